Context: an optimization exercise on an open-source flow, tuned for small area, a short achievable clock period and few clock cycles. The choices shown serve that exercise and are no tape-out recipe.
In this exercise RTL edits were held to simulation tests only and were not proved equivalent to the original.
Runs are listed by start time; runs that overlapped did not see each other's results, and the first one shown may already differ from the original design.
Not every run is shown, and edits may drop behaviour that the tests do not exercise.
Power and IR drop assume default switching activity.

===== flow/run.sh =====
#!/bin/bash
# synth_recipe.tcl (not shown) runs the flow's synth.tcl, then flattens the netlist and writes it again
# the make line also repeats each setting of config.mk as NAME=value (left out here)
make -C /OpenROAD-flow-scripts/flow DESIGN_CONFIG=/design/flow/config.mk WORK_HOME=/design/flow/orfs CLKGATE_MAP_FILE= SYNTH_SCRIPT=/design/flow/synth_recipe.tcl finish

===== flow/config.mk =====
export PLATFORM = sky130hd
export DESIGN_NAME = Dense
export DESIGN_NICKNAME = Dense
export VERILOG_FILES = /design/flow/design.v
export SDC_FILE = /design/flow/constraint.sdc
export NUM_CORES = 8
export LEC_CHECK = 0
export CAP_MARGIN = 20
export CORE_MARGIN = 2
export CORE_UTILIZATION = 40
export SLEW_MARGIN = 20

===== flow/constraint.sdc =====
create_clock -name core_clock -period 22.0 [get_ports {clk}]
set_input_delay 4.4000 -clock core_clock [delete_from_list [all_inputs] [get_ports {clk}]]
set_output_delay 4.4000 -clock core_clock [all_outputs]
set_load 0.01 [all_outputs]

===== flow/design.v =====
module LoopCounter #(parameter STOP = 10, WIDTH = 4) (
    clk, 
    rst,
    en, 
    clr, 
    co, 
    cnt
);
    input clk, rst, en, clr;
    output co;
    output reg [WIDTH-1:0] cnt;
    always @(posedge clk or posedge rst) begin
        if (rst)
            cnt <= {WIDTH{1'b0}};
        else if (clr)
            cnt <= {WIDTH{1'b0}};
        else if (en) begin
            if (cnt == STOP - 1) begin
                cnt <= {WIDTH{1'b0}};
            end
            else
                cnt <= cnt + 1;
        end
    end
    assign co = (en & (cnt == STOP - 1));
endmodule
module Register #(parameter SIZE = 32) (
    clk, 
    rst, 
    ld,
    clr,
    dataIn,
    dataOut
);
    input clk, rst, ld, clr;
    input [SIZE-1:0] dataIn;
    output reg [SIZE-1:0] dataOut;
    always @(posedge clk or posedge rst) begin
        if (rst)
            dataOut <= {SIZE{1'b0}};
        else if (clr)
            dataOut <= {SIZE{1'b0}};
        else if (ld)
            dataOut <= dataIn;
    end
endmodule
module Mux2 #(parameter SIZE = 32) (
    data0,
    data1,
    sel,
    out
);
    input [SIZE-1:0] data0, data1;
    input sel;
    output wire [SIZE-1:0] out;
    assign out = sel ? data1 : data0;
endmodule
module Adder #(parameter IN = 32, OUT = 32) (
    data0, 
    data1,
    sum
);
    input [IN-1:0] data0, data1;
    output [OUT-1:0] sum;
    assign sum = data0 + data1;
endmodule
module FixedPointMultiplier #(parameter WIDTH = 32, FRAC_SIZE = 30) (
    data0,
    data1,
    prod
);
    input   signed   [WIDTH-1:0] data0, data1;
    output  signed  [WIDTH-1:0] prod;
    localparam PARTIAL_PROD_SIZE = 2 * WIDTH;
    localparam INT_SIZE = WIDTH - FRAC_SIZE;
    wire    [PARTIAL_PROD_SIZE-1:0]     partialProd;
    assign partialProd = data0 * data1;
    assign prod = partialProd[PARTIAL_PROD_SIZE - INT_SIZE - 1 : FRAC_SIZE];
endmodule
module DenseDatapath #(parameter 
    IN_COUNT = 1600, 
    OUT_COUNT = 10, 
    DATA_SIZE = 32,
    WEIGHT_ADR_WIDTH = 14,
    BIAS_ADR_WIDTH = 4,
    IN_ADR_WIDTH = 11,
    OUT_ADR_WIDTH = 4
) (
    clk,
    rst,
    clear,
    inCntEn,
    clearReg,
    WorB,
    load,
    outCntEn,
    mulDone,
    calcDone,
    putData,
    weightAdr,
    weightData,
    biasAdr,
    biasData,
    axisif_bufferIn_data,
    axisif_bufferIn_adr,
    axisif_bufferOut_data,
    axisif_bufferOut_adr
);
    input clk, rst;
    input clear;
    input inCntEn;
    input clearReg;
    input WorB;
    input load;
    input outCntEn;
    output mulDone;
    output calcDone;
    output putData;
    output  [WEIGHT_ADR_WIDTH-1:0]              weightAdr;
    input   [DATA_SIZE-1:0]                     weightData;
    output  [BIAS_ADR_WIDTH-1:0]                biasAdr;
    input   [DATA_SIZE-1:0]                     biasData;
    input    [DATA_SIZE-1:0]             axisif_bufferIn_data;
    output   [IN_ADR_WIDTH-1:0]          axisif_bufferIn_adr;
    output   [DATA_SIZE-1:0]             axisif_bufferOut_data;
    output   [OUT_ADR_WIDTH-1:0]         axisif_bufferOut_adr;
    wire inputIndexGenerator_co;
    wire [IN_ADR_WIDTH-1:0] inputIndexGenerator_cnt;
    LoopCounter #(IN_COUNT, IN_ADR_WIDTH) inputIndexGenerator (
        .clk(clk), 
        .rst(rst),
        .en(inCntEn), 
        .clr(clear), 
        .co(inputIndexGenerator_co), 
        .cnt(inputIndexGenerator_cnt)
    );
    assign mulDone = inputIndexGenerator_co;
    wire outputIndexGenerator_co;
    wire [OUT_ADR_WIDTH-1:0] outputIndexGenerator_cnt;
    LoopCounter #(OUT_COUNT, OUT_ADR_WIDTH) outputIndexGenerator (
        .clk(clk), 
        .rst(rst),
        .en(outCntEn), 
        .clr(clear), 
        .co(outputIndexGenerator_co), 
        .cnt(outputIndexGenerator_cnt)
    );
    assign calcDone = outputIndexGenerator_co;
    assign putData = outputIndexGenerator_co;
    assign axisif_bufferIn_adr = inputIndexGenerator_cnt;
    assign axisif_bufferOut_adr = outputIndexGenerator_cnt;
    assign biasAdr = outputIndexGenerator_cnt;
    assign weightAdr = (inputIndexGenerator_cnt * OUT_COUNT) + outputIndexGenerator_cnt;
    localparam CALC_DATA_SIZE = DATA_SIZE;  
    wire [CALC_DATA_SIZE-1:0] signExtened_axisif_bufferIn_data;
    wire [CALC_DATA_SIZE-1:0] signExtened_weightData;
    assign signExtened_axisif_bufferIn_data = axisif_bufferIn_data;  
    assign signExtened_weightData = weightData;
    wire [CALC_DATA_SIZE-1:0] mul_prod;
    FixedPointMultiplier #(.WIDTH(CALC_DATA_SIZE), .FRAC_SIZE(30)) mul (
        .data0(signExtened_axisif_bufferIn_data),
        .data1(signExtened_weightData),
        .prod(mul_prod)
    );
    wire [CALC_DATA_SIZE-1:0] muxWeightOrBias_out;
    Mux2 #(CALC_DATA_SIZE) muxWeightOrBias(
        .data0(mul_prod),
        .data1(biasData),  
        .sel(WorB),
        .out(muxWeightOrBias_out)
    );
    wire [CALC_DATA_SIZE-1:0] add_data0, add_sum;
    Adder #(CALC_DATA_SIZE, CALC_DATA_SIZE) add (
        .data0(add_data0), 
        .data1(muxWeightOrBias_out),
        .sum(add_sum)
    );
    assign axisif_bufferOut_data = add_sum;
    Register #(CALC_DATA_SIZE) partialProductRegister (
        .clk(clk), 
        .rst(rst), 
        .ld(load),
        .clr(clearReg),
        .dataIn(add_sum),
        .dataOut(add_data0)
    );
endmodule
module DenseController (
    clk, 
    rst,
    mulDone,
    calcDone,
    putData,
    clear,
    WorB,
    load,
    inCntEn,
    outCntEn,
    clearReg,
    axisif_start,
    axisif_bufferOut_wr,
    axisif_done
);
    input clk, rst;
    input axisif_start;
    input mulDone;
    input calcDone;
    input putData;
    output reg clear;
    output reg WorB;
    output reg load;
    output reg inCntEn;
    output reg outCntEn;
    output reg clearReg;
    output reg axisif_bufferOut_wr;
    output reg axisif_done;
    localparam STATE_Idle = 0, 
               STATE_Init = 1, 
               STATE_GetData = 2, 
               STATE_ReInitInputCounter = 3, 
               STATE_CalcWeights = 4, 
               STATE_CalcBias = 5, 
               STATE_ReInitOutputCounter = 6, 
               STATE_PutData = 7;
    reg [2:0] ps, ns;
    always @(posedge clk or posedge rst) begin
        if (rst) begin
            ps <= STATE_Idle;
        end else begin
            ps <= ns;
        end
    end
    always @(*) begin
        ns = STATE_Idle;
        case (ps)
            STATE_Idle: ns = axisif_start ? STATE_CalcWeights : STATE_Idle;
            STATE_CalcWeights: ns = mulDone ? STATE_CalcBias : STATE_CalcWeights;
            STATE_CalcBias: ns = calcDone ? STATE_ReInitOutputCounter : STATE_CalcWeights;
            STATE_ReInitOutputCounter: ns = STATE_PutData;
            STATE_PutData: ns = putData ? STATE_Idle : STATE_PutData;
        endcase
    end
    always @(*) begin
        {clear, axisif_done, WorB, load, inCntEn, axisif_bufferOut_wr, outCntEn, clearReg} = 8'b0;
        case (ps)
            STATE_Idle: begin 
                clear = 1;
                axisif_done = 1;
            end
            STATE_CalcWeights: begin
                WorB = 0;
                load = 1;
                inCntEn = 1;
            end
            STATE_CalcBias: begin
                WorB = 1;
                axisif_bufferOut_wr = 1;
                outCntEn = 1;
                clearReg = 1;
            end
            STATE_ReInitOutputCounter: begin
                clear = 1;
            end
            STATE_PutData: begin
                outCntEn = 1;
            end
        endcase
    end
endmodule
module Dense #(parameter 
    IN_COUNT = 1600, 
    OUT_COUNT = 10, 
    DATA_SIZE = 32,
    WEIGHT_ADR_WIDTH = 14,
    BIAS_ADR_WIDTH = 4,
    IN_ADR_WIDTH = 11,
    OUT_ADR_WIDTH = 4
) (
    clk, 
    rst,
    weightAdr,
    weightData,
    biasAdr,
    biasData,
    axisif_start,
    axisif_done,
    axisif_bufferIn_adr,
    axisif_bufferIn_data,
    axisif_bufferOut_adr,
    axisif_bufferOut_data,
    axisif_bufferOut_wr
);
    input clk, rst;
    output  [WEIGHT_ADR_WIDTH-1:0]              weightAdr;
    input   [DATA_SIZE-1:0]                     weightData;
    output  [BIAS_ADR_WIDTH-1:0]                biasAdr;
    input   [DATA_SIZE-1:0]                     biasData;
    input                                   axisif_start;
    output                                  axisif_done;
    output      [IN_ADR_WIDTH-1:0]          axisif_bufferIn_adr;
    input       [DATA_SIZE-1:0]             axisif_bufferIn_data;
    output      [OUT_ADR_WIDTH-1:0]         axisif_bufferOut_adr;
    output      [DATA_SIZE-1:0]             axisif_bufferOut_data;
    output                                  axisif_bufferOut_wr;
    wire clear, inCntEn, clearReg, WorB, load, outCntEn;
    wire mulDone, calcDone, putData;
    DenseDatapath #(
        .IN_COUNT(IN_COUNT),
        .OUT_COUNT(OUT_COUNT),
        .DATA_SIZE(DATA_SIZE),
        .WEIGHT_ADR_WIDTH(WEIGHT_ADR_WIDTH),
        .BIAS_ADR_WIDTH(BIAS_ADR_WIDTH),
        .IN_ADR_WIDTH(IN_ADR_WIDTH),
        .OUT_ADR_WIDTH(OUT_ADR_WIDTH)
    ) denseDP (
        .clk(clk),
        .rst(rst),
        .clear(clear),
        .inCntEn(inCntEn),
        .clearReg(clearReg),
        .WorB(WorB),
        .load(load),
        .outCntEn(outCntEn),
        .mulDone(mulDone),
        .calcDone(calcDone),
        .putData(putData),
        .weightAdr(weightAdr),
        .weightData(weightData),
        .biasAdr(biasAdr),
        .biasData(biasData),
        .axisif_bufferIn_data(axisif_bufferIn_data),
        .axisif_bufferIn_adr(axisif_bufferIn_adr),
        .axisif_bufferOut_data(axisif_bufferOut_data),
        .axisif_bufferOut_adr(axisif_bufferOut_adr)
    );
    DenseController denseCU (
        .clk(clk), 
        .rst(rst),
        .mulDone(mulDone),
        .calcDone(calcDone),
        .putData(putData),
        .clear(clear),
        .WorB(WorB),
        .load(load),
        .inCntEn(inCntEn),
        .outCntEn(outCntEn),
        .clearReg(clearReg),
        .axisif_start(axisif_start),
        .axisif_bufferOut_wr(axisif_bufferOut_wr),
        .axisif_done(axisif_done)
    );
endmodule

==> results of run 1 <==
## flip-flops by register name, indices dropped and copies added, names as in the netlist
| signal | cells |
|---|---|
| denseDP.inputIndexGenerator.cnt | 11 |
| denseDP.partialProductRegister.dataOut | 32 |
| denseDP.outputIndexGenerator.cnt | 4 |
| denseCU.ps | 3 |
## layer usage
metal	GRT usage, %	vias to the layer above	wire [µm]
li1	-	12442	-
met1	30.1	14757	45200
met2	37.9	692	53000
met3	1.66	135	4550
met4	7.27	0	3870
met5	0	-	0
## worst max-delay path: cells and delay by family
kind | cells | cell delay, ps
adder cells (fa/ha/maj) | 10 | 4850
AO/OA/AOI/OAI | 15 | 3670
AND/OR/NAND/NOR | 3 | 740
buffers and inverters | 5 | 1970
XOR/XNOR | 2 | 460
## worst paths after layout
path                       cells after the start                                  startpoint  slack [ps]                                    endpoint
setup / recovery                              35                     axisif_bufferIn_data[9]        1470                   axisif_bufferOut_data[31]
hold / removal                                 2  denseDP.partialProductRegister.dataOut[28]         500  denseDP.partialProductRegister.dataOut[28]
setup reg to reg                              17                               denseCU.ps[1]       15630  denseDP.partialProductRegister.dataOut[31]
hold reg to reg                                2  denseDP.partialProductRegister.dataOut[28]         500  denseDP.partialProductRegister.dataOut[28]
max in group asynchronous                      3                                         rst       16910  denseDP.partialProductRegister.dataOut[29]
min in group asynchronous                      3                                         rst        4580          denseDP.inputIndexGenerator.cnt[5]
## cells in the final DEF (no fill, tap or decap), drive strengths merged, types with 30 or more instances in the layout
cell type,netlist,layout
xnor2,68,68
xor2,36,36
dfrtp,50,50
buf,15,90
a21oi,93,93
nand2,618,618
inv,954,956
fa,1064,1064
a21o,42,42
clkdlybuf4s50,0,158
nor2b,30,30
nor2,57,57
o21ai,72,72
and2,444,444
nand3,31,31
ha,234,234
## synthesized netlist by cell type, drive strengths merged (4+ instances only)
library cell / instances / area share [%]
nand2b: 20 / 0.32
o211ai: 9 / 0.18
nand4: 13 / 0.21
o21bai: 19 / 0.36
nor2b: 30 / 0.48
xor2: 36 / 0.80
ha: 234 / 7.5
clkbuf: 212 / 2.0
and2: 444 / 7.1
nand2: 618 / 5.9
buf: 15 / 0.20
nand3: 31 / 0.39
a31oi: 13 / 0.21
a21oi: 93 / 1.2
xnor2: 68 / 1.5
o21a: 5 / 0.096
or3: 6 / 0.096
a22oi: 4 / 0.076
a211oi: 13 / 0.29
a22o: 28 / 0.62
dfrtp: 50 / 3.2
nor4: 7 / 0.15
a21o: 42 / 0.80
o21ai: 72 / 0.93
nor3: 9 / 0.11
o31ai: 10 / 0.19
and3: 18 / 0.29
fa: 1064 / 54
inv: 954 / 9.1
nor2: 57 / 0.54
## kinds of logic (layout without fill, tap and decap cells)
logic type	Yosys count	after routing	synth area share, %
compound gates	336	336	5.64
xor+xnor	104	104	2.32
fa+ha+maj	1298	1298	61.7
buf+inv	1181	1210	11.3
flops	50	50	3.18
mux	1	1	0.0255
other cells	0	5	0
simple gates	1266	1266	15.8
## per-stage QoR
step	area (µm²)	hold WS [ps]
after floorplan	39300	455
after global placement	42300	471
after detailed placement	42300	482
after CTS	42400	506
after global routing	42400	531
final	42400	504
## final cells by class
cell class / instances / area share, %
Multi-Input combinational cell: 3005 / 79.2
Inverter: 954 / 8.44
Tap cell: 1276 / 3.76
Timing Repair Buffer: 248 / 5.28
Clock inverter: 3 / 0.0678
Antenna cell: 5 / 0.0295
Sequential cell: 50 / 2.95
Clock buffer: 5 / 0.295
==> key figures, run 1 <==
Outcome
  – Outcome: no timing/DRC/antenna violations

Place
  – Dpl hpwl: roughly 92 mm
  – Buffers added on ports: ~170
  – Gpl congestion: 0.908
  – Cell total after placement: 5533
  – Pre-CTS setup slack: around 1500 ps

STA
  – RSZ-0062 raised after global routing: no
  – Final TNS setup: 0 ps
  – Actual slew at the worst max-slew pin: 1180 ps
  – Count of final hold-check violations: 0
  – Clock Skew: slightly above 9 ps
  – Slew HR: 21.1%
  – Max Clk Rate: 0.0487 GHz
  – Crit share post-route: 93.3%
  – Setup Viol. Count Final: 0
  – Tmin final: 20530 ps
  – Fin. max-slew vios: 0
  – Final worst slack: 1470 ps

Clock network
  – H-tree levels: 2
  – # Post-CTS Setup Buffers: 0
  – PostCTS Resize Cnt: 0
  – Worst skew pair latency: slightly above 300 ps
  – CTS buffer count: 5
  – Post-CTS Hold Buffers: 0
  – Root buf cell: clkbuf_16
  – CTS tree: done
  – CTS clk-pin slew, worst paths: approximately 70 ps
  – Clock Sinks: 50
  – Clk buf depth: 2

Synthesis
  – Top FF cell, synth: dfrtp_1
  – Asr flop ratio synth: 100%
  – Synthesized instance count: 4236
  – Yosys reg bits: 50
  – Netlist Area Pre-Place: ~0.04 mm²
  – Avg Cell Area, Syn: 9.28 µm²
  – Sequential cell area fraction in the yosys report: 3.18%
  – Post-synth cell types: 69
  – Yosys warnings: 4
  – Post-synth EDFFs: 0

Global routing
  – Largest net degree at the start of global routing: 51
  – Vias in the first global route: approximately 31000
  – Initial antenna violation count: 4
  – Global-route wire length before repair: 177 mm
  – Gr usage total: 22.2%
  – GR Overflow Total: 0

Finish
  – Footprint of the multi-input gates: 0.0336 mm²
  – Area Growth Syn to Fin: 7.96%
  – Util after Layout: between 40% and 50%
  – Nets: about 5700
  – Share of layout cells above drive strength 1: 2.70%
  – Non-Filler Instances: 5546
  – # fillers: around 9500
  – Register Area: 0.00125 mm²

Setup path
  – Setup crit start kind: input port
  – Slowest stage delay, CP: 1250 ps
  – Critical Path End Type: output port
  – Slowest-stage cell, CP: clkdlybuf4s50_1
  – Worst-path fanout max: 23
  – Cell mode on critical path: fa_1
  – WP data required: about 18000 ps
  – Worst Path Arrival: about 16000 ps
  – Critical path class: input port to output port

Detailed routing
  – Vias per cell: 5.05
  – First DRT Iteration DRCs: 1561
  – WL per Instance: 19.2 µm
  – Final WL: 107 mm
  – Drt drc: 0
  – First drt pass iteration count: 5
  – ANT nets after route: 0
  – Vias: 28026

Floorplanning
  – Die Ht: 317 µm
  – Initial core utilization: about 40%
  – Cell Rows: 114
  – Die width: 317 µm
  – # IOs: 166
  – Die Area: 0.101 mm²
  – Core area: 0.0970 mm²

Worst hold path
  – Hold Crit Class: flip-flop to flip-flop

Job
  – Max-Cap Viols: 0
Testbench counts, summed over its fixed seeds: cycles 640,880.
Power of run 1 is not shown: default switching activity piles up to over one toggle a cycle in this logic, so the estimate is an artifact.
--- run 2: outline of the changes from run 1 ---
flow/design.v: 352 -> 2901 lines; modules unchanged: 0
  FullAdd: new, 10 lines
  HalfAdd: new, 9 lines
  MacTree: new, 2711 lines, shown in part
  Dense: edited, 83 -> 171 lines
  removed: LoopCounter, Register, Mux2, Adder, FixedPointMultiplier, DenseDatapath, DenseController
==> module FullAdd as of run 2 <==
module FullAdd (
    input  a,
    input  b,
    input  c,
    output s,
    output co
);
    assign s = a ^ b ^ c;
    assign co = (a & b) | (a & c) | (b & c);
endmodule
==> module HalfAdd as of run 2 <==
module HalfAdd (
    input  a,
    input  b,
    output s,
    output co
);
    assign s = a ^ b;
    assign co = a & b;
endmodule
==> module MacTree as of run 2, first 170 of 2711 lines <==
module MacTree (
    input  [31:0] x,
    input  [31:0] w,
    input  [31:0] acc,
    output [31:0] hs,
    output [31:0] hc,
    output        cin
);
wire bo0;
wire bt0;
wire bn0;
wire bo1;
wire bt1;
wire bn1;
wire bo2;
wire bt2;
wire bn2;
wire bo3;
wire bt3;
wire bn3;
wire bo4;
wire bt4;
wire bn4;
wire bo5;
wire bt5;
wire bn5;
wire bo6;
wire bt6;
wire bn6;
wire bo7;
wire bt7;
wire bn7;
wire bo8;
wire bt8;
wire bn8;
wire bo9;
wire bt9;
wire bn9;
wire bo10;
wire bt10;
wire bn10;
wire bo11;
wire bt11;
wire bn11;
wire bo12;
wire bt12;
wire bn12;
wire bo13;
wire bt13;
wire bn13;
wire bo14;
wire bt14;
wire bn14;
wire bo15;
wire bt15;
wire bn15;
wire p1;
wire p2;
wire p3;
wire p4;
wire p5;
wire p6;
wire p7;
wire p8;
wire p9;
wire p10;
wire p11;
wire p12;
wire p13;
wire p14;
wire p15;
wire p16;
wire p17;
wire p18;
wire p19;
wire p20;
wire p21;
wire p22;
wire p23;
wire p24;
wire p25;
wire p26;
wire p27;
wire p28;
wire p29;
wire p30;
wire p31;
wire p32;
wire p33;
wire p34;
wire p35;
wire p36;
wire p37;
wire p38;
wire p39;
wire p40;
wire p41;
wire p42;
wire p43;
wire p44;
wire p45;
wire p46;
wire p47;
wire p48;
wire p49;
wire p50;
wire p51;
wire p52;
wire p53;
wire p54;
wire p55;
wire p56;
wire p57;
wire p58;
wire p59;
wire p60;
wire p61;
wire p62;
wire p63;
wire p64;
wire p65;
wire p66;
wire p67;
wire p68;
wire p69;
wire p70;
wire p71;
wire p72;
wire p73;
wire p74;
wire p75;
wire p76;
wire p77;
wire p78;
wire p79;
wire p80;
wire p81;
wire p82;
wire p83;
wire p84;
wire p85;
wire p86;
wire p87;
wire p88;
wire p89;
wire p90;
wire p91;
wire p92;
wire p93;
wire p94;
wire p95;
wire p96;
wire p97;
wire p98;
wire p99;
wire p100;
wire p101;
wire p102;
wire p103;
wire p104;
wire p105;
wire p106;
wire p107;
wire p108;
wire p109;
wire p110;
wire p111;
wire p112;
wire p113;
wire p114;
==> module Dense as of run 2 <==
module Dense #(parameter
    IN_COUNT = 1600,
    OUT_COUNT = 10,
    DATA_SIZE = 32,
    WEIGHT_ADR_WIDTH = 14,
    BIAS_ADR_WIDTH = 4,
    IN_ADR_WIDTH = 11,
    OUT_ADR_WIDTH = 4
) (
    clk,
    rst,
    weightAdr,
    weightData,
    biasAdr,
    biasData,
    axisif_start,
    axisif_done,
    axisif_bufferIn_adr,
    axisif_bufferIn_data,
    axisif_bufferOut_adr,
    axisif_bufferOut_data,
    axisif_bufferOut_wr
);
    input clk, rst;
    output  [WEIGHT_ADR_WIDTH-1:0]              weightAdr;
    input   [DATA_SIZE-1:0]                     weightData;
    output  [BIAS_ADR_WIDTH-1:0]                biasAdr;
    input   [DATA_SIZE-1:0]                     biasData;
    input                                   axisif_start;
    output                                  axisif_done;
    output      [IN_ADR_WIDTH-1:0]          axisif_bufferIn_adr;
    input       [DATA_SIZE-1:0]             axisif_bufferIn_data;
    output      [OUT_ADR_WIDTH-1:0]         axisif_bufferOut_adr;
    output      [DATA_SIZE-1:0]             axisif_bufferOut_data;
    output                                  axisif_bufferOut_wr;
    localparam PH_IDLE = 2'd0, PH_BIAS = 2'd1, PH_RUN = 2'd2;
    reg [1:0]  ph;
    reg [2:0]  bcnt;      
    reg        pass;      
    reg [10:0] s;         
    reg [13:0] sbase;     
    reg        sdone;     
    reg        hold2;     
    reg [2:0]  cnt;       
    reg [2:0]  sl;        
    reg [13:0] wa;        
    reg        aB, aC, aW;
    reg        bB, bC;
    reg [3:0]  adrB, adrC, adrW;
    reg        done_r;
    reg [31:0] x1, wr1;
    reg [31:0] r0, r1, r2, r3;
    reg [31:0] hs_r, hc_r;
    reg        cin_r;
    wire nz = |axisif_bufferIn_data;
    wire busy = (ph != PH_IDLE);
    wire free = (cnt[2:1] == 2'b00);              
    wire gate = (ph == PH_RUN) | ((ph == PH_BIAS) & (bcnt == 3'd1));
    wire dec = busy & ~sdone & ~hold2 & nz & free & gate;
    wire adv = busy & ~sdone & (hold2 | ~nz);
    wire last_in = (s == IN_COUNT - 1);
    wire pass_end = (ph == PH_RUN) & sdone & free;
    wire [2:0] sl_n = (sl == 3'd4) ? 3'd0 : sl + 3'd1;
    wire aA = busy;
    wire aA_n = (ph == PH_IDLE) ? axisif_start : ~(pass_end & pass);
    wire bA = (ph == PH_BIAS);
    wire [3:0] adrA = pass ? {1'b0, sl} + 4'd5 : {1'b0, sl};
    always @(posedge clk or posedge rst) begin
        if (rst) begin
            ph <= PH_IDLE;
            bcnt <= 3'd0;
            pass <= 1'b0;
            s <= 11'd0;
            sbase <= 14'd0;
            sdone <= 1'b0;
            hold2 <= 1'b0;
            cnt <= 3'd0;
            sl <= 3'd0;
            wa <= 14'd0;
            aB <= 1'b0;
            aC <= 1'b0;
            aW <= 1'b0;
            bB <= 1'b0;
            bC <= 1'b0;
            adrB <= 4'd0;
            adrC <= 4'd0;
            adrW <= 4'd0;
            done_r <= 1'b1;
        end else begin
            sl <= sl_n;
            aB <= aA;
            aC <= aB;
            aW <= aC;
            bB <= bA;
            bC <= bB;
            adrB <= adrA;
            adrC <= adrB;
            adrW <= adrC;
            done_r <= ~(aA_n | aA | aB | aC);
            hold2 <= dec;
            if (dec)
                wa <= sbase + {11'd0, sl_n};
            else if (sl_n == 3'd0)
                wa <= wa - 14'd4;
            else
                wa <= wa + 14'd1;
            if (dec)
                cnt <= 3'd5;
            else if (cnt != 3'd0)
                cnt <= cnt - 3'd1;
            if (adv) begin
                if (last_in)
                    sdone <= 1'b1;
                else begin
                    s <= s + 11'd1;
                    sbase <= sbase + 14'd10;
                end
            end
            case (ph)
                PH_IDLE: if (axisif_start) begin
                    ph <= PH_BIAS;
                    bcnt <= 3'd5;
                    pass <= 1'b0;
                    s <= 11'd0;
                    sbase <= 14'd0;
                    sdone <= 1'b0;
                end
                PH_BIAS: begin
                    bcnt <= bcnt - 3'd1;
                    if (bcnt == 3'd1)
                        ph <= PH_RUN;
                end
                default: if (pass_end) begin
                    if (pass) begin
                        ph <= PH_IDLE;
                    end else begin
                        ph <= PH_BIAS;
                        bcnt <= 3'd5;
                        pass <= 1'b1;
                        s <= 11'd0;
                        sbase <= 14'd5;
                        sdone <= 1'b0;
                    end
                end
            endcase
        end
    end
    wire [31:0] hs, hc;
    wire cin;
    MacTree tree (.x(x1), .w(wr1), .acc(r3), .hs(hs), .hc(hc), .cin(cin));
    wire [32:0] sum = {hs_r, 1'b1} + {hc_r, cin_r};
    always @(posedge clk) begin
        wr1 <= weightData & {32{cnt != 3'd0}};
        if (hold2)
            x1 <= axisif_bufferIn_data;
        hs_r <= hs;
        hc_r <= hc;
        cin_r <= cin;
        r0 <= bC ? biasData : sum[32:1];
        r1 <= r0;
        r2 <= r1;
        r3 <= r2;
    end
    assign weightAdr = wa;
    assign biasAdr = adrC;
    assign axisif_bufferIn_adr = s;
    assign axisif_bufferOut_adr = adrW;
    assign axisif_bufferOut_data = r0;
    assign axisif_bufferOut_wr = aW;
    assign axisif_done = done_r;
endmodule
--- a/flow/config.mk
+++ b/flow/config.mk
@@ -9,3 +9,4 @@
 export CORE_MARGIN = 2
 export CORE_UTILIZATION = 40
 export SLEW_MARGIN = 20
+export SYNTH_HIERARCHICAL = 1
==> key figures, run 2 <==
STA
  – Final TNS setup: 0 ps (unchanged)
  – Count of final hold-check violations: 0 (unchanged)
  – Clock Skew: 24.3 ps (was 9.12 ps)
  – Slew HR: 39.5% (was 21.1%)
  – Crit share post-route: 30.3% (was 93.3%)
  – RSZ-0062 raised after global routing: no (unchanged)
  – Actual slew at the worst max-slew pin: 908 ps (was 1180 ps)
  – Fin. max-slew vios: 0 (unchanged)
  – Tmin final: 6660 ps (was 20530 ps)
  – Setup Viol. Count Final: 0 (unchanged)
  – Max Clk Rate: 0.150 GHz (was 0.0487 GHz)

Synthesis
  – Most instantiated cells after synthesis: xnor2_1 (543), a22oi_1 (467), fa_1 (452), dfxtp_1 (225), clkbuf_1 (191) (was fa_1 (1064), inv_1 (954), nand2_1 (618), and2_1 (444), ha_1 (234))
  – Yosys reg bits: 328 (was 50)
  – Area leader, netlist: fa_1 (unchanged)
  – Asr flop ratio synth: 21.6% (was 100%)
  – Most common cell in the netlist: xnor2_1 (was fa_1)
  – Post-synth EDFFs: 32 (was 0)
  – Synth top area share: 27.5% (was 54.2%)
  – Synthesized instance count: 3169 (was 4236)
  – Netlist Area Pre-Place: 0.0329 mm² (was 0.0393 mm²)
  – Sequential cell area fraction in the yosys report: 22.0% (was 3.18%)
  – Synth top area cells: fa_1 (27%), xnor2_1 (14%), dfxtp_1 (14%) (was fa_1 (54%), inv_1 (9.1%), ha_1 (7.5%))
  – Post-synth cell types: 69 (unchanged)
  – Avg Cell Area, Syn: 10.4 µm² (was 9.28 µm²)
  – Top FF cell, synth: dfxtp_1 (was dfrtp_1)
  – Yosys warnings: 7 (was 4)

Place
  – Gpl congestion: 0.899 (was 0.908)
  – Buffers added on ports: 165 (unchanged)
  – Dpl hpwl: 67.5 mm (was 92.0 mm)

Clock network
  – Clk buf depth: 3 (was 2)
  – Root buf cell: clkbuf_16 (unchanged)
  – CTS buffer count: 38 (was 5)
  – H-tree levels: 2 (unchanged)
  – CTS tree: done (unchanged)
  – # Post-CTS Setup Buffers: 0 (unchanged)
  – Worst skew pair latency: 590 ps (was 310 ps)
  – PostCTS Resize Cnt: 0 (unchanged)
  – Clock Sinks: 328 (was 50)
  – CTS clk-pin slew, worst paths: 60 ps (was 70 ps)
  – Post-CTS Hold Buffers: 0 (unchanged)

Outcome
  – Outcome: no timing/DRC/antenna violations (unchanged)

Job
  – Max-Cap Viols: 0 (unchanged)

Global routing
  – Global-route wire length before repair: 156 mm (was 177 mm)
  – Initial antenna violation count: 0 (was 4)
  – Gr usage total: 24.0% (was 22.2%)
  – Vias in the first global route: 25438 (was 31160)
  – GR Overflow Total: 0 (unchanged)
  – Largest net degree at the start of global routing: 72 (was 51)

Floorplanning
  – Initial core utilization: 40.3% (was 40.5%)
  – Die width: 291 µm (was 317 µm)
  – Core area: 0.0817 mm² (was 0.0970 mm²)
  – Die Area: 0.0846 mm² (was 0.101 mm²)
  – Die Ht: 291 µm (was 317 µm)
  – Cell Rows: 105 (was 114)
  – # IOs: 166 (unchanged)

Finish
  – Commonest non-fill, non-tap cell in the layout: xnor2_1 (was fa_1)
  – Area Growth Syn to Fin: 9.87% (was 7.96%)
  – # fillers: 7774 (was 9526)
  – Most frequent cells in the layout: xnor2_1 (543), a22oi_1 (467), fa_1 (452) (was fa_1 (1064), inv_1 (953), nand2_1 (618))
  – Diodes inserted: 0 (was 5)
  – Share of layout cells above drive strength 1: 6.13% (was 2.70%)
  – Nets: 3800 (was 5661)

Detailed routing
  – WL per Instance: 24.3 µm (was 19.2 µm)
  – Drt drc: 0 (unchanged)
  – Vias: 24753 (was 28026)
  – Vias per cell: 5.89 (was 5.05)
  – First DRT Iteration DRCs: 2625 (was 1561)
  – Final WL: 102 mm (was 107 mm)
  – ANT nets after route: 0 (unchanged)
  – First drt pass iteration count: 6 (was 5)

Setup path
  – WP data required: 22530 ps (was 17600 ps)
  – Worst-path fanout max: 32 (was 23)
  – Setup crit start kind: flip-flop (was input port)
  – Critical path class: flip-flop to flip-flop (was input port to output port)
  – Critical Path End Type: flip-flop (was output port)
  – Worst Path Arrival: 7190 ps (was 16130 ps)

Worst hold path
  – Hold Crit Class: flip-flop to flip-flop (unchanged)
-- run 2: cell types whose count changed after synthesis, sizes merged, moves of 32 or more --
cell,before,now
inv,954,98
fa,1064,452
nand2,618,128
xnor2,68,543
a22oi,4,467
and2,444,5
dfxtp,0,225
buf,15,167
ha,234,147
edfxtp,0,32
-- run 2: stage by stage --
| step | cells | setup slack, ps | hold slack, ps | instance area, µm² | utilization (%) |
|---|---|---|---|---|---|
| 2_1_floorplan | 3169 | 15810 | 310 | 32900 | - |
| 3_3_place_gp | 4132 | 14830 | 310 | 34900 | 42.7 |
| 3_5_place_dp | 4132 | 14820 | 312 | 34900 | 42.7 |
| 4_1_cts | 4200 | 15430 | 325 | 36200 | 44.2 |
| 5_1_grt | 4200 | 15200 | 328 | 36200 | 44.2 |
| 6_report | 4200 | 15340 | 323 | 36200 | 44.2 |
-- run 2: logic make-up after synthesis --
logic type | after synthesis | synth area share (%)
compound gates | 763 | 16.0
xor+xnor | 593 | 15.8
fa+ha+maj | 599 | 33.1
buf+inv | 468 | 6.46
flops | 328 | 22.0
mux | 13 | 0.418
simple gates | 405 | 6.25
-- run 2: worst paths after layout --
path | end | cells after the start | slack [ps] | startpoint
min reg2reg | r3[1] | 0 | 320 | r2[1]
max reg2reg | cin_r | 18 | 15340 | wr1[1]
min in group asynchronous | adrW[0] | 3 | 4400 | rst
max in group asynchronous | bC | 3 | 16960 | rst
min | r3[1] | 0 | 320 | r2[1]
max | cin_r | 18 | 15340 | wr1[1]
-- run 2: worst max-delay path: stages, from the launching register on --
cell       delay (ps)
dfxtp_2           310
buf_4             390
ha_1              620
buf_4             440
a22oi_1           170
xnor2_1           230
fa_1              460
fa_1              430
fa_1              450
fa_1              400
fa_1              510
fa_1              410
ha_1              320
ha_1              310
nand4_1           200
nor3_2            280
nand2_1           140
a2111oi_2         340
a21o_1            150
-- run 2: layer usage --
layer / vias to the layer above / GRT usage, % / routed length, µm
met2: 1542 / 35.7 / 43900
met3: 223 / 6.20 / 11800
met5: - / 0 / 0
met4: 0 / 8.20 / 3300
li1: 10642 / - / -
met1: 12346 / 33.7 / 43200
-- run 2: layout make-up --
type                    count  area, µm²  area share (%)
inverters                 110        415            1.15
multi-input cells        2373      23600            65.3
well taps                1070       1340            3.70
repair buffers            251       2300            6.35
clock inverters            16        181           0.502
flip-flops and latches    328       7250            20.0
clock buffers              52       1070            2.97
-- run 2: Yosys stat by module, one instance, submodules excluded --
module   flops+latches  cells
HalfAdd              0      1
FullAdd              0      1
Dense              328   1018
MacTree              0   1657
Testbench counts for the RTL of run 2, summed over its fixed seeds: cycles 328,620.
Power of run 2 is not shown: the default activity estimate is doubtful for this run.
==> run 3, diff against run 2 <==
--- a/flow/design.v
+++ b/flow/design.v
@@ -21,8 +21,8 @@
     input  [31:0] x,
     input  [31:0] w,
     input  [31:0] acc,
-    output [31:0] hs,
-    output [31:0] hc,
+    output [41:0] hs,
+    output [41:0] hc,
     output        cin
 );
 wire bo0;
@@ -2721,12 +2721,12 @@
 assign s1544 = ~(acc[31] ^ p527);
 assign k1545 = acc[31] | p527;
 HalfAdd us1546 (.a(s1544), .b(k1541), .s(s1546), .co(k1547));
-wire [29:0] lowa = {k919, s916, k865, k839, k815, k791, k769, k747, k727, k707, s704, k671, k655, k639, k625, k611, s608, k587, k577, s574, s564, k551, s548, s542, s536, s532, k529, p34, p2, bn0};
-wire [29:0] lowb = {s946, s918, s890, s864, s838, s814, s790, s768, s746, s726, s706, s688, s670, s654, s638, s624, s610, s598, s586, s576, s566, s558, s550, s544, s538, s534, s530, s528, 1'b0, p1};
-wire [30:0] lows = {1'b0, lowa} + {1'b0, lowb};
-assign cin = lows[30];
-assign hs = {s1546, k1539, s1538, k1527, s1526, k1511, s1510, k1491, s1490, k1467, s1466, k1439, s1438, k1407, s1406, k1371, s1370, k1331, s1330, k1287, s1286, k1239, s1238, k1187, s1186, k1131, s1130, k1071, k1039, k1007, s1006, k947};
-assign hc = {k1543, s1542, k1533, s1532, k1519, s1518, k1501, s1500, k1479, s1478, k1453, s1452, k1423, s1422, k1389, s1388, k1351, s1350, k1309, s1308, k1263, s1262, k1213, s1212, k1159, s1158, k1101, s1100, s1070, s1038, k977, s976};
+wire [19:0] lowa = {s704, k671, k655, k639, k625, k611, s608, k587, k577, s574, s564, k551, s548, s542, s536, s532, k529, p34, p2, bn0};
+wire [19:0] lowb = {s706, s688, s670, s654, s638, s624, s610, s598, s586, s576, s566, s558, s550, s544, s538, s534, s530, s528, 1'b0, p1};
+wire [20:0] lows = {1'b0, lowa} + {1'b0, lowb};
+assign cin = lows[20];
+assign hs = {s1546, k1539, s1538, k1527, s1526, k1511, s1510, k1491, s1490, k1467, s1466, k1439, s1438, k1407, s1406, k1371, s1370, k1331, s1330, k1287, s1286, k1239, s1238, k1187, s1186, k1131, s1130, k1071, k1039, k1007, s1006, k947, k919, s916, k865, k839, k815, k791, k769, k747, k727, k707};
+assign hc = {k1543, s1542, k1533, s1532, k1519, s1518, k1501, s1500, k1479, s1478, k1453, s1452, k1423, s1422, k1389, s1388, k1351, s1350, k1309, s1308, k1263, s1262, k1213, s1212, k1159, s1158, k1101, s1100, s1070, s1038, k977, s976, s946, s918, s890, s864, s838, s814, s790, s768, s746, s726};
 endmodule
 module Dense #(parameter
     IN_COUNT = 1600,
@@ -2780,7 +2780,8 @@
     reg        done_r;
     reg [31:0] x1, wr1;
     reg [31:0] r0, r1, r2, r3;
-    reg [31:0] hs_r, hc_r;
+    localparam CW = 42;   
+    reg [CW-1:0] hs_r, hc_r;
     reg        cin_r;
     wire nz = |axisif_bufferIn_data;
     wire busy = (ph != PH_IDLE);
@@ -2798,46 +2799,55 @@
     always @(posedge clk or posedge rst) begin
         if (rst) begin
             ph <= PH_IDLE;
-            bcnt <= 3'd0;
-            pass <= 1'b0;
-            s <= 11'd0;
-            sbase <= 14'd0;
-            sdone <= 1'b0;
             hold2 <= 1'b0;
             cnt <= 3'd0;
             sl <= 3'd0;
-            wa <= 14'd0;
             aB <= 1'b0;
             aC <= 1'b0;
             aW <= 1'b0;
-            bB <= 1'b0;
-            bC <= 1'b0;
-            adrB <= 4'd0;
-            adrC <= 4'd0;
-            adrW <= 4'd0;
             done_r <= 1'b1;
         end else begin
             sl <= sl_n;
             aB <= aA;
             aC <= aB;
             aW <= aC;
-            bB <= bA;
-            bC <= bB;
-            adrB <= adrA;
-            adrC <= adrB;
-            adrW <= adrC;
             done_r <= ~(aA_n | aA | aB | aC);
             hold2 <= dec;
             if (dec)
-                wa <= sbase + {11'd0, sl_n};
-            else if (sl_n == 3'd0)
-                wa <= wa - 14'd4;
-            else
-                wa <= wa + 14'd1;
-            if (dec)
                 cnt <= 3'd5;
             else if (cnt != 3'd0)
                 cnt <= cnt - 3'd1;
+            case (ph)
+                PH_IDLE: if (axisif_start)
+                    ph <= PH_BIAS;
+                PH_BIAS: if (bcnt == 3'd1)
+                    ph <= PH_RUN;
+                default: if (pass_end)
+                    ph <= pass ? PH_IDLE : PH_BIAS;
+            endcase
+        end
+    end
+    wire restart = ((ph == PH_IDLE) & axisif_start) | (pass_end & ~pass);
+    always @(posedge clk) begin
+        bB <= bA;
+        bC <= bB;
+        adrB <= adrA;
+        adrC <= adrB;
+        adrW <= adrC;
+        if (dec)
+            wa <= sbase + {11'd0, sl_n};
+        else if (sl_n == 3'd0)
+            wa <= wa - 14'd4;
+        else
+            wa <= wa + 14'd1;
+        if (restart) begin
+            bcnt <= 3'd5;
+            pass <= (ph != PH_IDLE);
+            s <= 11'd0;
+            sbase <= (ph != PH_IDLE) ? 14'd5 : 14'd0;
+            sdone <= 1'b0;
+        end else begin
+            bcnt <= bcnt - 3'd1;
             if (adv) begin
                 if (last_in)
                     sdone <= 1'b1;
@@ -2846,39 +2856,12 @@
                     sbase <= sbase + 14'd10;
                 end
             end
-            case (ph)
-                PH_IDLE: if (axisif_start) begin
-                    ph <= PH_BIAS;
-                    bcnt <= 3'd5;
-                    pass <= 1'b0;
-                    s <= 11'd0;
-                    sbase <= 14'd0;
-                    sdone <= 1'b0;
-                end
-                PH_BIAS: begin
-                    bcnt <= bcnt - 3'd1;
-                    if (bcnt == 3'd1)
-                        ph <= PH_RUN;
-                end
-                default: if (pass_end) begin
-                    if (pass) begin
-                        ph <= PH_IDLE;
-                    end else begin
-                        ph <= PH_BIAS;
-                        bcnt <= 3'd5;
-                        pass <= 1'b1;
-                        s <= 11'd0;
-                        sbase <= 14'd5;
-                        sdone <= 1'b0;
-                    end
-                end
-            endcase
         end
     end
-    wire [31:0] hs, hc;
+    wire [CW-1:0] hs, hc;
     wire cin;
     MacTree tree (.x(x1), .w(wr1), .acc(r3), .hs(hs), .hc(hc), .cin(cin));
-    wire [32:0] sum = {hs_r, 1'b1} + {hc_r, cin_r};
+    wire [CW:0] sum = {hs_r, 1'b1} + {hc_r, cin_r};
     always @(posedge clk) begin
         wr1 <= weightData & {32{cnt != 3'd0}};
         if (hold2)
@@ -2886,7 +2869,7 @@
         hs_r <= hs;
         hc_r <= hc;
         cin_r <= cin;
-        r0 <= bC ? biasData : sum[32:1];
+        r0 <= bC ? biasData : sum[CW:CW-31];
         r1 <= r0;
         r2 <= r1;
         r3 <= r2;
==> flow/flow/run.sh (new file) <==
#!/bin/bash
# Own layout flow: the standard ORFS flow (standard.sh), with timing repair
# aiming for a larger setup slack than the default, so that the repair steps
# size up and buffer the critical paths. The clock period and constraints are
# the standard flow's, unchanged. make's full output goes to flow_make.log; every ORFS step
# also writes its own log under orfs/logs/.
set -euo pipefail
bash standard.sh SETUP_SLACK_MARGIN=16.5 finish > flow_make.log 2>&1
==> flow/standard.sh (new file) <==
#!/bin/bash
# synth_recipe.tcl (not shown) runs the flow's synth.tcl, then flattens the netlist and writes it again
# the make line also repeats each setting of config.mk as NAME=value (left out here)
make -C /OpenROAD-flow-scripts/flow DESIGN_CONFIG=/design/flow/config.mk WORK_HOME=/design/flow/orfs CLKGATE_MAP_FILE= SYNTH_SCRIPT=/design/flow/synth_recipe.tcl "${@:-finish}"
removed: flow/run.sh
==> key figures, run 3 <==
Global routing
  – Global-route wire length before repair: 161 mm (was 156 mm)
  – Largest net degree at the start of global routing: 66 (was 72)
  – Gr usage total: 24.7% (was 24.0%)
  – GR Overflow Total: 0 (unchanged)
  – Vias in the first global route: 25736 (was 25438)
  – Initial antenna violation count: 5 (was 0)

Synthesis
  – Most common cell in the netlist: xnor2_1 (unchanged)
  – Synthesized instance count: 3178 (was 3169)
  – Area leader, netlist: fa_1 (unchanged)
  – Sequential cell area fraction in the yosys report: 22.7% (was 22.0%)
  – Netlist Area Pre-Place: 0.0331 mm² (was 0.0329 mm²)
  – Top FF cell, synth: dfxtp_1 (unchanged)
  – Asr flop ratio synth: 3.74% (was 21.6%)
  – Yosys reg bits: 348 (was 328)
  – Synth top area share: 27.2% (was 27.5%)
  – Avg Cell Area, Syn: 10.4 µm² (about the same)
  – Most instantiated cells after synthesis: xnor2_1 (542), a22oi_1 (467), fa_1 (451), dfxtp_1 (286), clkbuf_1 (222) (was xnor2_1 (543), a22oi_1 (467), fa_1 (452), dfxtp_1 (225), clkbuf_1 (191))
  – Synth top area cells: fa_1 (27%), dfxtp_1 (17%), xnor2_1 (14%) (was fa_1 (27%), xnor2_1 (14%), dfxtp_1 (14%))
  – Yosys warnings: 7 (unchanged)
  – Post-synth cell types: 78 (was 69)
  – Post-synth EDFFs: 49 (was 32)

Setup path
  – Worst Path Arrival: 6260 ps (was 7190 ps)
  – Critical path class: input port to flip-flop (was flip-flop to flip-flop)
  – Cell mode on critical path: nand4_1 (was fa_1)
  – WP data required: 22500 ps (was 22530 ps)
  – Buf+Inv Stages, Crit Path: 2 (unchanged)
  – Cell breakdown of the critical path: buf_8 > nor4_4 > nand4_1 > o21bai_4 > nand4_1 > buf_6 > or3_4 > a21oi_2 (was buf_4 > ha_1 > buf_4 > a22oi_1 > xnor2_1 > fa_1 > fa_1 > fa_1 > fa_1 > fa_1 > fa_1 > ha_1 > ha_1 > nand4_1 > nor3_2 > nand2_1 > a2111oi_2 > a21o_1)
  – Slowest stage delay, CP: 500 ps (was 620 ps)
  – Setup crit start kind: input port (was flip-flop)
  – Worst-path fanout max: 7 (was 32)
  – Critical Path End Type: flip-flop (unchanged)
  – CP delay by family, top: simple AND/OR/NAND/NOR gates (was adder cells)
  – Slowest-stage cell, CP: nor4_4 (was ha_1)

Floorplanning
  – Core area: 0.0821 mm² (was 0.0817 mm²)
  – Die Ht: 292 µm (was 291 µm)
  – Cell Rows: 105 (unchanged)
  – Initial core utilization: 40.4% (was 40.3%)
  – # IOs: 166 (unchanged)
  – Die width: 292 µm (was 291 µm)
  – Die Area: 0.0852 mm² (was 0.0846 mm²)

Detailed routing
  – First drt pass iteration count: 6 (unchanged)
  – Vias per cell: 5.94 (was 5.89)
  – WL per Instance: 25.0 µm (was 24.3 µm)
  – ANT nets after route: 0 (unchanged)
  – Final WL: 106 mm (was 102 mm)
  – Vias: 25162 (was 24753)
  – First DRT Iteration DRCs: 2675 (was 2625)
  – Drt drc: 0 (unchanged)

STA
  – Final TNS setup: 0 ps (unchanged)
  – Clock Skew: 18.4 ps (was 24.3 ps)
  – RSZ-0062 raised after global routing: yes (was no)
  – Crit share post-route: 26.2% (was 30.3%)
  – Actual slew at the worst max-slew pin: 1020 ps (was 908 ps)
  – Setup Viol. Count Final: 0 (unchanged)
  – Count of final hold-check violations: 0 (unchanged)
  – Max Clk Rate: 0.174 GHz (was 0.150 GHz)
  – Min Hold Slack: 320 ps (was 323 ps)
  – Tmin final: 5760 ps (was 6660 ps)
  – Fin. max-slew vios: 0 (unchanged)
  – Slew HR: 32.0% (was 39.5%)

Finish
  – Most frequent cells in the layout: xnor2_1 (542), a22oi_1 (467), fa_1 (451) (was xnor2_1 (543), a22oi_1 (467), fa_1 (452))
  – Share of layout cells above drive strength 1: 12.5% (was 6.13%)
  – # fillers: 7658 (was 7774)
  – Commonest non-fill, non-tap cell in the layout: xnor2_1 (unchanged)
  – Footprint of the multi-input gates: 0.0238 mm² (was 0.0236 mm²)
  – Register Area: 0.00762 mm² (was 0.00725 mm²)
  – Final Cell Area: 0.0368 mm² (was 0.0362 mm²)
  – Largest registers: hc_r (42), hs_r (42)
  – Nets: 3833 (was 3800)
  – Area Growth Syn to Fin: 11.1% (was 9.87%)

Place
  – Gpl congestion: 0.883 (was 0.899)
  – Buffers added on ports: 165 (unchanged)
  – Placed inst area: 0.0351 mm² (was 0.0349 mm²)
  – Dpl hpwl: 67.0 mm (was 67.5 mm)

Clock network
  – CTS buffer count: 39 (was 38)
  – Clock Sinks: 348 (was 328)
  – Worst skew pair latency: 580 ps (was 590 ps)
  – CTS clk-pin slew, worst paths: 60 ps (about the same)
  – H-tree levels: 2 (unchanged)
  – Root buf cell: clkbuf_16 (unchanged)
  – Clk buf depth: 3 (unchanged)
  – CTS tree: done (unchanged)

Worst hold path
  – Hold Crit Class: flip-flop to flip-flop (unchanged)

Power and ir drop
  – Pleak: 0.0137 µW
  – Int Pwr: 3120 µW
  – P per Cell Area: ~150 mW/mm²
  – Max IR drop VDD: around 0.00014 V
  – Logic pwr share: 68.9%
  – Flop pwr share: 19.1%
  – P_sw: 2440 µW
  – Switching part of the total power: a little over two fifths
  – Clock power share: a little under an eighth

Job
  – Max-Cap Viols: 0 (unchanged)

Outcome
  – Outcome: no timing/DRC/antenna violations (unchanged)
run 3: cell count changes after synthesis, moves of 16 or more:
| cell | before | now |
|---|---|---|
| and2_1 | 5 | 39 |
| buf_2 | 95 | 55 |
| buf_4 | 66 | 84 |
| clkbuf_1 | 191 | 222 |
| dfrtp_1 | 70 | 12 |
| dfxtp_1 | 225 | 286 |
| edfxtp_1 | 32 | 49 |
| nor2_1 | 71 | 55 |
| nor2b_1 | 41 | 14 |
| o21ai_0 | 86 | 65 |
| o21ai_1 | 5 | 30 |
run 3: modules after synthesis (local to each module, per instance):
module	copies in the design	cells inside	flops+latches	area (µm²)
Dense	1	1034	348	11900
MacTree	1	1650	0	11700
FullAdd	450	1	0	20.0
HalfAdd	44	1	0	12.5
run 3: final timing paths:
| kind | startpoint | to | slack (ps) | cells after the start |
|---|---|---|---|---|
| max | axisif_bufferIn_data[4] | s[6] | 16240 | 8 |
| min | r1[22] | r2[22] | 320 | 0 |
| max reg2reg | wr1[11] | hc_r[14] | 16670 | 10 |
| min reg2reg | r1[22] | r2[22] | 320 | 0 |
| max in group asynchronous | rst | cnt[1] | 17470 | 2 |
| min in group asynchronous | rst | cnt[0] | 4170 | 2 |
run 3: routing by layer:
| metal | vias to the layer above | GRT usage (%) | share of wire [%] |
|---|---|---|---|
| met5 | - | 0 | 0.047 |
| met4 | 8 | 10.9 | 4.8 |
| met3 | 358 | 7.68 | 11 |
| met2 | 1595 | 37.7 | 44 |
| met1 | 12501 | 32.0 | 39 |
| li1 | 10700 | - | - |
run 3: through the flow:
step,setup WS [ps],std cells,utilization [%],total power [µW]
CTS,16270,4229,44.6,5640
detailed placement,14600,4126,42.8,4950
floorplan,16210,3178,-,5330
global placement,14640,4126,42.8,4890
global route,16190,4236,44.8,6250
finish,16240,4237,44.8,5560
run 3: final cells by class:
class | instances | area share, %
diodes | 1 | 0.00680
clock buffers | 51 | 2.97
clock inverters | 20 | 0.615
inverters | 119 | 1.25
multi-input cells | 2345 | 64.5
flip-flops and latches | 348 | 20.7
well taps | 1070 | 3.64
repair buffers | 283 | 6.26
run 3: kinds of logic after synthesis:
kind of cell,synth area share (%)
muxes,0.283
xor gates and xnor gates,15.5
DFF,22.7
buffers and inverters,6.69
AOI/OAI and AO/OA,15.9
adders and majority gates,32.8
and+or+nand+nor,6.09
run 3: repair_timing:
item | 4_1_cts | 5_1_grt
hold buffers | 0 | 0
buffers inserted | 31 | 7
gates cloned | 1 | 0
resized for setup | 448 | 42
pin swaps | 27 | 12
setup endpoints to repair | 133 | 64
run 3: worst reg2reg max path: cells and delay by family, from the launching register on:
family                   cells  cell delay [ps]
AO/OA/AOI/OAI                1              280
XOR/XNOR                     1              200
adder cells (fa/ha/maj)      8             4340
flip-flops                   1              400
run 3: power groups by stage:
stage / Clock (µW) / Sequential [µW] / Combinational [µW]
finish: 667 / 1060 / 3830
floorplan: 0 / 1060 / 4270
global route: 711 / 1080 / 4460
CTS: 688 / 1070 / 3890
detailed placement: 0 / 1080 / 3880
global placement: 0 / 1080 / 3820
Testbench counts for the RTL of run 3, summed over its fixed seeds: cycles 328,620.
==> run 4, diff against run 3 <==
--- a/flow/design.v
+++ b/flow/design.v
@@ -1,3 +1,14 @@
+module Mux2 #(parameter SIZE = 32) (
+    data0,
+    data1,
+    sel,
+    out
+);
+    input [SIZE-1:0] data0, data1;
+    input sel;
+    output wire [SIZE-1:0] out;
+    assign out = sel ? data1 : data0;
+endmodule
 module FullAdd (
     input  a,
     input  b,
@@ -17,6 +28,401 @@
     assign s = a ^ b;
     assign co = a & b;
 endmodule
+module CarryAdd (
+    input  [41:0] a,
+    input  [41:0] b,
+    input         ci,
+    output [41:0] s
+);
+wire G1;
+wire G10;
+wire G11;
+wire G12;
+wire G13;
+wire G14;
+wire G15;
+wire G16;
+wire G17;
+wire G18;
+wire G19;
+wire G2;
+wire G20;
+wire G21;
+wire G22;
+wire G23;
+wire G24;
+wire G25;
+wire G26;
+wire G27;
+wire G28;
+wire G29;
+wire G3;
+wire G30;
+wire G31;
+wire G32;
+wire G33;
+wire G34;
+wire G35;
+wire G36;
+wire G37;
+wire G38;
+wire G39;
+wire G4;
+wire G40;
+wire G41;
+wire G42;
+wire G43;
+wire G44;
+wire G45;
+wire G46;
+wire G47;
+wire G48;
+wire G49;
+wire G5;
+wire G50;
+wire G51;
+wire G52;
+wire G53;
+wire G54;
+wire G55;
+wire G56;
+wire G57;
+wire G58;
+wire G59;
+wire G6;
+wire G60;
+wire G61;
+wire G62;
+wire G63;
+wire G64;
+wire G65;
+wire G66;
+wire G67;
+wire G68;
+wire G69;
+wire G7;
+wire G70;
+wire G71;
+wire G72;
+wire G73;
+wire G74;
+wire G75;
+wire G76;
+wire G8;
+wire G9;
+wire P10;
+wire P11;
+wire P12;
+wire P13;
+wire P14;
+wire P15;
+wire P16;
+wire P17;
+wire P18;
+wire P19;
+wire P2;
+wire P20;
+wire P21;
+wire P23;
+wire P24;
+wire P25;
+wire P26;
+wire P27;
+wire P28;
+wire P29;
+wire P3;
+wire P30;
+wire P31;
+wire P33;
+wire P34;
+wire P35;
+wire P36;
+wire P38;
+wire P4;
+wire P5;
+wire P6;
+wire P7;
+wire P8;
+wire P9;
+wire g0;
+wire g1;
+wire g10;
+wire g11;
+wire g12;
+wire g13;
+wire g14;
+wire g15;
+wire g16;
+wire g17;
+wire g18;
+wire g19;
+wire g2;
+wire g20;
+wire g21;
+wire g22;
+wire g23;
+wire g24;
+wire g25;
+wire g26;
+wire g27;
+wire g28;
+wire g29;
+wire g3;
+wire g30;
+wire g31;
+wire g32;
+wire g33;
+wire g34;
+wire g35;
+wire g36;
+wire g37;
+wire g38;
+wire g39;
+wire g4;
+wire g40;
+wire g41;
+wire g5;
+wire g6;
+wire g7;
+wire g8;
+wire g9;
+wire p0;
+wire p1;
+wire p10;
+wire p11;
+wire p12;
+wire p13;
+wire p14;
+wire p15;
+wire p16;
+wire p17;
+wire p18;
+wire p19;
+wire p2;
+wire p20;
+wire p21;
+wire p22;
+wire p23;
+wire p24;
+wire p25;
+wire p26;
+wire p27;
+wire p28;
+wire p29;
+wire p3;
+wire p30;
+wire p31;
+wire p32;
+wire p33;
+wire p34;
+wire p35;
+wire p36;
+wire p37;
+wire p38;
+wire p39;
+wire p4;
+wire p40;
+wire p41;
+wire p5;
+wire p6;
+wire p7;
+wire p8;
+wire p9;
+HalfAdd h0 (.a(a[0]), .b(b[0]), .s(p0), .co(g0));
+HalfAdd h1 (.a(a[1]), .b(b[1]), .s(p1), .co(g1));
+HalfAdd h2 (.a(a[2]), .b(b[2]), .s(p2), .co(g2));
+HalfAdd h3 (.a(a[3]), .b(b[3]), .s(p3), .co(g3));
+HalfAdd h4 (.a(a[4]), .b(b[4]), .s(p4), .co(g4));
+HalfAdd h5 (.a(a[5]), .b(b[5]), .s(p5), .co(g5));
+HalfAdd h6 (.a(a[6]), .b(b[6]), .s(p6), .co(g6));
+HalfAdd h7 (.a(a[7]), .b(b[7]), .s(p7), .co(g7));
+HalfAdd h8 (.a(a[8]), .b(b[8]), .s(p8), .co(g8));
+HalfAdd h9 (.a(a[9]), .b(b[9]), .s(p9), .co(g9));
+HalfAdd h10 (.a(a[10]), .b(b[10]), .s(p10), .co(g10));
+HalfAdd h11 (.a(a[11]), .b(b[11]), .s(p11), .co(g11));
+HalfAdd h12 (.a(a[12]), .b(b[12]), .s(p12), .co(g12));
+HalfAdd h13 (.a(a[13]), .b(b[13]), .s(p13), .co(g13));
+HalfAdd h14 (.a(a[14]), .b(b[14]), .s(p14), .co(g14));
+HalfAdd h15 (.a(a[15]), .b(b[15]), .s(p15), .co(g15));
+HalfAdd h16 (.a(a[16]), .b(b[16]), .s(p16), .co(g16));
+HalfAdd h17 (.a(a[17]), .b(b[17]), .s(p17), .co(g17));
+HalfAdd h18 (.a(a[18]), .b(b[18]), .s(p18), .co(g18));
+HalfAdd h19 (.a(a[19]), .b(b[19]), .s(p19), .co(g19));
+HalfAdd h20 (.a(a[20]), .b(b[20]), .s(p20), .co(g20));
+HalfAdd h21 (.a(a[21]), .b(b[21]), .s(p21), .co(g21));
+HalfAdd h22 (.a(a[22]), .b(b[22]), .s(p22), .co(g22));
+HalfAdd h23 (.a(a[23]), .b(b[23]), .s(p23), .co(g23));
+HalfAdd h24 (.a(a[24]), .b(b[24]), .s(p24), .co(g24));
+HalfAdd h25 (.a(a[25]), .b(b[25]), .s(p25), .co(g25));
+HalfAdd h26 (.a(a[26]), .b(b[26]), .s(p26), .co(g26));
+HalfAdd h27 (.a(a[27]), .b(b[27]), .s(p27), .co(g27));
+HalfAdd h28 (.a(a[28]), .b(b[28]), .s(p28), .co(g28));
+HalfAdd h29 (.a(a[29]), .b(b[29]), .s(p29), .co(g29));
+HalfAdd h30 (.a(a[30]), .b(b[30]), .s(p30), .co(g30));
+HalfAdd h31 (.a(a[31]), .b(b[31]), .s(p31), .co(g31));
+HalfAdd h32 (.a(a[32]), .b(b[32]), .s(p32), .co(g32));
+HalfAdd h33 (.a(a[33]), .b(b[33]), .s(p33), .co(g33));
+HalfAdd h34 (.a(a[34]), .b(b[34]), .s(p34), .co(g34));
+HalfAdd h35 (.a(a[35]), .b(b[35]), .s(p35), .co(g35));
+HalfAdd h36 (.a(a[36]), .b(b[36]), .s(p36), .co(g36));
+HalfAdd h37 (.a(a[37]), .b(b[37]), .s(p37), .co(g37));
+HalfAdd h38 (.a(a[38]), .b(b[38]), .s(p38), .co(g38));
+HalfAdd h39 (.a(a[39]), .b(b[39]), .s(p39), .co(g39));
+HalfAdd h40 (.a(a[40]), .b(b[40]), .s(p40), .co(g40));
+HalfAdd h41 (.a(a[41]), .b(b[41]), .s(p41), .co(g41));
+assign G1 = g0 | (p0 & ci);
+assign G2 = g2 | (p2 & g1);
+assign P2 = p2 & p1;
+assign G3 = g4 | (p4 & g3);
+assign P3 = p4 & p3;
+assign G4 = g6 | (p6 & g5);
+assign P4 = p6 & p5;
+assign G5 = g8 | (p8 & g7);
+assign P5 = p8 & p7;
+assign G6 = g10 | (p10 & g9);
+assign P6 = p10 & p9;
+assign G7 = g12 | (p12 & g11);
+assign P7 = p12 & p11;
+assign G8 = g14 | (p14 & g13);
+assign P8 = p14 & p13;
+assign G9 = g16 | (p16 & g15);
+assign P9 = p16 & p15;
+assign G10 = g18 | (p18 & g17);
+assign P10 = p18 & p17;
+assign G11 = g20 | (p20 & g19);
+assign P11 = p20 & p19;
+assign G12 = g22 | (p22 & g21);
+assign P12 = p22 & p21;
+assign G13 = g24 | (p24 & g23);
+assign P13 = p24 & p23;
+assign G14 = g26 | (p26 & g25);
+assign P14 = p26 & p25;
+assign G15 = g28 | (p28 & g27);
+assign P15 = p28 & p27;
+assign G16 = g30 | (p30 & g29);
+assign P16 = p30 & p29;
+assign G17 = g32 | (p32 & g31);
+assign P17 = p32 & p31;
+assign G18 = g34 | (p34 & g33);
+assign P18 = p34 & p33;
+assign G19 = g36 | (p36 & g35);
+assign P19 = p36 & p35;
+assign G20 = g38 | (p38 & g37);
+assign P20 = p38 & p37;
+assign G21 = g40 | (p40 & g39);
+assign P21 = p40 & p39;
+assign G22 = G2 | (P2 & G1);
+assign G23 = G4 | (P4 & G3);
+assign P23 = P4 & P3;
+assign G24 = G6 | (P6 & G5);
+assign P24 = P6 & P5;
+assign G25 = G8 | (P8 & G7);
+assign P25 = P8 & P7;
+assign G26 = G10 | (P10 & G9);
+assign P26 = P10 & P9;
+assign G27 = G12 | (P12 & G11);
+assign P27 = P12 & P11;
+assign G28 = G14 | (P14 & G13);
+assign P28 = P14 & P13;
+assign G29 = G16 | (P16 & G15);
+assign P29 = P16 & P15;
+assign G30 = G18 | (P18 & G17);
+assign P30 = P18 & P17;
+assign G31 = G20 | (P20 & G19);
+assign P31 = P20 & P19;
+assign G32 = G23 | (P23 & G22);
+assign G33 = G25 | (P25 & G24);
+assign P33 = P25 & P24;
+assign G34 = G27 | (P27 & G26);
+assign P34 = P27 & P26;
+assign G35 = G29 | (P29 & G28);
+assign P35 = P29 & P28;
+assign G36 = G31 | (P31 & G30);
+assign P36 = P31 & P30;
+assign G37 = G33 | (P33 & G32);
+assign G38 = G35 | (P35 & G34);
+assign P38 = P35 & P34;
+assign G39 = G38 | (P38 & G37);
+assign G40 = G34 | (P34 & G37);
+assign G41 = G36 | (P36 & G39);
+assign G42 = G24 | (P24 & G32);
+assign G43 = G26 | (P26 & G37);
+assign G44 = G28 | (P28 & G40);
+assign G45 = G30 | (P30 & G39);
+assign G46 = G3 | (P3 & G22);
+assign G47 = G5 | (P5 & G32);
+assign G48 = G7 | (P7 & G42);
+assign G49 = G9 | (P9 & G37);
+assign G50 = G11 | (P11 & G43);
+assign G51 = G13 | (P13 & G40);
+assign G52 = G15 | (P15 & G44);
+assign G53 = G17 | (P17 & G39);
+assign G54 = G19 | (P19 & G45);
+assign G55 = G21 | (P21 & G41);
+assign G56 = g1 | (p1 & G1);
+assign G57 = g3 | (p3 & G22);
+assign G58 = g5 | (p5 & G46);
+assign G59 = g7 | (p7 & G32);
+assign G60 = g9 | (p9 & G47);
+assign G61 = g11 | (p11 & G42);
+assign G62 = g13 | (p13 & G48);
+assign G63 = g15 | (p15 & G37);
+assign G64 = g17 | (p17 & G49);
+assign G65 = g19 | (p19 & G43);
+assign G66 = g21 | (p21 & G50);
+assign G67 = g23 | (p23 & G40);
+assign G68 = g25 | (p25 & G51);
+assign G69 = g27 | (p27 & G44);
+assign G70 = g29 | (p29 & G52);
+assign G71 = g31 | (p31 & G39);
+assign G72 = g33 | (p33 & G53);
+assign G73 = g35 | (p35 & G45);
+assign G74 = g37 | (p37 & G54);
+assign G75 = g39 | (p39 & G41);
+assign G76 = g41 | (p41 & G55);
+assign s[0] = p0 ^ ci;
+assign s[1] = p1 ^ G1;
+assign s[2] = p2 ^ G56;
+assign s[3] = p3 ^ G22;
+assign s[4] = p4 ^ G57;
+assign s[5] = p5 ^ G46;
+assign s[6] = p6 ^ G58;
+assign s[7] = p7 ^ G32;
+assign s[8] = p8 ^ G59;
+assign s[9] = p9 ^ G47;
+assign s[10] = p10 ^ G60;
+assign s[11] = p11 ^ G42;
+assign s[12] = p12 ^ G61;
+assign s[13] = p13 ^ G48;
+assign s[14] = p14 ^ G62;
+assign s[15] = p15 ^ G37;
+assign s[16] = p16 ^ G63;
+assign s[17] = p17 ^ G49;
+assign s[18] = p18 ^ G64;
+assign s[19] = p19 ^ G43;
+assign s[20] = p20 ^ G65;
+assign s[21] = p21 ^ G50;
+assign s[22] = p22 ^ G66;
+assign s[23] = p23 ^ G40;
+assign s[24] = p24 ^ G67;
+assign s[25] = p25 ^ G51;
+assign s[26] = p26 ^ G68;
+assign s[27] = p27 ^ G44;
+assign s[28] = p28 ^ G69;
+assign s[29] = p29 ^ G52;
+assign s[30] = p30 ^ G70;
+assign s[31] = p31 ^ G39;
+assign s[32] = p32 ^ G71;
+assign s[33] = p33 ^ G53;
+assign s[34] = p34 ^ G72;
+assign s[35] = p35 ^ G45;
+assign s[36] = p36 ^ G73;
+assign s[37] = p37 ^ G54;
+assign s[38] = p38 ^ G74;
+assign s[39] = p39 ^ G41;
+assign s[40] = p40 ^ G75;
+assign s[41] = p41 ^ G55;
+endmodule
 module MacTree (
     input  [31:0] x,
     input  [31:0] w,
@@ -2765,10 +3171,8 @@
     output                                  axisif_bufferOut_wr;
     localparam PH_IDLE = 2'd0, PH_BIAS = 2'd1, PH_RUN = 2'd2;
     reg [1:0]  ph;
-    reg [2:0]  bcnt;      
     reg        pass;      
     reg [10:0] s;         
-    reg [13:0] sbase;     
     reg        sdone;     
     reg        hold2;     
     reg [2:0]  cnt;       
@@ -2784,84 +3188,74 @@
     reg [CW-1:0] hs_r, hc_r;
     reg        cin_r;
     wire nz = |axisif_bufferIn_data;
-    wire busy = (ph != PH_IDLE);
+    wire idle = (ph == PH_IDLE);
+    wire busy = ~idle;
     wire free = (cnt[2:1] == 2'b00);              
-    wire gate = (ph == PH_RUN) | ((ph == PH_BIAS) & (bcnt == 3'd1));
-    wire dec = busy & ~sdone & ~hold2 & nz & free & gate;
-    wire adv = busy & ~sdone & (hold2 | ~nz);
-    wire last_in = (s == IN_COUNT - 1);
     wire pass_end = (ph == PH_RUN) & sdone & free;
-    wire [2:0] sl_n = (sl == 3'd4) ? 3'd0 : sl + 3'd1;
+    wire init = idle | (pass_end & ~pass);        
+    wire canD = busy & ~sdone & ~hold2 & free;    
+    wire last_in = (s == IN_COUNT - 1);
+    wire [2:0] sl_n = sl[2] ? 3'd0 : sl + 3'd1;
+    wire [13:0] cand = {s, 3'b000} + {2'b00, s, 1'b0} + (pass ? 14'd5 : 14'd0) + {11'd0, sl_n};
+    wire [13:0] step = (sl_n == 3'd0) ? wa - 14'd4 : wa + 14'd1;
+    wire [2:0] cntdec = (cnt == 3'd0) ? 3'd0 : cnt - 3'd1;
     wire aA = busy;
-    wire aA_n = (ph == PH_IDLE) ? axisif_start : ~(pass_end & pass);
+    wire aA_n = idle ? axisif_start : ~(pass_end & pass);
     wire bA = (ph == PH_BIAS);
     wire [3:0] adrA = pass ? {1'b0, sl} + 4'd5 : {1'b0, sl};
+    wire scan = busy & ~sdone;
+    wire advn = scan & hold2;
+    wire [10:0] s_z = init ? 11'd0 : (scan & ~last_in) ? s + 11'd1 : s;
+    wire [10:0] s_n = init ? 11'd0 : (advn & ~last_in) ? s + 11'd1 : s;
+    wire sdone_z = ~init & (sdone | (scan & last_in));
+    wire sdone_n = ~init & (sdone | (advn & last_in));
+    wire [13:0] wa_n = canD ? cand : step;
+    wire [2:0] cnt_z = init ? 3'd5 : cntdec;
+    wire [2:0] cnt_n = (init | canD) ? 3'd5 : cntdec;
+    wire [29:0] nxt;
+    Mux2 #(30) late (
+        .data0({s_z, sdone_z, step, cnt_z, 1'b0}),
+        .data1({s_n, sdone_n, wa_n, cnt_n, canD}),
+        .sel(nz),
+        .out(nxt)
+    );
     always @(posedge clk or posedge rst) begin
         if (rst) begin
             ph <= PH_IDLE;
-            hold2 <= 1'b0;
-            cnt <= 3'd0;
-            sl <= 3'd0;
             aB <= 1'b0;
             aC <= 1'b0;
             aW <= 1'b0;
             done_r <= 1'b1;
         end else begin
-            sl <= sl_n;
             aB <= aA;
             aC <= aB;
             aW <= aC;
             done_r <= ~(aA_n | aA | aB | aC);
-            hold2 <= dec;
-            if (dec)
-                cnt <= 3'd5;
-            else if (cnt != 3'd0)
-                cnt <= cnt - 3'd1;
             case (ph)
                 PH_IDLE: if (axisif_start)
                     ph <= PH_BIAS;
-                PH_BIAS: if (bcnt == 3'd1)
+                PH_BIAS: if (cnt == 3'd1)
                     ph <= PH_RUN;
                 default: if (pass_end)
                     ph <= pass ? PH_IDLE : PH_BIAS;
             endcase
         end
     end
-    wire restart = ((ph == PH_IDLE) & axisif_start) | (pass_end & ~pass);
     always @(posedge clk) begin
+        sl <= sl_n;
         bB <= bA;
         bC <= bB;
         adrB <= adrA;
         adrC <= adrB;
         adrW <= adrC;
-        if (dec)
-            wa <= sbase + {11'd0, sl_n};
-        else if (sl_n == 3'd0)
-            wa <= wa - 14'd4;
-        else
-            wa <= wa + 14'd1;
-        if (restart) begin
-            bcnt <= 3'd5;
-            pass <= (ph != PH_IDLE);
-            s <= 11'd0;
-            sbase <= (ph != PH_IDLE) ? 14'd5 : 14'd0;
-            sdone <= 1'b0;
-        end else begin
-            bcnt <= bcnt - 3'd1;
-            if (adv) begin
-                if (last_in)
-                    sdone <= 1'b1;
-                else begin
-                    s <= s + 11'd1;
-                    sbase <= sbase + 14'd10;
-                end
-            end
-        end
+        pass <= ~idle & (pass | pass_end);
+        {s, sdone, wa, cnt, hold2} <= nxt;
     end
     wire [CW-1:0] hs, hc;
     wire cin;
     MacTree tree (.x(x1), .w(wr1), .acc(r3), .hs(hs), .hc(hc), .cin(cin));
-    wire [CW:0] sum = {hs_r, 1'b1} + {hc_r, cin_r};
+    wire [CW-1:0] sum;
+    CarryAdd cpa (.a(hs_r), .b(hc_r), .ci(cin_r), .s(sum));
     always @(posedge clk) begin
         wr1 <= weightData & {32{cnt != 3'd0}};
         if (hold2)
@@ -2869,7 +3263,7 @@
         hs_r <= hs;
         hc_r <= hc;
         cin_r <= cin;
-        r0 <= bC ? biasData : sum[CW:CW-31];
+        r0 <= bC ? biasData : sum[CW-1:CW-32];
         r1 <= r0;
         r2 <= r1;
         r3 <= r2;
==> key figures, run 4 <==
Global routing
  – Met3 global-route usage: 6.38% (was 7.68%)
  – Largest net degree at the start of global routing: 66 (unchanged)
  – Global-route wire length before repair: 157 mm (was 161 mm)
  – GR Util met1: 32.6% (was 32.0%)
  – Vias in the first global route: 25180 (was 25736)
  – Initial antenna violation count: 5 (unchanged)
  – GR Overflow Total: 0 (unchanged)
  – GR Util met2: 37.5% (was 37.7%)
  – Gr usage total: 24.3% (was 24.7%)
  – Gr busiest metal: met2 (unchanged)

Floorplanning
  – # IOs: 166 (unchanged)
  – Cell Rows: 105 (unchanged)
  – Die width: 291 µm (was 292 µm)
  – Die Ht: 291 µm (was 292 µm)
  – Initial core utilization: 40.3% (was 40.4%)
  – Die Area: 0.0848 mm² (was 0.0852 mm²)
  – Core area: 0.0818 mm² (was 0.0821 mm²)

Detailed routing
  – First drt pass iteration count: 6 (unchanged)
  – First DRT Iteration DRCs: 2351 (was 2675)
  – Vias: 24230 (was 25162)
  – WL per Instance: 25.0 µm (about the same)
  – Drt drc: 0 (unchanged)
  – Final WL: 104 mm (was 106 mm)
  – ANT nets after route: 0 (unchanged)
  – Vias per cell: 5.84 (was 5.94)

Setup path
  – WP data required: 17600 ps (was 22500 ps)
  – CP delay by family, top: flip-flops (was simple AND/OR/NAND/NOR gates)
  – R2r setup slk: 16630 ps (was 16670 ps)
  – Setup crit start kind: flip-flop (was input port)
  – Worst Path Arrival: 1190 ps (was 6260 ps)
  – Critical Path End Type: output port (was flip-flop)
  – Critical path class: flip-flop to output port (was input port to flip-flop)
  – Buf+Inv Stages, Crit Path: 1 (was 2)
  – Worst-path fanout max: 1 (was 7)
  – Slowest-stage cell, CP: dfstp_2 (was nor4_4)
  – Cell breakdown of the critical path: buf_6 (was buf_8 > nor4_4 > nand4_1 > o21bai_4 > nand4_1 > buf_6 > or3_4 > a21oi_2)
  – Slowest stage delay, CP: 520 ps (was 500 ps)

Place
  – Buffers added on ports: 165 (unchanged)
  – Dpl hpwl: 65.6 mm (was 67.0 mm)
  – Cell total after placement: 4044 (was 4126)
  – Gpl congestion: 0.854 (was 0.883)

Synthesis
  – Synthesized instance count: 3091 (was 3178)
  – Yosys warnings: 7 (unchanged)
  – Netlist Area Pre-Place: 0.0330 mm² (was 0.0331 mm²)
  – Avg Cell Area, Syn: 10.7 µm² (was 10.4 µm²)

Power and ir drop
  – P per Cell Area: 150 mW/mm² (was 151 mW/mm²)
  – Max IR drop VDD: 0.000117 V (was 0.000137 V)
  – Pleak: 0.0140 µW (was 0.0137 µW)

STA
  – Fin. max-slew vios: 0 (unchanged)
  – Setup Viol. Count Final: 0 (unchanged)
  – Actual slew at the worst max-slew pin: 1000 ps (was 1020 ps)
  – Crit share post-route: 25.4% (was 26.2%)
  – Slew HR: 33.3% (was 32.0%)
  – Clock Skew: 16.3 ps (was 18.4 ps)
  – RSZ-0062 raised after global routing: yes (unchanged)
  – Max Clk Rate: 0.179 GHz (was 0.174 GHz)
  – Min Hold Slack: 321 ps (was 320 ps)
  – Tmin final: 5590 ps (was 5760 ps)
  – Count of final hold-check violations: 0 (unchanged)
  – Final TNS setup: 0 ps (unchanged)

Finish
  – Most frequent cells in the layout: xnor2_1 (534), a22oi_1 (465), fa_1 (451) (was xnor2_1 (542), a22oi_1 (467), fa_1 (451))
  – Largest registers: hc_r (42), hs_r (42) (unchanged)
  – Area Growth Syn to Fin: 10.0% (was 11.1%)
  – # fillers: 7714 (was 7658)
  – Share of layout cells above drive strength 1: 13.8% (was 12.5%)
  – Commonest non-fill, non-tap cell in the layout: xnor2_1 (unchanged)
  – Non-Filler Instances: 4147 (was 4237)
  – Nets: 3778 (was 3833)

Clock network
  – Root buf cell: clkbuf_16 (unchanged)
  – H-tree levels: 2 (unchanged)
  – Post-CTS Hold Buffers: 0 (unchanged)
  – CTS tree: done (unchanged)
  – CTS buffer count: 39 (unchanged)
  – Worst skew pair latency: 580 ps (about the same)
  – Clk buf depth: 3 (unchanged)
  – Clock Sinks: 331 (was 348)
  – CTS clk-pin slew, worst paths: 60 ps (about the same)

Outcome
  – Outcome: no timing/DRC/antenna violations (unchanged)

Worst hold path
  – Hold Crit Class: flip-flop to flip-flop (unchanged)

Job
  – Max-Cap Viols: 0 (unchanged)
## run 4: timing repair
action / in CTS / in global routing
setup endpoints to repair: 116 / 37
pin swaps: 12 / 6
setup buffers: 25 / 1
resized for setup: 386 / 22
cloned: 3 / 0
## run 4: final timing paths
check	cells past startpoint	startpoint	to
max in group asynchronous	2	rst	done_r
worst max-delay path	1	done_r	axisif_done
worst max register to register	12	wr1[9]	hc_r[14]
worst min register to register	0	adrB[1]	adrC[1]
min in group asynchronous	2	rst	ph[1]
worst min-delay path	0	adrB[1]	adrC[1]
## run 4: routing by layer
metal  part of all wire [%]  vias up
met2                     44     1451
met1                     41    12074
li1                       -    10392
met4                    3.9       10
met3                     11      303
met5                  0.066        -
## run 4: metrics by stage
step | util (%) | total power (µW) | instance area [µm²] | setup WS, ps
after global routing | 44.3 | 6150 | 36300 | 16390
after CTS | 44.3 | 5540 | 36300 | 16390
after floorplan | - | 5290 | 33000 | 16410
after global placement | 42.7 | 4750 | 34900 | 15130
final | 44.3 | 5450 | 36300 | 16410
after detailed placement | 42.7 | 4860 | 34900 | 15090
## run 4: final cells by class
cell class / count / area (µm²) / area share [%]
well taps: 1070 / 1340 / 3.69
repair buffers: 275 / 2140 / 5.91
diodes: 3 / 7.51 / 0.0207
multi-input cells: 2285 / 24000 / 66.1
flip-flops and latches: 331 / 7080 / 19.5
clock inverters: 16 / 180 / 0.496
inverters: 112 / 433 / 1.19
clock buffers: 55 / 1130 / 3.11
## run 4: power by group
group / internal (µW) / total, µW / switching, µW
Combinational: 1780 / 3750 / 1970
Clock: 394 / 662 / 268
Sequential: 948 / 1030 / 83.0
## run 4: worst register-to-register path, delay by kind of cell, from the launching register on
family | cells | cell delay, ps
buf+inv | 2 | 750
simple gates | 1 | 430
xor+xnor | 1 | 200
flops | 1 | 360
fa+ha+maj | 8 | 3520
Testbench counts for the RTL of run 4, summed over its fixed seeds: cycles 328,620.
## Run 5: large edit since run 4, in outline
flow/design.v: 3278 -> 3294 lines; modules unchanged: 4
  MacTree: edited, 2711 -> 2711 lines, shown in part
  BoothEnc: new, 16 lines
  Dense: edited, 142 -> 142 lines
==> module MacTree, changes in run 5, first 143 of 1385 lines <==
@@ -6,54 +6,86 @@
     output [41:0] hc,
     output        cin
 );
-wire bo0;
-wire bt0;
-wire bn0;
-wire bo1;
-wire bt1;
-wire bn1;
-wire bo2;
-wire bt2;
-wire bn2;
-wire bo3;
-wire bt3;
-wire bn3;
-wire bo4;
-wire bt4;
-wire bn4;
-wire bo5;
-wire bt5;
-wire bn5;
-wire bo6;
-wire bt6;
-wire bn6;
-wire bo7;
-wire bt7;
-wire bn7;
-wire bo8;
-wire bt8;
-wire bn8;
-wire bo9;
-wire bt9;
-wire bn9;
-wire bo10;
-wire bt10;
-wire bn10;
-wire bo11;
-wire bt11;
-wire bn11;
-wire bo12;
-wire bt12;
-wire bn12;
-wire bo13;
-wire bt13;
-wire bn13;
-wire bo14;
-wire bt14;
-wire bn14;
-wire bo15;
-wire bt15;
-wire bn15;
+wire ba0;
+wire bb0;
+wire bg0;
+wire bh0;
+wire bp0;
+wire ba1;
+wire bb1;
+wire bg1;
+wire bh1;
+wire bp1;
+wire ba2;
+wire bb2;
+wire bg2;
+wire bh2;
+wire bp2;
+wire ba3;
+wire bb3;
+wire bg3;
+wire bh3;
+wire bp3;
+wire ba4;
+wire bb4;
+wire bg4;
+wire bh4;
+wire bp4;
+wire ba5;
+wire bb5;
+wire bg5;
+wire bh5;
+wire bp5;
+wire ba6;
+wire bb6;
+wire bg6;
+wire bh6;
+wire bp6;
+wire ba7;
+wire bb7;
+wire bg7;
+wire bh7;
+wire bp7;
+wire ba8;
+wire bb8;
+wire bg8;
+wire bh8;
+wire bp8;
+wire ba9;
+wire bb9;
+wire bg9;
+wire bh9;
+wire bp9;
+wire ba10;
+wire bb10;
+wire bg10;
+wire bh10;
+wire bp10;
+wire ba11;
+wire bb11;
+wire bg11;
+wire bh11;
+wire bp11;
+wire ba12;
+wire bb12;
+wire bg12;
+wire bh12;
+wire bp12;
+wire ba13;
+wire bb13;
+wire bg13;
+wire bh13;
+wire bp13;
+wire ba14;
+wire bb14;
+wire bg14;
+wire bh14;
+wire bp14;
+wire ba15;
+wire bb15;
+wire bg15;
+wire bh15;
+wire bp15;
 wire p1;
 wire p2;
 wire p3;
@@ -1601,594 +1633,562 @@
 wire k1545;
 wire s1546;
 wire k1547;
-assign bo0 = w[0] ^ 1'b0;
-assign bt0 = (w[1] & ~w[0] & ~1'b0) | (~w[1] & w[0] & 1'b0);
-assign bn0 = w[1] & ~(w[0] & 1'b0);
-assign bo1 = w[2] ^ w[1];
==> module BoothEnc as of run 5 <==
module BoothEnc (
    input  b2,
    input  b1,
    input  b0,
    output sa,
    output sb,
    output ng,
    output ngn,
    output pb
);
    assign sa = ~(b1 ^ b0);
    assign sb = ~((b2 & ~b1 & ~b0) | (~b2 & b1 & b0));
    assign ng = b2;
    assign ngn = ~b2;
    assign pb = (b2 & ~(b1 & b0)) | (~b2 & ~b1 & ~b0);
endmodule
==> module Dense, changes in run 5 <==
@@ -45,7 +45,7 @@
     reg        aB, aC, aW;
     reg        bB, bC;
     reg [3:0]  adrB, adrC, adrW;
-    reg        done_r;
+    reg        busy_r;    
     reg [31:0] x1, wr1;
     reg [31:0] r0, r1, r2, r3;
     localparam CW = 42;   
@@ -73,13 +73,12 @@
     wire [10:0] s_n = init ? 11'd0 : (advn & ~last_in) ? s + 11'd1 : s;
     wire sdone_z = ~init & (sdone | (scan & last_in));
     wire sdone_n = ~init & (sdone | (advn & last_in));
-    wire [13:0] wa_n = canD ? cand : step;
     wire [2:0] cnt_z = init ? 3'd5 : cntdec;
     wire [2:0] cnt_n = (init | canD) ? 3'd5 : cntdec;
-    wire [29:0] nxt;
-    Mux2 #(30) late (
-        .data0({s_z, sdone_z, step, cnt_z, 1'b0}),
-        .data1({s_n, sdone_n, wa_n, cnt_n, canD}),
+    wire [15:0] nxt;
+    Mux2 #(16) late (
+        .data0({s_z, sdone_z, cnt_z, 1'b0}),
+        .data1({s_n, sdone_n, cnt_n, canD}),
         .sel(nz),
         .out(nxt)
     );
@@ -89,12 +88,12 @@
             aB <= 1'b0;
             aC <= 1'b0;
             aW <= 1'b0;
-            done_r <= 1'b1;
+            busy_r <= 1'b0;
         end else begin
             aB <= aA;
             aC <= aB;
             aW <= aC;
-            done_r <= ~(aA_n | aA | aB | aC);
+            busy_r <= aA_n | aA | aB | aC;
             case (ph)
                 PH_IDLE: if (axisif_start)
                     ph <= PH_BIAS;
@@ -113,7 +112,8 @@
         adrC <= adrB;
         adrW <= adrC;
         pass <= ~idle & (pass | pass_end);
-        {s, sdone, wa, cnt, hold2} <= nxt;
+        {s, sdone, cnt, hold2} <= nxt;
+        wa <= canD ? cand : step;
     end
     wire [CW-1:0] hs, hc;
     wire cin;
@@ -138,5 +138,5 @@
     assign axisif_bufferOut_adr = adrW;
     assign axisif_bufferOut_data = r0;
     assign axisif_bufferOut_wr = aW;
-    assign axisif_done = done_r;
+    assign axisif_done = ~busy_r;
 endmodule
==> flow/flow/run.sh (replaced) <==
#!/bin/bash
# Own layout flow: the standard ORFS flow (standard.sh) with two changes:
#  - timing repair aims for a larger setup slack than the default, so that the
#    repair steps size up and buffer the critical paths;
#  - the port buffers are buf_2 cells.
# The clock period and constraints are the standard flow's, unchanged. make's full output
# goes to flow_make.log; every ORFS step also writes its own log under
# orfs/logs/.
set -euo pipefail
bash standard.sh SETUP_SLACK_MARGIN=16.5 "BUFFER_PORTS_ARGS=-buffer_cell sky130_fd_sc_hd__buf_2" finish > flow_make.log 2>&1
--- a/flow/config.mk
+++ b/flow/config.mk
@@ -7,6 +7,6 @@
 export LEC_CHECK = 0
 export CAP_MARGIN = 20
 export CORE_MARGIN = 2
-export CORE_UTILIZATION = 40
+export CORE_UTILIZATION = 60
 export SLEW_MARGIN = 20
 export SYNTH_HIERARCHICAL = 1
==> key figures, run 5 <==
Outcome
  – Outcome: no timing/DRC/antenna violations (unchanged)

Power and ir drop
  – P_sw: 2350 µW (was 2320 µW)
  – Clock power share: 11.6% (was 12.2%)
  – Switching part of the total power: 43.2% (was 42.6%)
  – Logic pwr share: 69.6% (was 68.9%)
  – Max IR drop VDD: 0.000131 V (was 0.000117 V)
  – Int Pwr: 3090 µW (was 3130 µW)
  – Pleak: 0.0132 µW (was 0.0140 µW)
  – Flop pwr share: 18.8% (was 18.9%)
  – P per Cell Area: 157 mW/mm² (was 150 mW/mm²)

STA
  – Crit share post-route: 25.0% (was 25.4%)
  – Max Clk Rate: 0.181 GHz (was 0.179 GHz)
  – Actual slew at the worst max-slew pin: 1050 ps (was 1000 ps)
  – Clock Skew: 28.9 ps (was 16.3 ps)
  – Final TNS setup: 0 ps (unchanged)
  – Fin. max-slew vios: 0 (unchanged)
  – Tmin final: 5510 ps (was 5590 ps)
  – Setup Viol. Count Final: 0 (unchanged)
  – RSZ-0062 raised after global routing: yes (unchanged)
  – Count of final hold-check violations: 0 (unchanged)
  – Slew HR: 29.7% (was 33.3%)

Global routing
  – Gr usage total: 35.8% (was 24.3%)
  – Largest net degree at the start of global routing: 41 (was 66)
  – GR Overflow Total: 0 (unchanged)
  – Vias in the first global route: 25861 (was 25180)
  – Global-route wire length before repair: 153 mm (was 157 mm)
  – Initial antenna violation count: 1 (was 5)

Detailed routing
  – ANT nets after route: 0 (unchanged)
  – Drt drc: 0 (unchanged)
  – First drt pass iteration count: 6 (unchanged)
  – Vias: 24414 (was 24230)
  – Final WL: 99.4 mm (was 104 mm)
  – WL per Instance: 26.6 µm (was 25.0 µm)
  – First DRT Iteration DRCs: 2333 (was 2351)
  – Vias per cell: 6.54 (was 5.84)

Finish
  – Most frequent cells in the layout: xnor2_1 (538), o22ai_1 (495), fa_1 (452) (was xnor2_1 (534), a22oi_1 (465), fa_1 (451))
  – Nets: 3743 (was 3778)
  – Largest registers: hc_r (42), hs_r (42) (unchanged)
  – Non-Filler Instances: 3734 (was 4147)
  – Area Growth Syn to Fin: 6.47% (was 10.0%)
  – Util after Layout: 64.5% (was 44.3%)
  – Final Cell Area: 0.0347 mm² (was 0.0363 mm²)
  – Commonest non-fill, non-tap cell in the layout: xnor2_1 (unchanged)
  – Share of layout cells above drive strength 1: 16.9% (was 13.8%)

Floorplanning
  – Cell Rows: 85 (was 105)
  – Die Area: 0.0561 mm² (was 0.0848 mm²)
  – Initial core utilization: 60.6% (was 40.3%)
  – Die Ht: 237 µm (was 291 µm)
  – Die width: 237 µm (was 291 µm)
  – Core area: 0.0537 mm² (was 0.0818 mm²)
  – # IOs: 166 (unchanged)

Clock network
  – Worst skew pair latency: 580 ps (about the same)
  – CTS buffer count: 38 (was 39)
  – H-tree levels: 2 (unchanged)
  – Clock Sinks: 331 (unchanged)
  – Root buf cell: clkbuf_16 (unchanged)
  – CTS clk-pin slew, worst paths: 60 ps (about the same)
  – Post-CTS Hold Buffers: 0 (unchanged)
  – Clk buf depth: 3 (unchanged)
  – CTS tree: done (unchanged)

Place
  – Cell total after placement: 3639 (was 4044)
  – Buffers added on ports: 165 (unchanged)
  – Placed inst area: 0.0329 mm² (was 0.0349 mm²)
  – Gpl congestion: 0.934 (was 0.854)
  – Dpl hpwl: 65.9 mm (was 65.6 mm)

Setup path
  – R2r setup slk: 16570 ps (was 16630 ps)
  – Cell breakdown of the critical path: buf_2 (was buf_6)
  – Slowest stage delay, CP: 400 ps (was 520 ps)
  – CP delay by family, top: flip-flops (unchanged)
  – WP data required: 17600 ps (about the same)
  – Buf+Inv Stages, Crit Path: 1 (unchanged)
  – Slowest-stage cell, CP: edfxtp_1 (was dfstp_2)
  – Critical Path End Type: output port (unchanged)
  – Critical path class: flip-flop to output port (unchanged)
  – Setup crit start kind: flip-flop (unchanged)
  – Worst-path fanout max: 2 (was 1)
  – Worst Path Arrival: 1110 ps (was 1190 ps)

Job
  – Max-Cap Viols: 0 (unchanged)

Synthesis
  – Yosys warnings: 7 (unchanged)
  – Synthesized instance count: 3100 (was 3091)
  – Netlist Area Pre-Place: 0.0326 mm² (was 0.0330 mm²)
  – Avg Cell Area, Syn: 10.5 µm² (was 10.7 µm²)

Worst hold path
  – Hold Crit Class: flip-flop to flip-flop (unchanged)
==> run 5: cell count changes in the layout (fill, tap and decap cells not counted), sizes merged, moves of 19 or more <==
cell / change
o22ai: +494
a22oi: -464
buf: +91
clkdlybuf4s50: -68
nand2b: -31
a21oi: -24
mux2: -19
nand2: -19
==> run 5: per-stage QoR <==
stage               total power [µW]  hold WS [ps]  setup WS (ps)
detailed placement              4790           312          16090
floorplan                       5130           310          16330
global placement                4690           312          16080
global route                    6070           329          16400
CTS                             5510           322          16460
finish                          5440           321          16490
==> run 5: power by group through the flow <==
stage	clock network (µW)	logic [µW]	registers (µW)
2_1_floorplan	0	4090	1030
3_3_place_gp	0	3650	1040
3_5_place_dp	0	3750	1040
4_1_cts	646	3830	1030
5_1_grt	670	4360	1050
6_report	630	3780	1020
==> run 5: worst paths after layout <==
check                           startpoint      endpoint  cells after the start
worst max-delay path                 wa[1]  weightAdr[1]                      1
worst min-delay path                r2[25]        r3[25]                      0
worst max register to register      wr1[5]         cin_r                     17
worst min register to register      r2[25]        r3[25]                      0
max in group asynchronous              rst         ph[1]                      2
min in group asynchronous              rst         ph[0]                      2
==> run 5: what timing repair did <==
| item | CTS | global route |
|---|---|---|
| buffers inserted | 18 | 8 |
| setup endpoints to repair | 51 | 25 |
| gates resized for setup | 62 | 35 |
==> run 5: per-layer routing <==
layer	routed length (µm)	track usage, %
met3	9840	8.16
met5	0	0.173
met1	37900	46.3
met4	4930	15.9
met2	46700	57.7
==> run 5: cell type report <==
| class | instances | area [µm²] |
|---|---|---|
| repair buffers | 274 | 1830 |
| clock buffers | 52 | 1080 |
| clock inverters | 16 | 164 |
| multi-input cells | 2259 | 23200 |
| fillers | 4398 | 19000 |
| well taps | 696 | 871 |
| inverters | 105 | 405 |
| flip-flops and latches | 331 | 7100 |
| diodes | 1 | 2.50 |
Testbench counts for the RTL of run 5, summed over its fixed seeds: cycles 328,620.
==> run 6, diff against run 5 <==
--- a/flow/design.v
+++ b/flow/design.v
@@ -32,7 +32,7 @@
     input  [41:0] a,
     input  [41:0] b,
     input         ci,
-    output [41:0] s
+    output [41:10] s
 );
 wire G1;
 wire G10;
@@ -228,16 +228,26 @@
 wire p7;
 wire p8;
 wire p9;
-HalfAdd h0 (.a(a[0]), .b(b[0]), .s(p0), .co(g0));
-HalfAdd h1 (.a(a[1]), .b(b[1]), .s(p1), .co(g1));
-HalfAdd h2 (.a(a[2]), .b(b[2]), .s(p2), .co(g2));
-HalfAdd h3 (.a(a[3]), .b(b[3]), .s(p3), .co(g3));
-HalfAdd h4 (.a(a[4]), .b(b[4]), .s(p4), .co(g4));
-HalfAdd h5 (.a(a[5]), .b(b[5]), .s(p5), .co(g5));
-HalfAdd h6 (.a(a[6]), .b(b[6]), .s(p6), .co(g6));
-HalfAdd h7 (.a(a[7]), .b(b[7]), .s(p7), .co(g7));
-HalfAdd h8 (.a(a[8]), .b(b[8]), .s(p8), .co(g8));
-HalfAdd h9 (.a(a[9]), .b(b[9]), .s(p9), .co(g9));
+assign g0 = a[0] & b[0];
+assign p0 = a[0] | b[0];
+assign g1 = a[1] & b[1];
+assign p1 = a[1] | b[1];
+assign g2 = a[2] & b[2];
+assign p2 = a[2] | b[2];
+assign g3 = a[3] & b[3];
+assign p3 = a[3] | b[3];
+assign g4 = a[4] & b[4];
+assign p4 = a[4] | b[4];
+assign g5 = a[5] & b[5];
+assign p5 = a[5] | b[5];
+assign g6 = a[6] & b[6];
+assign p6 = a[6] | b[6];
+assign g7 = a[7] & b[7];
+assign p7 = a[7] | b[7];
+assign g8 = a[8] & b[8];
+assign p8 = a[8] | b[8];
+assign g9 = a[9] & b[9];
+assign p9 = a[9] | b[9];
 HalfAdd h10 (.a(a[10]), .b(b[10]), .s(p10), .co(g10));
 HalfAdd h11 (.a(a[11]), .b(b[11]), .s(p11), .co(g11));
 HalfAdd h12 (.a(a[12]), .b(b[12]), .s(p12), .co(g12));
@@ -380,16 +390,6 @@
 assign G74 = g37 | (p37 & G54);
 assign G75 = g39 | (p39 & G41);
 assign G76 = g41 | (p41 & G55);
-assign s[0] = p0 ^ ci;
-assign s[1] = p1 ^ G1;
-assign s[2] = p2 ^ G56;
-assign s[3] = p3 ^ G22;
-assign s[4] = p4 ^ G57;
-assign s[5] = p5 ^ G46;
-assign s[6] = p6 ^ G58;
-assign s[7] = p7 ^ G32;
-assign s[8] = p8 ^ G59;
-assign s[9] = p9 ^ G47;
 assign s[10] = p10 ^ G60;
 assign s[11] = p11 ^ G42;
 assign s[12] = p12 ^ G61;
@@ -3129,8 +3129,47 @@
 HalfAdd us1546 (.a(s1544), .b(k1541), .s(s1546), .co(k1547));
 wire [19:0] lowa = {s704, k671, k655, k639, k625, k611, s608, k587, k577, s574, s564, k551, s548, s542, s536, s532, k529, p34, p2, bp0};
 wire [19:0] lowb = {s706, s688, s670, s654, s638, s624, s610, s598, s586, s576, s566, s558, s550, s544, s538, s534, s530, s528, 1'b0, p1};
-wire [20:0] lows = {1'b0, lowa} + {1'b0, lowb};
-assign cin = lows[20];
+wire [19:0] lg = lowa & lowb;
+wire [19:0] lt = lowa | lowb;
+wire cg1 = lg[1] | (lt[1] & lg[0]);
+wire ct1 = lt[1] & lt[0];
+wire cg2 = lg[3] | (lt[3] & lg[2]);
+wire ct2 = lt[3] & lt[2];
+wire cg3 = lg[5] | (lt[5] & lg[4]);
+wire ct3 = lt[5] & lt[4];
+wire cg4 = lg[7] | (lt[7] & lg[6]);
+wire ct4 = lt[7] & lt[6];
+wire cg5 = lg[9] | (lt[9] & lg[8]);
+wire ct5 = lt[9] & lt[8];
+wire cg6 = lg[11] | (lt[11] & lg[10]);
+wire ct6 = lt[11] & lt[10];
+wire cg7 = lg[13] | (lt[13] & lg[12]);
+wire ct7 = lt[13] & lt[12];
+wire cg8 = lg[15] | (lt[15] & lg[14]);
+wire ct8 = lt[15] & lt[14];
+wire cg9 = lg[17] | (lt[17] & lg[16]);
+wire ct9 = lt[17] & lt[16];
+wire cg10 = lg[19] | (lt[19] & lg[18]);
+wire ct10 = lt[19] & lt[18];
+wire cg11 = cg2 | (ct2 & cg1);
+wire ct11 = ct2 & ct1;
+wire cg12 = cg4 | (ct4 & cg3);
+wire ct12 = ct4 & ct3;
+wire cg13 = cg6 | (ct6 & cg5);
+wire ct13 = ct6 & ct5;
+wire cg14 = cg8 | (ct8 & cg7);
+wire ct14 = ct8 & ct7;
+wire cg15 = cg10 | (ct10 & cg9);
+wire ct15 = ct10 & ct9;
+wire cg16 = cg12 | (ct12 & cg11);
+wire ct16 = ct12 & ct11;
+wire cg17 = cg14 | (ct14 & cg13);
+wire ct17 = ct14 & ct13;
+wire cg18 = cg17 | (ct17 & cg16);
+wire ct18 = ct17 & ct16;
+wire cg19 = cg15 | (ct15 & cg18);
+wire ct19 = ct15 & ct18;
+assign cin = cg19;
 assign hs = {s1546, k1539, s1538, k1527, s1526, k1511, s1510, k1491, s1490, k1467, s1466, k1439, s1438, k1407, s1406, k1371, s1370, k1331, s1330, k1287, s1286, k1239, s1238, k1187, s1186, k1131, s1130, k1071, k1039, k1007, s1006, k947, k919, s916, k865, k839, k815, k791, k769, k747, k727, k707};
 assign hc = {k1543, s1542, k1533, s1532, k1519, s1518, k1501, s1500, k1479, s1478, k1453, s1452, k1423, s1422, k1389, s1388, k1351, s1350, k1309, s1308, k1263, s1262, k1213, s1212, k1159, s1158, k1101, s1100, s1070, s1038, k977, s976, s946, s918, s890, s864, s838, s814, s790, s768, s746, s726};
 endmodule
@@ -3196,7 +3235,8 @@
     reg [13:0] wa;        
     reg        aB, aC, aW;
     reg        bB, bC;
-    reg [3:0]  adrB, adrC, adrW;
+    reg        passB;
+    reg [3:0]  adrC, adrW;
     reg        busy_r;    
     reg [31:0] x1, wr1;
     reg [31:0] r0, r1, r2, r3;
@@ -3213,12 +3253,14 @@
     wire last_in = (s == IN_COUNT - 1);
     wire [2:0] sl_n = sl[2] ? 3'd0 : sl + 3'd1;
     wire [13:0] cand = {s, 3'b000} + {2'b00, s, 1'b0} + (pass ? 14'd5 : 14'd0) + {11'd0, sl_n};
-    wire [13:0] step = (sl_n == 3'd0) ? wa - 14'd4 : wa + 14'd1;
+    wire wrap = (sl_n == 3'd0);
+    wire [13:0] step = wa + {{12{wrap}}, 1'b0, ~wrap};    
     wire [2:0] cntdec = (cnt == 3'd0) ? 3'd0 : cnt - 3'd1;
     wire aA = busy;
     wire aA_n = idle ? axisif_start : ~(pass_end & pass);
     wire bA = (ph == PH_BIAS);
-    wire [3:0] adrA = pass ? {1'b0, sl} + 4'd5 : {1'b0, sl};
+    wire [2:0] slC_n = (sl == 3'd0) ? 3'd4 : sl - 3'd1;
+    wire [3:0] adrC_n = passB ? {1'b0, slC_n} + 4'd5 : {1'b0, slC_n};
     wire scan = busy & ~sdone;
     wire advn = scan & hold2;
     wire [10:0] s_z = init ? 11'd0 : (scan & ~last_in) ? s + 11'd1 : s;
@@ -3237,11 +3279,13 @@
     always @(posedge clk or posedge rst) begin
         if (rst) begin
             ph <= PH_IDLE;
+            sl <= 3'd0;
             aB <= 1'b0;
             aC <= 1'b0;
             aW <= 1'b0;
             busy_r <= 1'b0;
         end else begin
+            sl <= sl_n;
             aB <= aA;
             aC <= aB;
             aW <= aC;
@@ -3257,20 +3301,19 @@
         end
     end
     always @(posedge clk) begin
-        sl <= sl_n;
         bB <= bA;
         bC <= bB;
-        adrB <= adrA;
-        adrC <= adrB;
+        passB <= pass;
+        adrC <= adrC_n;
         adrW <= adrC;
         pass <= ~idle & (pass | pass_end);
         {s, sdone, cnt, hold2} <= nxt;
-        wa <= canD ? cand : step;
+        wa <= (canD | init) ? cand : step;
     end
     wire [CW-1:0] hs, hc;
     wire cin;
     MacTree tree (.x(x1), .w(wr1), .acc(r3), .hs(hs), .hc(hc), .cin(cin));
-    wire [CW-1:0] sum;
+    wire [CW-1:CW-32] sum;
     CarryAdd cpa (.a(hs_r), .b(hc_r), .ci(cin_r), .s(sum));
     always @(posedge clk) begin
         wr1 <= weightData & {32{cnt != 3'd0}};
--- a/flow/config.mk
+++ b/flow/config.mk
@@ -7,6 +7,8 @@
 export LEC_CHECK = 0
 export CAP_MARGIN = 20
 export CORE_MARGIN = 2
-export CORE_UTILIZATION = 60
+export CORE_UTILIZATION = 70
+export CTS_CLUSTER_DIAMETER = 120
+export CTS_CLUSTER_SIZE = 25
 export SLEW_MARGIN = 20
 export SYNTH_HIERARCHICAL = 1
==> key figures, run 6 <==
Outcome
  – Outcome: no timing/DRC/antenna violations (unchanged)

Job
  – Max-Cap Viols: 0 (unchanged)

Floorplanning
  – Core area: 0.0456 mm² (was 0.0537 mm²)
  – Cell Rows: 78 (was 85)
  – # IOs: 166 (unchanged)
  – Die Ht: 219 µm (was 237 µm)
  – Initial core utilization: 71.1% (was 60.6%)
  – Die width: 219 µm (was 237 µm)
  – Die Area: 0.0480 mm² (was 0.0561 mm²)

STA
  – Clock Skew: 20.1 ps (was 28.9 ps)
  – Fin. max-slew vios: 0 (unchanged)
  – Actual slew at the worst max-slew pin: 1070 ps (was 1050 ps)
  – Max Clk Rate: 0.180 GHz (was 0.181 GHz)
  – Tmin final: 5550 ps (was 5510 ps)
  – Final TNS setup: 0 ps (unchanged)
  – Slew HR: 28.3% (was 29.7%)
  – Count of final hold-check violations: 0 (unchanged)
  – Setup Viol. Count Final: 0 (unchanged)
  – RSZ-0062 raised after global routing: yes (unchanged)
  – Crit share post-route: 25.2% (was 25.0%)

Finish
  – Largest registers: hc_r (42), hs_r (42) (unchanged)
  – Most frequent cells in the layout: xnor2_1 (541), o22ai_1 (503), fa_1 (452) (was xnor2_1 (538), o22ai_1 (495), fa_1 (452))
  – Footprint of the multi-input gates: 0.0233 mm² (was 0.0232 mm²)
  – Register Area: 0.00704 mm² (was 0.00710 mm²)
  – # fillers: 3266 (was 4398)
  – Area Growth Syn to Fin: 3.82% (was 6.47%)
  – Share of layout cells above drive strength 1: 15.7% (was 16.9%)
  – Nets: 3701 (was 3743)
  – Commonest non-fill, non-tap cell in the layout: xnor2_1 (unchanged)

Detailed routing
  – First drt pass iteration count: 8 (was 6)
  – Drt drc: 0 (unchanged)
  – WL per Instance: 27.1 µm (was 26.6 µm)
  – Final WL: 97.7 mm (was 99.4 mm)
  – ANT nets after route: 0 (unchanged)
  – Vias: 25444 (was 24414)
  – First DRT Iteration DRCs: 3130 (was 2333)
  – Vias per cell: 7.05 (was 6.54)

Setup path
  – Critical Path End Type: flip-flop (was output port)
  – Cell breakdown of the critical path: buf_2 > nor4_2 > nand4_1 > or2_4 > mux2_4 (was buf_2)
  – Critical path class: input port to flip-flop (was flip-flop to output port)
  – R2r setup slk: 16500 ps (was 16570 ps)
  – Worst Path Arrival: 5990 ps (was 1110 ps)
  – FF-to-FF path depth: 17 (unchanged)
  – Reg-to-reg startpoint: wr1[5] (unchanged)
  – Setup crit start kind: input port (was flip-flop)
  – CP delay by family, top: simple AND/OR/NAND/NOR gates (was flip-flops)
  – Slowest-stage cell, CP: nor4_2 (was edfxtp_1)
  – Buf+Inv Stages, Crit Path: 1 (unchanged)
  – R2r endpoint: cin_r (unchanged)
  – Slowest stage delay, CP: 550 ps (was 400 ps)
  – Worst-path fanout max: 16 (was 2)
  – WP data required: 22440 ps (was 17600 ps)

Power and ir drop
  – Clock power share: 6.9% (was 11.6%)
  – Pleak: 0.0126 µW (was 0.0132 µW)
  – Pwr Total: 5130 µW (was 5440 µW)
  – Flop pwr share: 19.9% (was 18.8%)
  – P per Cell Area: 152 mW/mm² (was 157 mW/mm²)
  – Switching part of the total power: 44.3% (was 43.2%)
  – P_sw: 2280 µW (was 2350 µW)
  – Int Pwr: 2860 µW (was 3090 µW)
  – Max IR drop VDD: 0.000225 V (was 0.000131 V)
  – Logic pwr share: 73.2% (was 69.6%)

Clock network
  – Post-CTS Hold Buffers: 0 (unchanged)
  – Root buf cell: clkbuf_16 (unchanged)
  – CTS buffer count: 17 (was 38)
  – Clock Sinks: 328 (was 331)
  – Clk buf depth: 3 (unchanged)
  – H-tree levels: 1 (was 2)
  – CTS clk-pin slew, worst paths: 100 ps (was 60 ps)
  – Worst skew pair latency: 560 ps (was 580 ps)
  – CTS tree: done (unchanged)

Global routing
  – Gr usage total: 40.9% (was 35.8%)
  – GR Overflow Total: 0 (unchanged)
  – Initial antenna violation count: 2 (was 1)
  – Global-route wire length before repair: 150 mm (was 153 mm)
  – Vias in the first global route: 26916 (was 25861)
  – Largest net degree at the start of global routing: 45 (was 41)

Synthesis
  – Post-synth EDFFs: 32
  – Synth top area cells: fa_1 (28%), dfxtp_1 (18%), xnor2_1 (15%)
  – Post-synth cell types: 85
  – Most instantiated cells after synthesis: xnor2_1 (541), o22ai_1 (503), fa_1 (452), dfxtp_1 (287), clkbuf_1 (275)
  – Most common cell in the netlist: xnor2_1
  – Synth top area share: 27.9%
  – Yosys warnings: 7 (unchanged)
  – Area leader, netlist: fa_1
  – Asr flop ratio synth: 2.74%
  – Netlist Area Pre-Place: 0.0324 mm² (was 0.0326 mm²)
  – Top FF cell, synth: dfxtp_1
  – Avg Cell Area, Syn: 10.4 µm² (was 10.5 µm²)
  – Yosys reg bits: 328
  – Sequential cell area fraction in the yosys report: 21.4%
  – Synthesized instance count: 3119 (was 3100)

Place
  – Gpl congestion: 0.933 (was 0.934)
  – Dpl hpwl: 62.9 mm (was 65.9 mm)
  – Buffers added on ports: 165 (unchanged)

Worst hold path
  – Hold depth: 0 (unchanged)
  – Hold Crit Class: flip-flop to flip-flop (unchanged)
  – Hold wc startpoint: r2[12] (was r2[25])
  – Hold-critical path endpoint: r3[12] (was r3[25])
## run 6: cells by family after synthesis
logic type | Yosys count | share of synthesized area, %
buffers and inverters | 511 | 7.30
multiplexers | 58 | 2.10
AO/OA/AOI/OAI | 736 | 14.5
flip-flops | 328 | 21.4
AND/OR/NAND/NOR | 305 | 5.35
other | 2 | 0.0232
XOR/XNOR | 573 | 15.5
adder cells (fa/ha/maj) | 606 | 33.9
## run 6: per-stage QoR
stage	utilization (%)	instance area [µm²]	cells	worst slack (ps)	hold WS (ps)
after floorplan	-	32500	3122	16330	310
after detailed placement	71.9	32800	3557	15910	312
after global routing	73.8	33600	3609	16380	335
after CTS	73.5	33500	3600	16460	331
final	73.8	33600	3609	16450	322
after global placement	71.9	32800	3557	15960	311
## run 6: per-module statistics from Yosys, one instance, submodules excluded, excerpt
module	flip-flops and latches	area, µm²	copies in the design
HalfAdd	0	12.5	76
Dense	328	9890	1
CarryAdd	0	1030	1
MacTree	0	10300	1
BoothEnc	0	61.3	16
FullAdd	0	20.0	450
## run 6: layout make-up
class | count | area share (%)
diodes | 2 | 0.0149
clock buffers | 26 | 1.39
clock inverters | 3 | 0.108
inverters | 100 | 1.13
multi-input cells | 2283 | 69.1
flip-flops and latches | 328 | 20.9
well taps | 600 | 2.23
repair buffers | 267 | 5.06
## run 6: metal layers
metal	vias up	wire, µm	GRT usage [%]
met5	-	0	0
met4	0	6260	22.2
met3	586	12700	13.3
met2	2020	44200	64.7
met1	12401	34500	49.8
li1	10437	-	-
## run 6: how the worst max path moves through the flow
stage | from | depth (start not counted) | end
final | axisif_bufferIn_data[17] | 5 | s[6]
after global routing | wr1[3] | 17 | cin_r
after global placement | axisif_bufferIn_data[17] | 5 | s[7]
after floorplan | axisif_bufferIn_data[5] | 6 | s[0]
after detailed placement | axisif_bufferIn_data[17] | 5 | s[4]
after CTS | busy_r | 2 | axisif_done
## run 6: power by group through the flow
stage / Sequential (µW) / Clock, µW / Combinational [µW]
finish: 1020 / 355 / 3760
global route: 1040 / 384 / 4270
floorplan: 1030 / 0 / 4110
global placement: 1030 / 0 / 3550
detailed placement: 1040 / 0 / 3700
CTS: 1020 / 361 / 3760
## run 6: repair_timing
action	CTS	global route
pin swaps	0	1
setup endpoints to repair	47	22
resized for setup	55	24
buffers inserted	14	7
Testbench counts for the RTL of run 6, summed over its fixed seeds: cycles 328,620.
==> run 7, diff against run 6 <==
==> flow/run.sh (new file) <==
#!/bin/bash
# synth_recipe.tcl (not shown) runs the flow's synth.tcl, then flattens the netlist and writes it again
# the make line also repeats each setting of config.mk as NAME=value (left out here)
make -C /OpenROAD-flow-scripts/flow DESIGN_CONFIG=/design/flow/config.mk WORK_HOME=/design/flow/orfs CLKGATE_MAP_FILE= SYNTH_SCRIPT=/design/flow/synth_recipe.tcl finish
removed: flow/flow/run.sh
removed: flow/standard.sh
==> key figures, run 7 <==
Place
  – Buffers added on ports: 165 (unchanged)
  – Dpl hpwl: 62.6 mm (was 62.9 mm)
  – Gpl congestion: 0.916 (was 0.933)
  – Placed inst area: 0.0335 mm² (was 0.0328 mm²)
  – Pre-CTS setup slack: 15190 ps (was 15910 ps)

Setup path
  – Crit. Startpoint: axisif_bufferIn_data[17] (unchanged)
  – Slowest-stage cell, CP: nor4_1 (was nor4_2)
  – Reg-to-reg startpoint: wr1[9] (was wr1[5])
  – Slowest stage delay, CP: 740 ps (was 550 ps)
  – Critical path class: input port to flip-flop (unchanged)
  – Setup crit start kind: input port (unchanged)
  – WP data required: 22460 ps (was 22440 ps)
  – Critical Path End Type: flip-flop (unchanged)
  – Worst Path Arrival: 6710 ps (was 5990 ps)
  – Cell breakdown of the critical path: clkdlybuf4s50_1 > nor4_1 > nand4_1 > or2_2 > mux2_4 (was buf_2 > nor4_2 > nand4_1 > or2_4 > mux2_4)
  – Worst-path fanout max: 16 (unchanged)

STA
  – Final TNS setup: 0 ps (unchanged)
  – Count of final hold-check violations: 0 (unchanged)
  – Final worst slack: 15750 ps (was 16450 ps)
  – RSZ-0062 raised after global routing: no (was yes)
  – Fin. max-slew vios: 0 (unchanged)
  – Slew HR: 19.1% (was 28.3%)
  – Actual slew at the worst max-slew pin: 1210 ps (was 1070 ps)
  – Clock Skew: 23.9 ps (was 20.1 ps)
  – Setup Viol. Count Final: 0 (unchanged)
  – Tmin final: 6250 ps (was 5550 ps)
  – Max Clk Rate: 0.160 GHz (was 0.180 GHz)
  – Crit share post-route: 28.4% (was 25.2%)

Power and ir drop
  – Pleak: 0.0124 µW (was 0.0126 µW)
  – Max IR drop VDD: 0.000194 V (was 0.000225 V)
  – P per Cell Area: 154 mW/mm² (was 152 mW/mm²)

Finish
  – Area Growth Syn to Fin: 5.00% (was 3.82%)
  – Largest registers: hc_r (42), hs_r (42) (unchanged)
  – Share of layout cells above drive strength 1: 8.41% (was 15.7%)
  – Diodes inserted: 0 (was 2)
  – Commonest non-fill, non-tap cell in the layout: xnor2_1 (unchanged)
  – Nets: 3680 (was 3701)
  – Final Cell Area: 0.0340 mm² (was 0.0336 mm²)
  – Most frequent cells in the layout: xnor2_1 (541), o22ai_1 (503), fa_1 (452) (unchanged)

Floorplanning
  – Initial core utilization: 71.1% (unchanged)
  – # IOs: 166 (unchanged)
  – Die width: 219 µm (unchanged)
  – Core area: 0.0456 mm² (unchanged)
  – Die Ht: 219 µm (unchanged)
  – Cell Rows: 78 (unchanged)
  – Die Area: 0.0480 mm² (unchanged)

Synthesis
  – Asr flop ratio synth: 2.74% (unchanged)
  – Sequential cell area fraction in the yosys report: 21.4% (unchanged)
  – Post-synth EDFFs: 32 (unchanged)
  – Yosys warnings: 7 (unchanged)
  – Area leader, netlist: fa_1 (unchanged)
  – Yosys reg bits: 328 (unchanged)
  – Avg Cell Area, Syn: 10.4 µm² (unchanged)
  – Synthesized instance count: 3119 (unchanged)
  – Synth top area share: 27.9% (unchanged)
  – Top FF cell, synth: dfxtp_1 (unchanged)
  – Most instantiated cells after synthesis: xnor2_1 (541), o22ai_1 (503), fa_1 (452), dfxtp_1 (287), clkbuf_1 (275) (unchanged)
  – Post-synth cell types: 85 (unchanged)
  – Netlist Area Pre-Place: 0.0324 mm² (unchanged)
  – Most common cell in the netlist: xnor2_1 (unchanged)
  – Synth top area cells: fa_1 (28%), dfxtp_1 (18%), xnor2_1 (15%) (unchanged)

Job
  – Max-Cap Viols: 0 (unchanged)

Clock network
  – CTS buffer count: 17 (unchanged)
  – Clock Sinks: 328 (unchanged)
  – CTS tree: done (unchanged)
  – CTS clk-pin slew, worst paths: 110 ps (was 100 ps)
  – Root buf cell: clkbuf_16 (unchanged)
  – Post-CTS Hold Buffers: 0 (unchanged)
  – Worst skew pair latency: 560 ps (about the same)
  – Clk buf depth: 3 (unchanged)
  – PostCTS Resize Cnt: 0 (was 55)
  – H-tree levels: 1 (unchanged)
  – # Post-CTS Setup Buffers: 0 (was 14)

Detailed routing
  – Drt drc: 0 (unchanged)
  – ANT nets after route: 0 (unchanged)
  – First drt pass iteration count: 9 (was 8)
  – Vias per cell: 7.16 (was 7.05)
  – WL per Instance: 27.4 µm (was 27.1 µm)
  – Final WL: 98.3 mm (was 97.7 mm)
  – First DRT Iteration DRCs: 3584 (was 3130)
  – Vias: 25660 (was 25444)

Worst hold path
  – Hold Crit Class: flip-flop to flip-flop (unchanged)
  – Hold wc startpoint: bB (was r2[12])

Global routing
  – Initial antenna violation count: 1 (was 2)
  – Largest net degree at the start of global routing: 45 (unchanged)
  – GR Overflow Total: 0 (unchanged)
  – Gr usage total: 41.3% (was 40.9%)
  – Vias in the first global route: 26916 (unchanged)
  – Global-route wire length before repair: 151 mm (was 150 mm)

Outcome
  – Outcome: no timing/DRC/antenna violations (unchanged)
## run 7: final timing paths
| path | to | slack (ps) | cells after the start |
|---|---|---|---|
| max in group asynchronous | sl[1] | 17640 | 2 |
| worst max register to register | cin_r | 15990 | 16 |
| worst min-delay path | bC | 330 | 0 |
| worst min register to register | bC | 330 | 0 |
| worst max-delay path | s[3] | 15750 | 5 |
| min in group asynchronous | ph[1] | 4100 | 2 |
## run 7: cell type report
type | count | area, µm²
fill | 3240 | 11500
clock inverter | 2 | 28.8
multi-input combinational | 2283 | 23200
inverter | 100 | 375
clock buffer | 24 | 462
tap | 600 | 751
sequential | 328 | 6950
timing repair buffer | 246 | 2260
## run 7: per-module statistics from Yosys (local to each module, per instance), excerpt
| module | times used | cells | cell area [µm²] | flops+latches |
|---|---|---|---|---|
| BoothEnc | 16 | 9 | 61.3 | 0 |
| CarryAdd | 1 | 150 | 1030 | 0 |
| Dense | 1 | 744 | 9890 | 328 |
| FullAdd | 450 | 1 | 20.0 | 0 |
| HalfAdd | 76 | 1 | 12.5 | 0 |
| MacTree | 1 | 1537 | 10300 | 0 |
## run 7: routing by layer
layer,global-route usage (%),wire [µm],share of wire (%)
met3,14.1,13600,14
met1,50.9,34400,35
met5,0.208,0,0
met4,22.3,6250,6.4
met2,64.2,44000,45
## run 7: cell families (layout without fill, tap and decap cells)
logic type      after synthesis  after routing  share of synthesized area [%]
compound gates              736            736                           14.5
fa+ha+maj                   606            606                           33.9
xor+xnor                    573            573                           15.5
buf+inv                     511            372                           7.30
flops                       328            328                           21.4
simple gates                305            305                           5.35
mux                          58             58                           2.10
other cells                   2              5                         0.0232
## run 7: power breakdown
part	internal, µW	leakage (µW)	switching [µW]
sequential	932	0.00279	91.1
combinational	1830	0.00937	2040
clock	151	0.000238	206
## run 7: metrics by stage
stage	util (%)	hold WS, ps	instances	total power, µW
after floorplan	-	310	3122	5140
after global placement	73.6	310	3557	4680
after detailed placement	73.6	312	3557	4820
after CTS	74.7	331	3583	5240
after global routing	74.7	333	3583	5780
final	74.7	331	3583	5250
## run 7: critical path: cells and delay by family
kind                   cells  cell delay [ps]
muxes                      1              390
buffers and inverters      1              440
and+or+nand+nor            3             1470
==> run 8, diff against run 7 <==
--- a/flow/design.v
+++ b/flow/design.v
@@ -9,6 +9,45 @@
     output wire [SIZE-1:0] out;
     assign out = sel ? data1 : data0;
 endmodule
+module Nor2g (
+    input  a,
+    input  b,
+    output y
+);
+    assign y = ~(a | b);
+endmodule
+module Nand2g (
+    input  a,
+    input  b,
+    output y
+);
+    assign y = ~(a & b);
+endmodule
+module ZeroTest (
+    input  [31:0] d,
+    output        z
+);
+    wire [15:0] l1;
+    wire [7:0]  l2;
+    wire [3:0]  l3;
+    wire [1:0]  l4;
+    genvar i;
+    generate
+        for (i = 0; i < 16; i = i + 1) begin : g1
+            Nor2g u (.a(d[2*i]), .b(d[2*i+1]), .y(l1[i]));
+        end
+        for (i = 0; i < 8; i = i + 1) begin : g2
+            Nand2g u (.a(l1[2*i]), .b(l1[2*i+1]), .y(l2[i]));
+        end
+        for (i = 0; i < 4; i = i + 1) begin : g3
+            Nor2g u (.a(l2[2*i]), .b(l2[2*i+1]), .y(l3[i]));
+        end
+        for (i = 0; i < 2; i = i + 1) begin : g4
+            Nand2g u (.a(l3[2*i]), .b(l3[2*i+1]), .y(l4[i]));
+        end
+    endgenerate
+    Nor2g u5 (.a(l4[0]), .b(l4[1]), .y(z));
+endmodule
 module FullAdd (
     input  a,
     input  b,
@@ -3243,7 +3282,8 @@
     localparam CW = 42;   
     reg [CW-1:0] hs_r, hc_r;
     reg        cin_r;
-    wire nz = |axisif_bufferIn_data;
+    wire zin;
+    ZeroTest zt (.d(axisif_bufferIn_data), .z(zin));
     wire idle = (ph == PH_IDLE);
     wire busy = ~idle;
     wire free = (cnt[2:1] == 2'b00);              
@@ -3271,9 +3311,9 @@
     wire [2:0] cnt_n = (init | canD) ? 3'd5 : cntdec;
     wire [15:0] nxt;
     Mux2 #(16) late (
-        .data0({s_z, sdone_z, cnt_z, 1'b0}),
-        .data1({s_n, sdone_n, cnt_n, canD}),
-        .sel(nz),
+        .data0({s_n, sdone_n, cnt_n, canD}),
+        .data1({s_z, sdone_z, cnt_z, 1'b0}),
+        .sel(zin),
         .out(nxt)
     );
     always @(posedge clk or posedge rst) begin
==> flow/flow/run.sh (new file) <==
#!/bin/bash
# Own layout flow: the standard ORFS flow (standard.sh) with two changes:
#  - timing repair aims for a larger setup slack than the default, so that the
#    repair steps size up and buffer the critical paths;
#  - the port buffers are buf_2 cells.
# The clock period and constraints are the standard flow's, unchanged. make's full output
# goes to flow_make.log; every ORFS step also writes its own log under
# orfs/logs/.
set -euo pipefail
bash standard.sh SETUP_SLACK_MARGIN=16.5 "BUFFER_PORTS_ARGS=-buffer_cell sky130_fd_sc_hd__buf_2" finish > flow_make.log 2>&1
==> flow/standard.sh (new file) <==
#!/bin/bash
# synth_recipe.tcl (not shown) runs the flow's synth.tcl, then flattens the netlist and writes it again
# the make line also repeats each setting of config.mk as NAME=value (left out here)
make -C /OpenROAD-flow-scripts/flow DESIGN_CONFIG=/design/flow/config.mk WORK_HOME=/design/flow/orfs CLKGATE_MAP_FILE= SYNTH_SCRIPT=/design/flow/synth_recipe.tcl "${@:-finish}"
removed: flow/run.sh
==> key figures, run 8 <==
Synthesis
  – Netlist Area Pre-Place: 0.0325 mm² (was 0.0324 mm²)
  – Sequential cell area fraction in the yosys report: 21.4% (about the same)
  – Most common cell in the netlist: xnor2_1 (unchanged)
  – Asr flop ratio synth: 2.74% (unchanged)
  – Post-synth cell types: 85 (unchanged)
  – Top FF cell, synth: dfxtp_1 (unchanged)
  – Synthesized instance count: 3139 (was 3119)
  – Synth top area cells: fa_1 (28%), dfxtp_1 (18%), xnor2_1 (15%) (unchanged)
  – Avg Cell Area, Syn: 10.3 µm² (was 10.4 µm²)
  – Area leader, netlist: fa_1 (unchanged)
  – Yosys reg bits: 328 (unchanged)
  – Synth top area share: 27.9% (about the same)
  – Most instantiated cells after synthesis: xnor2_1 (541), o22ai_1 (503), fa_1 (452), dfxtp_1 (287), clkbuf_1 (279) (was xnor2_1 (541), o22ai_1 (503), fa_1 (452), dfxtp_1 (287), clkbuf_1 (275))
  – Yosys warnings: 7 (unchanged)
  – Post-synth EDFFs: 32 (unchanged)

STA
  – Clock Skew: 22.4 ps (was 23.9 ps)
  – Setup Viol. Count Final: 0 (unchanged)
  – Final worst slack: 16510 ps (was 15750 ps)
  – Slew HR: 25.8% (was 19.1%)
  – Crit share post-route: 25.0% (was 28.4%)
  – Tmin final: 5490 ps (was 6250 ps)
  – Fin. max-slew vios: 0 (unchanged)
  – Count of final hold-check violations: 0 (unchanged)
  – Actual slew at the worst max-slew pin: 1110 ps (was 1210 ps)
  – Final TNS setup: 0 ps (unchanged)
  – Max Clk Rate: 0.182 GHz (was 0.160 GHz)
  – RSZ-0062 raised after global routing: yes (was no)

Detailed routing
  – Final WL: 99.1 mm (was 98.3 mm)
  – Drt drc: 0 (unchanged)
  – WL per Instance: 27.3 µm (was 27.4 µm)
  – First DRT Iteration DRCs: 3373 (was 3584)
  – Vias per cell: 7.04 (was 7.16)
  – ANT nets after route: 0 (unchanged)
  – Vias: 25571 (was 25660)
  – First drt pass iteration count: 14 (was 9)

Clock network
  – Clock Sinks: 328 (unchanged)
  – Root buf cell: clkbuf_16 (unchanged)
  – CTS tree: done (unchanged)
  – Worst skew pair latency: 550 ps (was 560 ps)
  – H-tree levels: 1 (unchanged)
  – Clk buf depth: 3 (unchanged)
  – CTS buffer count: 17 (unchanged)
  – Post-CTS Hold Buffers: 0 (unchanged)
  – CTS clk-pin slew, worst paths: 110 ps (about the same)

Finish
  – Commonest non-fill, non-tap cell in the layout: xnor2_1 (unchanged)
  – Share of layout cells above drive strength 1: 15.5% (was 8.41%)
  – Largest registers: hc_r (42), hs_r (42) (unchanged)
  – Area Growth Syn to Fin: 3.86% (was 5.00%)
  – Nets: 3727 (was 3680)
  – # fillers: 3321 (was 3240)
  – Most frequent cells in the layout: xnor2_1 (541), o22ai_1 (503), fa_1 (452) (unchanged)
  – Diodes inserted: 0 (unchanged)
  – Util after Layout: 74.0% (was 74.7%)

Floorplanning
  – Die Ht: 219 µm (about the same)
  – Cell Rows: 78 (unchanged)
  – # IOs: 166 (unchanged)
  – Initial core utilization: 71.2% (was 71.1%)
  – Core area: 0.0456 mm² (unchanged)
  – Die width: 219 µm (about the same)
  – Die Area: 0.0481 mm² (was 0.0480 mm²)

Place
  – Dpl hpwl: 62.0 mm (was 62.6 mm)
  – Pre-CTS setup slack: 15310 ps (was 15190 ps)
  – Buffers added on ports: 165 (unchanged)
  – Gpl congestion: 0.928 (was 0.916)

Global routing
  – Initial antenna violation count: 0 (was 1)
  – Global-route wire length before repair: 152 mm (was 151 mm)
  – Largest net degree at the start of global routing: 45 (unchanged)
  – Gr usage total: 41.7% (was 41.3%)
  – GR Overflow Total: 0 (unchanged)
  – Vias in the first global route: 27066 (was 26916)

Worst hold path
  – Hold Crit Class: flip-flop to flip-flop (unchanged)
  – Hold wc startpoint: r1[7] (was bB)
  – Hold-critical path endpoint: r2[7] (was bC)
  – Hold depth: 0 (unchanged)

Setup path
  – R2r endpoint: hc_r[14] (was cin_r)
  – Cell breakdown of the critical path: buf_2 > nor2_1 > nand2_1 > nor2_2 > nand2_1 > nor2_4 > buf_12 > mux2_2 (was clkdlybuf4s50_1 > nor4_1 > nand4_1 > or2_2 > mux2_4)
  – Worst-path fanout max: 10 (was 16)
  – Slowest stage delay, CP: 350 ps (was 740 ps)
  – FF-to-FF path depth: 13 (was 16)
  – Setup crit start kind: input port (unchanged)
  – R2r setup slk: 16550 ps (was 15990 ps)
  – Critical path class: input port to flip-flop (unchanged)
  – Slowest-stage cell, CP: mux2_2 (was nor4_1)
  – Reg-to-reg startpoint: wr1[3] (was wr1[9])
  – WP data required: 22430 ps (was 22460 ps)
  – Worst Path Arrival: 5920 ps (was 6710 ps)
  – Cell mode on critical path: nand2_1
  – Critical Path End Type: flip-flop (unchanged)
  – Crit. Startpoint: axisif_bufferIn_data[1] (was axisif_bufferIn_data[17])

Power and ir drop
  – Max IR drop VDD: 0.000190 V (was 0.000194 V)
  – Pwr Total: 5260 µW (was 5250 µW)
  – P per Cell Area: 156 mW/mm² (was 154 mW/mm²)
  – Pleak: 0.0126 µW (was 0.0124 µW)

Job
  – Max-Cap Viols: 0 (unchanged)

Outcome
  – Outcome: no timing/DRC/antenna violations (unchanged)
-- run 8: what timing repair did --
| action | in CTS | in global routing |
|---|---|---|
| gates resized for setup | 51 | 33 |
| cloned | 0 | 0 |
| setup buffers | 12 | 15 |
| pin swaps | 1 | 0 |
| setup endpoints to repair | 47 | 40 |
-- run 8: worst max-delay path by stage --
stage              endpoint  depth (start not counted)
6_report             cnt[1]                          8
5_1_grt               cin_r                         17
4_1_cts        weightAdr[9]                          1
3_5_place_dp         cnt[1]                          7
3_3_place_gp          hold2                          7
2_1_floorplan          s[0]                          8
-- run 8: kinds of logic (layout without fill, tap and decap cells) --
group	after synthesis	in the layout	synth area share, %
AO/OA/AOI/OAI	736	736	14.5
XOR/XNOR	573	573	15.5
adder cells (fa/ha/maj)	606	606	33.8
buffers and inverters	511	402	7.27
flip-flops	328	328	21.4
multiplexers	58	58	2.10
other	2	5	0.0231
AND/OR/NAND/NOR	325	325	5.49
-- run 8: routing by layer --
metal / global-route usage [%] / wire length, µm / vias to the layer above
li1: - / - / 10468
met1: 52.6 / 36100 / 12486
met2: 64.6 / 44500 / 2090
met3: 13.2 / 12600 / 527
met4: 21.1 / 5880 / 0
met5: 0.208 / 0 / -
-- run 8: modules after synthesis (local to each module, per instance), a selection --
module    cells  flip-flops and latches  cell area (µm²)
BoothEnc      9                       0             61.3
CarryAdd    150                       0             1030
Dense       733                     328             9820
FullAdd       1                       0             20.0
HalfAdd       1                       0             12.5
MacTree    1537                       0            10300
Nand2g        1                       0             3.75
Nor2g         1                       0             3.75
-- run 8: report_power, final --
| group | leakage, µW | switching [µW] | internal [µW] |
|---|---|---|---|
| sequential | 0.00280 | 89.9 | 931 |
| combinational | 0.00958 | 2060 | 1820 |
| clock | 0.000244 | 202 | 156 |
| total | 0.0126 | 2350 | 2900 |
-- run 8: cell type report --
cell class                 instances  area [µm²]  share of cell area [%]
tap                              600         751                    2.23
clock buffer                      27         484                    1.44
multi-input combinational       2303       23300                    69.0
inverter                         100         383                    1.14
sequential                       328        7040                    20.9
timing repair buffer             273        1760                    5.22
clock inverter                     2        25.0                  0.0742
-- run 8: per-stage QoR --
stage / instances / hold WS (ps) / area, µm²
after floorplan: 3142 / 310 / 32500
after global placement: 3577 / 311 / 32800
after detailed placement: 3577 / 312 / 32800
after CTS: 3618 / 327 / 33500
after global routing: 3633 / 326 / 33700
final: 3633 / 320 / 33700
-- run 8: worst max-delay path: cells and delay by family --
family        cells  cell delay (ps)
mux               1              350
buf+inv           2              260
simple gates      5              900
Testbench counts for the RTL of run 8, summed over its fixed seeds: cycles 328,620.
==> run 9, diff against run 8 <==
==> flow/run.sh (new file) <==
#!/bin/bash
# synth_recipe.tcl (not shown) runs the flow's synth.tcl, then flattens the netlist and writes it again
# the make line also repeats each setting of config.mk as NAME=value (left out here)
make -C /OpenROAD-flow-scripts/flow DESIGN_CONFIG=/design/flow/config.mk WORK_HOME=/design/flow/orfs CLKGATE_MAP_FILE= SYNTH_SCRIPT=/design/flow/synth_recipe.tcl finish
removed: flow/flow/run.sh
removed: flow/standard.sh
==> key figures, run 9 <==
STA
  – Actual slew at the worst max-slew pin: 1080 ps (was 1110 ps)
  – Fin. max-slew vios: 0 (unchanged)
  – Setup Viol. Count Final: 0 (unchanged)
  – Count of final hold-check violations: 0 (unchanged)
  – Final TNS setup: 0 ps (unchanged)
  – RSZ-0062 raised after global routing: no (was yes)
  – Slew HR: 27.2% (was 25.8%)
  – Crit share post-route: 29.4% (was 25.0%)
  – Clock Skew: 24.4 ps (was 22.4 ps)
  – Tmin final: 6460 ps (was 5490 ps)
  – Max Clk Rate: 0.155 GHz (was 0.182 GHz)

Detailed routing
  – Met2 Wirelength: 44.0 mm (was 44.5 mm)
  – WL per Instance: 27.6 µm (was 27.3 µm)
  – Final WL: 99.5 mm (was 99.1 mm)
  – First DRT Iteration DRCs: 3725 (was 3373)
  – Drt drc: 0 (unchanged)
  – M1 WL: 35.8 mm (was 36.1 mm)
  – Vias: 25846 (was 25571)
  – Uppermost routed layer: met5 (was met4)
  – First drt pass iteration count: 9 (was 14)
  – Vias per cell: 7.17 (was 7.04)
  – Met3 Wirelength: 13.3 mm (was 12.6 mm)
  – ANT nets after route: 0 (unchanged)

Setup path
  – CP endpoint: cnt[1] (unchanged)
  – Setup crit start kind: input port (unchanged)
  – Slowest stage delay, CP: 830 ps (was 350 ps)
  – Cell breakdown of the critical path: clkdlybuf4s50_1 > nor2_1 > nand2_1 > nor2_1 > nand2_1 > nor2_2 > mux2_2 (was buf_2 > nor2_1 > nand2_1 > nor2_2 > nand2_1 > nor2_4 > buf_12 > mux2_2)
  – Slowest-stage cell, CP: nor2_2 (was mux2_2)
  – R2r setup slk: 16020 ps (was 16550 ps)
  – R2r endpoint: cin_r (was hc_r[14])
  – Crit. Startpoint: axisif_bufferIn_data[3] (was axisif_bufferIn_data[1])
  – Worst-path fanout max: 16 (was 10)
  – Reg-to-reg startpoint: wr1[3] (unchanged)
  – WP data required: 22430 ps (about the same)
  – Critical Path End Type: flip-flop (unchanged)
  – Critical path class: input port to flip-flop (unchanged)
  – Worst Path Arrival: 6890 ps (was 5920 ps)
  – FF-to-FF path depth: 17 (was 13)

Clock network
  – Post-CTS Hold Buffers: 0 (unchanged)
  – CTS tree: done (unchanged)
  – CTS buffer count: 17 (unchanged)
  – PostCTS Resize Cnt: 0 (was 51)
  – H-tree levels: 1 (unchanged)
  – Root buf cell: clkbuf_16 (unchanged)
  – CTS clk-pin slew, worst paths: 110 ps (about the same)
  – Clock Sinks: 328 (unchanged)
  – # Post-CTS Setup Buffers: 0 (was 12)
  – Clk buf depth: 3 (unchanged)
  – Worst skew pair latency: 550 ps (about the same)

Global routing
  – Vias in the first global route: 27238 (was 27066)
  – Global-route wire length before repair: 153 mm (was 152 mm)
  – Gr usage total: 41.8% (was 41.7%)
  – Initial antenna violation count: 4 (was 0)
  – GR Overflow Total: 0 (unchanged)
  – Largest net degree at the start of global routing: 45 (unchanged)

Finish
  – Util after Layout: 74.7% (was 74.0%)
  – Final Cell Area: 0.0341 mm² (was 0.0337 mm²)
  – Non-Filler Instances: 3606 (was 3633)
  – Nets: 3700 (was 3727)
  – Area Growth Syn to Fin: 4.96% (was 3.86%)
  – Largest registers: hc_r (42), hs_r (42) (unchanged)
  – Commonest non-fill, non-tap cell in the layout: xnor2_1 (unchanged)
  – Most frequent cells in the layout: xnor2_1 (541), o22ai_1 (503), fa_1 (452) (unchanged)
  – Share of layout cells above drive strength 1: 8.29% (was 15.5%)

Worst hold path
  – Hold Crit Class: flip-flop to flip-flop (unchanged)

Synthesis
  – Most instantiated cells after synthesis: xnor2_1 (541), o22ai_1 (503), fa_1 (452), dfxtp_1 (287), clkbuf_1 (279) (unchanged)
  – Post-synth cell types: 85 (unchanged)
  – Synth top area share: 27.9% (unchanged)
  – Most common cell in the netlist: xnor2_1 (unchanged)
  – Post-synth EDFFs: 32 (unchanged)
  – Yosys warnings: 7 (unchanged)
  – Avg Cell Area, Syn: 10.3 µm² (unchanged)
  – Asr flop ratio synth: 2.74% (unchanged)
  – Area leader, netlist: fa_1 (unchanged)
  – Synth top area cells: fa_1 (28%), dfxtp_1 (18%), xnor2_1 (15%) (unchanged)
  – Sequential cell area fraction in the yosys report: 21.4% (unchanged)
  – Synthesized instance count: 3139 (unchanged)
  – Yosys reg bits: 328 (unchanged)
  – Netlist Area Pre-Place: 0.0325 mm² (unchanged)
  – Top FF cell, synth: dfxtp_1 (unchanged)

Power and ir drop
  – Logic pwr share: 74.3% (was 73.8%)
  – Max IR drop VDD: 0.000184 V (was 0.000190 V)
  – Pleak: 0.0124 µW (was 0.0126 µW)
  – Pwr Total: 5350 µW (was 5260 µW)
  – Int Pwr: 2950 µW (was 2900 µW)
  – Switching part of the total power: 44.8% (about the same)
  – Clock power share: 6.6% (was 6.8%)
  – P per Cell Area: 157 mW/mm² (was 156 mW/mm²)
  – P_sw: 2400 µW (was 2350 µW)
  – Flop pwr share: 19.1% (was 19.4%)

Place
  – Buffers added on ports: 165 (unchanged)
  – Dpl hpwl: 62.5 mm (was 62.0 mm)
  – Placed inst area: 0.0336 mm² (was 0.0328 mm²)
  – Cell total after placement: 3577 (unchanged)
  – Gpl congestion: 0.941 (was 0.928)

Floorplanning
  – Die width: 219 µm (unchanged)
  – Die Area: 0.0481 mm² (unchanged)
  – Die Ht: 219 µm (unchanged)
  – Cell Rows: 78 (unchanged)
  – Core area: 0.0456 mm² (unchanged)
  – # IOs: 166 (unchanged)
  – Initial core utilization: 71.2% (unchanged)

Outcome
  – Outcome: no timing/DRC/antenna violations (unchanged)

Job
  – Max-Cap Viols: 0 (unchanged)
## run 9: stage by stage
| stage | worst slack, ps | hold slack [ps] |
|---|---|---|
| after CTS | 15550 | 316 |
| final | 15540 | 314 |
| after global routing | 15440 | 324 |
| after detailed placement | 14980 | 312 |
| after floorplan | 16530 | 310 |
| after global placement | 15030 | 310 |
## run 9: worst min-delay path by stage
| stage | startpoint | end | slack [ps] | depth (start not counted) |
|---|---|---|---|---|
| 6_report | r2[5] | r3[5] | 310 | 0 |
| 5_1_grt | r2[5] | r3[5] | 320 | 0 |
| 4_1_cts | r2[5] | r3[5] | 320 | 0 |
| 3_5_place_dp | r1[16] | r2[16] | 310 | 0 |
| 3_3_place_gp | r1[25] | r2[25] | 310 | 0 |
| 2_1_floorplan | bB | bC | 310 | 0 |
## run 9: routing by layer
| layer | vias to the layer above | track usage (%) |
|---|---|---|
| li1 | 10414 | - |
| met1 | 12574 | 52.7 |
| met2 | 2200 | 64.0 |
| met3 | 652 | 12.6 |
| met4 | 6 | 23.7 |
| met5 | - | 0.313 |
## run 9: power by group through the flow
stage	clock (µW)	sequential (µW)	combinational, µW
4_1_cts	359	1020	3930
3_5_place_dp	0	1040	3870
3_3_place_gp	0	1030	3710
5_1_grt	378	1040	4430
2_1_floorplan	0	1030	4110
6_report	353	1020	3970
## run 9: cell families after synthesis
family          synth area share, %
mux                            2.10
compound gates                 14.5
other cells                  0.0231
simple gates                   5.49
flops                          21.4
fa+ha+maj                      33.8
xor+xnor                       15.5
buf+inv                        7.27
## run 9: modules after synthesis, one instance, submodules excluded, excerpt
module	cells inside	cell area, µm²	times used	flip-flops and latches
BoothEnc	9	61.3	16	0
CarryAdd	150	1030	1	0
Dense	733	9820	1	328
FullAdd	1	20.0	450	0
MacTree	1537	10300	1	0
Nand2g	1	3.75	10	0
Nor2g	1	3.75	21	0
## run 9: critical path, delay by kind of cell
kind	cells	cell delay [ps]
and+or+nand+nor	5	1610
buffers and inverters	1	450
muxes	1	430
## run 9: layout make-up
class / count / area, µm²
Clock inverter: 2 / 25.0
Multi-Input combinational cell: 2303 / 23200
Inverter: 100 / 375
Timing Repair Buffer: 246 / 2260
Fill cell: 3209 / 11500
Tap cell: 600 / 751
Sequential cell: 328 / 6950
Clock buffer: 26 / 459
Antenna cell: 1 / 2.50

==> re-timing with driven ports <==
In the flow no input, the clock included, has a driving cell. The finished layouts below were timed again as built, in two steps. Step 1 sets driving cells, clkbuf_16 on the clock port and buf_2 on the other inputs (assumed; they add their load-dependent delay and slew). Step 2 adds t to the input delays and takes it off the output delays; t is the mean of the earliest and latest rising clock arrival at the registers after step 1. Input paths then give back, and output paths get back, about the clock's delay inside the block. Slacks: no drivers / after step 1 / after step 2; pairs: no drivers / after step 1.
run | t, ns | setup slack, ns | slew at the worst register clock pin (ns)
run 1 | 0.353 | 1.472 / 1.441 / 1.441 | 0.08 / 0.08
run 2 | 0.644 | 15.341 / 15.341 / 14.816 | 0.06 / 0.06
run 3 | 0.637 | 16.241 / 16.267 / 15.630 | 0.06 / 0.06
run 4 | 0.636 | 16.415 / 16.349 / 15.829 | 0.06 / 0.06
run 5 | 0.625 | 16.490 / 16.427 / 16.061 | 0.07 / 0.07
run 6 | 0.615 | 16.451 / 16.427 / 15.877 | 0.11 / 0.11
run 7 | 0.611 | 15.750 / 15.747 / 15.182 | 0.11 / 0.11
run 8 | 0.601 | 16.505 / 16.465 / 15.940 | 0.11 / 0.11
run 9 | 0.600 | 15.537 / 15.575 / 14.975 | 0.11 / 0.11
After both steps setup and hold are still met in every run listed. The setup slack of run 3, which loses most, moves by +0.026 ns with the drivers and by -0.611 ns with both steps.
